This design comes from an exercise in tuning for small area on the open sky130 flow, not from production work. Function was checked by simulation only, so behaviour that the tests miss may differ from the original. Order is by start time. A run may have started before the one above it ended, and the first run may already hold edits. Not every run is shown, and edits may drop behaviour that the tests do not exercise. No driver is modelled on the clock port, so clocking that relies on it looks cheaper here than on a real chip.

## design/flow/run.sh

```bash
#!/bin/bash
# synth_recipe.tcl (not shown) runs the flow's synth.tcl, then flattens the netlist and writes it again
# the make line also repeats each setting of config.mk as NAME=value (left out here)
make -C /OpenROAD-flow-scripts/flow DESIGN_CONFIG=/design/flow/config.mk WORK_HOME=/design/flow/orfs CLKGATE_MAP_FILE= SYNTH_SCRIPT=/design/flow/synth_recipe.tcl finish
```

## design/flow/config.mk

```make
export PLATFORM = sky130hd
export DESIGN_NAME = FemtoRV32
export DESIGN_NICKNAME = FemtoRV32
export VERILOG_FILES = /design/flow/design.v
export SDC_FILE = /design/flow/constraint.sdc
export NUM_CORES = 4
export LEC_CHECK = 0
export CAP_MARGIN = 20
export CORE_MARGIN = 2
export CORE_UTILIZATION = 40
export SLEW_MARGIN = 20
```

## design/flow/constraint.sdc

```tcl
create_clock -name core_clock -period 20.0 [get_ports {clk}]
set_input_delay 4.0000 -clock core_clock [delete_from_list [all_inputs] [get_ports {clk}]]
set_output_delay 4.0000 -clock core_clock [all_outputs]
set_load 0.01 [all_outputs]
```

## design/flow/design.v

```verilog
module FemtoRV32(
   input 	 clk,
   output [31:0] mem_addr,   
   output [31:0] mem_wdata,  
   output [3:0]  mem_wmask,  
   input [31:0]  mem_rdata,  
   output 	 mem_rstrb,  
   input 	 mem_rbusy,  
   input 	 mem_wbusy,  
   input 	 reset       
);
   parameter RESET_ADDR       = 32'h00000000;
   parameter ADDR_WIDTH       = 24;
   reg tee;
 wire [4:0] rdId = instr[11:7];
 (* onehot *)
 wire [7:0] funct3Is = 8'b00000001 << instr[14:12];
 wire [31:0] Uimm = {    instr[31],   instr[30:12], {12{1'b0}}};
 wire [31:0] Iimm = {{21{instr[31]}}, instr[30:20]};
 /*verilator lint_off UNUSED*/  
 wire [31:0] Simm = {{21{instr[31]}}, instr[30:25],instr[11:7]};
 wire [31:0] Bimm = {{20{instr[31]}}, instr[7],instr[30:25],instr[11:8],1'b0};
 wire [31:0] Jimm = {{12{instr[31]}}, instr[19:12],instr[20],instr[30:21],1'b0};
 /*verilator lint_on UNUSED*/
   wire isLoad    =  (instr[6:2] == 5'b00000);  
   wire isALUimm  =  (instr[6:2] == 5'b00100);  
   wire isStore   =  (instr[6:2] == 5'b01000);  
   wire isALUreg  =  (instr[6:2] == 5'b01100);  
   wire isSYSTEM  =  (instr[6:2] == 5'b11100);  
   wire isJAL     =  (instr[6:2] == 5'b11011);  
   wire isJALR    =  (instr[6:2] == 5'b11001);  
   wire isLUI     =  (instr[6:2] == 5'b01101);  
   wire isAUIPC   =  (instr[6:2] == 5'b00101);  
   wire isBranch  =  (instr[6:2] == 5'b11000);  
   wire isTEE     =  (instr[6:2] == 5'b00111);
   wire isALU = isALUimm | isALUreg;
   reg [31:0] rs1;
   reg [31:0] rs2;
   (* no_rw_check *)
   reg [31:0] registerFile [31:0];
   always @(posedge clk) begin
     if (writeBack)
       if (rdId != 0)
         registerFile[rdId] <= writeBackData;
   end
   wire [31:0] aluIn1 = rs1;
   wire [31:0] aluIn2 = isALUreg | isBranch | isTEE ? rs2 : Iimm;
   reg  [31:0] aluReg;        
   reg  [4:0]  aluShamt;      
   wire aluBusy = |aluShamt;  
   wire aluWr;                
   wire [31:0] aluPlus = aluIn1 + aluIn2;
   wire [32:0] aluMinus = {1'b1, ~aluIn2} + {1'b0,aluIn1} + 33'b1;
   wire        LT  = (aluIn1[31] ^ aluIn2[31]) ? aluIn1[31] : aluMinus[32];
   wire        LTU = aluMinus[32];
   wire        EQ  = (aluMinus[31:0] == 0);
   wire [31:0] aluOut =
     (funct3Is[0]  ? instr[30] & instr[5] ? aluMinus[31:0] : aluPlus : 32'b0) |
     (funct3Is[2]  ? {31'b0, LT}                                     : 32'b0) |
     (funct3Is[3]  ? {31'b0, LTU}                                    : 32'b0) |
     (funct3Is[4]  ? aluIn1 ^ aluIn2                                 : 32'b0) |
     (funct3Is[6]  ? aluIn1 | aluIn2                                 : 32'b0) |
     (funct3Is[7]  ? aluIn1 & aluIn2                                 : 32'b0) |
     (funct3IsShift ? aluReg                                         : 32'b0) ;
   wire funct3IsShift = funct3Is[1] | funct3Is[5];
   always @(posedge clk) begin
      if(aluWr) begin
         if (funct3IsShift) begin   
	    aluReg <= aluIn1;
	    aluShamt <= aluIn2[4:0];
	 end
      end
      if (|aluShamt) begin
         aluShamt <= aluShamt - 1;
	 aluReg <= funct3Is[1] ? aluReg << 1 :               
		   {instr[30] & aluReg[31], aluReg[31:1]};   
      end
      if(!reset) aluShamt <= 0;
   end
   wire predicate =
        funct3Is[0] &  EQ  |  
        funct3Is[1] & !EQ  |  
        funct3Is[4] &  LT  |  
        funct3Is[5] & !LT  |  
        funct3Is[6] &  LTU |  
        funct3Is[7] & !LTU ;  
   reg  [ADDR_WIDTH-1:0] PC;  
   reg  [31:2] instr;         
   wire [ADDR_WIDTH-1:0] PCplus4 = PC + 4;
   wire [ADDR_WIDTH-1:0] PCplusImm = PC + ( instr[3] ? Jimm[ADDR_WIDTH-1:0] :
					    instr[4] ? Uimm[ADDR_WIDTH-1:0] :
					               Bimm[ADDR_WIDTH-1:0] );
   wire [ADDR_WIDTH-1:0] loadstore_addr = rs1[ADDR_WIDTH-1:0] +
		   (instr[5] ? Simm[ADDR_WIDTH-1:0] : Iimm[ADDR_WIDTH-1:0]);
   /*verilator lint_off WIDTH*/
   wire mem_address_is_tee;
   assign mem_address_is_tee = loadstore_addr[21] && loadstore_addr[20];  
   assign mem_addr = (state[WAIT_INSTR_bit] | state[FETCH_INSTR_bit]) ?
                  PC :
                  ((mem_address_is_tee && !tee) ? 32'h400004 : loadstore_addr);
   wire [31:0] writeBackData  =
      (isSYSTEM            ? cycles     : 32'b0) |   
      (isLUI               ? Uimm       : 32'b0) |   
      (isALU               ? aluOut     : 32'b0) |   
      (isAUIPC             ? PCplusImm  : 32'b0) |   
      (isJALR   | isJAL    ? PCplus4    : 32'b0) |   
      (isLoad              ? LOAD_data  : 32'b0) ;   
   /*verilator lint_on WIDTH*/
   wire mem_byteAccess     = instr[13:12] == 2'b00;  
   wire mem_halfwordAccess = instr[13:12] == 2'b01;  
   wire LOAD_sign =
	!instr[14] & (mem_byteAccess ? LOAD_byte[7] : LOAD_halfword[15]);
   wire [31:0] LOAD_data =
         mem_byteAccess ? {{24{LOAD_sign}},     LOAD_byte} :
     mem_halfwordAccess ? {{16{LOAD_sign}}, LOAD_halfword} :
                          mem_rdata ;
   wire [15:0] LOAD_halfword =
	       loadstore_addr[1] ? mem_rdata[31:16] : mem_rdata[15:0];
   wire  [7:0] LOAD_byte =
	       loadstore_addr[0] ? LOAD_halfword[15:8] : LOAD_halfword[7:0];
   assign mem_wdata[ 7: 0] = (mem_address_is_tee && !tee)? 8'b0111  : rs2[7:0];
   assign mem_wdata[15: 8] = loadstore_addr[0] ? rs2[7:0]  : rs2[15: 8];
   assign mem_wdata[23:16] = loadstore_addr[1] ? rs2[7:0]  : rs2[23:16];
   assign mem_wdata[31:24] = loadstore_addr[0] ? rs2[7:0]  :
			     loadstore_addr[1] ? rs2[15:8] : rs2[31:24];
   wire [3:0] STORE_wmask =
	      mem_byteAccess      ?
	            (loadstore_addr[1] ?
		          (loadstore_addr[0] ? 4'b1000 : 4'b0100) :
		          (loadstore_addr[0] ? 4'b0010 : 4'b0001)
                    ) :
	      mem_halfwordAccess ?
	            (loadstore_addr[1] ? 4'b1100 : 4'b0011) :
              4'b1111;
   localparam FETCH_INSTR_bit     = 0;
   localparam WAIT_INSTR_bit      = 1;
   localparam EXECUTE_bit         = 2;
   localparam WAIT_ALU_OR_MEM_bit = 3;
   localparam NB_STATES           = 4;
   localparam FETCH_INSTR     = 1 << FETCH_INSTR_bit;
   localparam WAIT_INSTR      = 1 << WAIT_INSTR_bit;
   localparam EXECUTE         = 1 << EXECUTE_bit;
   localparam WAIT_ALU_OR_MEM = 1 << WAIT_ALU_OR_MEM_bit;
   (* onehot *)
   reg [NB_STATES-1:0] state;
   wire writeBack = ~(isBranch | isStore ) &
	            (state[EXECUTE_bit] | state[WAIT_ALU_OR_MEM_bit]);
   assign mem_rstrb = state[EXECUTE_bit] & isLoad | state[FETCH_INSTR_bit];
   assign mem_wmask = {4{state[EXECUTE_bit] & isStore}} & STORE_wmask;
   assign aluWr = state[EXECUTE_bit] & isALU;
   wire jumpToPCplusImm = isJAL | (isBranch & predicate);
   wire needToWait = isLoad | isStore | isALU & funct3IsShift;
   always @(posedge clk) begin
      if(!reset) begin
         state      <= WAIT_ALU_OR_MEM;  
         PC         <= RESET_ADDR[ADDR_WIDTH-1:0];
         tee        <= 0;
      end else
      case(1'b1)
        state[WAIT_INSTR_bit]: begin
           if(!mem_rbusy) begin  
              rs1 <= (mem_rdata[19:15] == 5'd0) ? 32'b0 : registerFile[mem_rdata[19:15]];
              rs2 <= (mem_rdata[24:20] == 5'd0) ? 32'b0 : registerFile[mem_rdata[24:20]];
              instr <= mem_rdata[31:2];  
              state <= EXECUTE;          
              tee <= (mem_rdata == 32'h0000007b) ? 1 : ((mem_rdata == 32'h0000007f) ? 0 : tee);
           end
        end
        state[EXECUTE_bit]: begin
           PC <= isJALR          ? {aluPlus[ADDR_WIDTH-1:1],1'b0} :
                 jumpToPCplusImm ? PCplusImm :
                 PCplus4;
	   state <= isTEE ? FETCH_INSTR : (needToWait ? WAIT_ALU_OR_MEM : FETCH_INSTR);
        end
        state[WAIT_ALU_OR_MEM_bit]: begin
           if(!aluBusy & !mem_rbusy & !mem_wbusy) state <= FETCH_INSTR;
        end
        default: begin  
          state <= WAIT_INSTR;
        end
      endcase
   end
   reg [31:0]  cycles;
   always @(posedge clk) cycles <= !reset ? 0 : cycles + 1;
endmodule
```

==> impl_metrics.json, run 1 <==
{
  "regArea_sq_um": 35830,
  "grt_setup_unrepaired": "no",
  "nFillCells": 14190,
  "grt_max_degree": 102,
  "cts_tree": "built",
  "maxSlewHeadroom_pct": 27.47,
  "syn_area_per_cell_sq_um": 14.42,
  "grt_util_all_layers_pct": 28.37,
  "path_max_fanout": 31,
  "overflow": 0,
  "grt_pass1_wl_microns": 337400,
  "via_per_inst": 6.622,
  "hold_viol_final": 0,
  "critPathLaunch": "instr[5]",
  "end_kind": "primary output",
  "fmax_mhz": 96.28,
  "start_util_pct": 40.27,
  "port_buffers": 96,
  "fp.dieArea_sq_um": 167100,
  "most-common-layout-cells": "1150 x edfxtp_1, 521 x mux4_2, 264 x nand2_1, 238 x nor2_1, 179 x a21oi_1",
  "ant_nets": 0,
  "synth_area_leaders": "edfxtp_1 53%, mux4_2 18%, ha_1 2.7%",
  "route.detailed.wl_per_inst_microns": 34.85,
  "layout_min_cycle_time_ns": 10.39,
  "status": "timing/DRC/antenna clean",
  "nets": 4802,
  "root_buffer": "clkbuf_16",
  "skew_ns": 0.04844,
  "place_congestion": 0.9891,
  "ys_warn_count": 1,
  "timing.critical_path.buf_inv": 1,
  "syn_inst": 4547,
  "cp.required_ns": 16.00,
  "die-height_microns": 408.8,
  "synthFlopType": "edfxtp_1",
  "timing.critical_path.mode_cell": "o21ai_0",
  "holdBufCountCts": 0,
  "setup_viol": 0,
  "clock_latency_ns": 0.78,
  "crit_family": "compound AO/OA/AOI/OAI gates",
  "setup.worst_path.class": "flop to primary output",
  "hpwlAfterDp_microns": 149600,
  "crit_chain": "mux2_2 > ha_1 > a21o_1 > a21o_1 > a21oi_1 > o21ai_0 > a31oi_1 > o21ai_0 > a211o_1 > a21oi_1 > xnor2_1 > and3b_1 > nor2_1 > o21ai_0 > clkdlybuf4s50_1",
  "rows": 148,
  "cts_made_buffers": 135,
  "drive_gt1_share_pct": 22.29,
  "ctsHtreeMaxLevel": 4,
  "hp-class": "flop to flop",
  "holdCritStartpoint": "cycles[0]",
  "antenna_found_initial": 12,
  "post-cts-setup-buffers": 0,
  "synthArstFlopShare_pct": 0,
  "grt_pass1_vias": 44370,
  "ys_ff_latch": 1215,
  "slowest_stage": "and3b_1",
  "synthToLayoutAreaGrowth_pct": 12.76,
  "synth.distinct_cells": 88,
  "synth-seq-area-share_pct": 54.66,
  "yosysTopAreaCellShare_pct": 52.68,
  "drc": 0,
  "tightest_slew_ns": 1.081,
  "cts.path.max_buffers": 3,
  "fp.dieW_microns": 408.8,
  "dr.pass1.iters": 8,
  "cp.arrival_ns": 6.39,
  "synth_edf_count": 1150,
  "reg2reg_slack_ns": 11.89,
  "synth_area_sq_um": 65560,
  "drt_iter0_drc": 6932,
  "final_max_slew_viol_count": 0,
  "period_share_pct": 51.93,
  "clkTransAtPathRegs_ns": 0.06,
  "routed_wirelength_microns": 240800,
  "slowest_delay_ns": 0.83,
  "core_area_sq_um": 162800,
  "cp-start-kind": "flop",
  "final_common_cell": "edfxtp_1",
  "vias": 45750,
  "drv_cap": 0,
  "ioPinCount": 105,
  "clock_sinks": 1215,
  "cts-resized-gates": 0,
  "fin_setup_tns_ns": 0,
  "r2r-start": "instr[3]",
  "multi_input_area_sq_um": 28460,
  "synth_area_leader_cell": "edfxtp_1"
}
[cells in the mapped netlist (20+ instances only)]
cell and number:
dfxtp_1 65, and2_1 26, a22o_1 23, nand2b_1 36, a221oi_1 43, o211ai_1 45, inv_1 137, a21oi_1 179
mux4_2 521, a221o_1 20, nand4_1 23, clkbuf_1 246, o21ai_0 164, xor2_1 50, nand3_1 48, nand2_1 266
nor3_1 47, a211oi_1 46, a222oi_1 21, nor2b_1 29, a31oi_1 53, buf_1 73, o31ai_1 38, nor2_1 271
edfxtp_1 1150, mux2i_1 144, o22ai_1 62, ha_1 144, a21o_1 58, xnor2_1 88, o221ai_1 45, mux2_2 89
nor4_1 31
[final cells by class]
type                    instances  share of cell area [%]
clock buffers                 177                   4.826
clock inverters                70                   1.038
flip-flops and latches       1215                   48.48
multi-input cells            2892                   38.51
diodes                          5                 0.01693
repair buffers                235                   2.747
inverters                     139                  0.7058
well taps                    2175                   3.682
[sequential cells by signal (all words and copies together), names as in the netlist]
name,count
state,4
tee,1
rs2,32
PC,23
cycles,32
registerFile,1024
aluReg,32
aluShamt,5
rs1,32
instr,30
[cells by family after synthesis]
family / count (synthesis) / share of synthesized area [%]
muxes: 754 / 21.63
AOI/OAI and AO/OA: 941 / 9.950
xor gates and xnor gates: 138 / 1.844
buffers and inverters: 479 / 2.821
other: 1 / 0.005720
adders and majority gates: 148 / 2.871
and+or+nand+nor: 871 / 6.220
DFF: 1215 / 54.66
[metrics by stage]
step	util [%]	instances	area (sq um)	setup WS, ns	hold slack [ns]
2_1_floorplan	-	4586	65700	11.21	0.4258
3_3_place_gp	42.71	6654	69520	10.63	0.4580
3_5_place_dp	42.74	6656	69570	10.51	0.4659
4_1_cts	45.40	6903	73900	9.670	0.4796
5_1_grt	45.41	6904	73910	9.204	0.5071
6_report	45.41	6908	73920	9.614	0.4749
[metal layers]
| metal | wire, microns | track usage, % |
|---|---|---|
| met5 | 20 | 0 |
| met4 | 13250 | 13.81 |
| met3 | 26010 | 5.934 |
| met2 | 108000 | 43.19 |
| met1 | 93440 | 38.73 |
[path summary, 6_finish.rpt]
check	to	cells past startpoint
hold / removal	cycles[0]	1
setup reg to reg	PC[7]	19
setup / recovery	mem_addr[2]	15
hold reg to reg	cycles[0]	1
Power of run 1 is not shown: the default activity estimate is doubtful for this run.
==> run 2, diff against run 1 <==
==> design/flow/design.v (replaced) <==
module FemtoRV32(
   input 	 clk,
   output [31:0] mem_addr,   
   output [31:0] mem_wdata,  
   output [3:0]  mem_wmask,  
   input [31:0]  mem_rdata,  
   output 	 mem_rstrb,  
   input 	 mem_rbusy,  
   input 	 mem_wbusy,  
   input 	 reset       
);
   parameter RESET_ADDR       = 32'h00000000;
   parameter ADDR_WIDTH       = 24;
   reg tee;
   reg  [ADDR_WIDTH-1:1] PC;   
   reg  [31:2] instr;
   localparam FETCH_INSTR_bit     = 0;
   localparam WAIT_INSTR_bit      = 1;
   localparam EXECUTE_bit         = 2;
   localparam WAIT_ALU_OR_MEM_bit = 3;
   localparam FETCH_INSTR     = 4'b0001;
   localparam WAIT_INSTR      = 4'b0010;
   localparam EXECUTE         = 4'b0100;
   localparam WAIT_ALU_OR_MEM = 4'b1000;
   reg [3:0] state;
   wire [4:0] rdId = instr[11:7];
   wire [7:0] funct3Is = 8'b00000001 << instr[14:12];
   wire [31:0] Uimm = {    instr[31],   instr[30:12], {12{1'b0}}};
   wire [31:0] Iimm = {{21{instr[31]}}, instr[30:20]};
   wire [31:0] Simm = {{21{instr[31]}}, instr[30:25],instr[11:7]};
   wire [31:0] Bimm = {{20{instr[31]}}, instr[7],instr[30:25],instr[11:8],1'b0};
   wire [31:0] Jimm = {{12{instr[31]}}, instr[19:12],instr[20],instr[30:21],1'b0};
   wire isLoad    =  (instr[6:2] == 5'b00000);
   wire isALUimm  =  (instr[6:2] == 5'b00100);
   wire isStore   =  (instr[6:2] == 5'b01000);
   wire isALUreg  =  (instr[6:2] == 5'b01100);
   wire isSYSTEM  =  (instr[6:2] == 5'b11100);
   wire isJAL     =  (instr[6:2] == 5'b11011);
   wire isJALR    =  (instr[6:2] == 5'b11001);
   wire isLUI     =  (instr[6:2] == 5'b01101);
   wire isAUIPC   =  (instr[6:2] == 5'b00101);
   wire isBranch  =  (instr[6:2] == 5'b11000);
   wire isALU = isALUimm | isALUreg;
   reg [31:0] registerFile [31:1];
   wire [4:0]  rdAddr = state[WAIT_INSTR_bit] ? mem_rdata[19:15] : instr[24:20];
   wire [31:0] rdPort = (rdAddr == 5'd0) ? 32'b0 : registerFile[rdAddr];
   wire [31:0] writeBackData;
   wire        writeBack;
   always @(posedge clk) begin
     if (writeBack && rdId != 0)
       registerFile[rdId] <= writeBackData;
   end
   reg  [31:0] aluReg;    
   reg  [4:0]  aluShamt;
   wire [31:0] aluIn1 = aluReg;
   wire [31:0] aluIn2 = isALUreg | isBranch ? rdPort : Iimm;
   wire aluBusy = |aluShamt;
   wire [31:0] aluPlus = aluIn1 + aluIn2;
   wire [32:0] aluMinus = {1'b1, ~aluIn2} + {1'b0,aluIn1} + 33'b1;
   wire        LT  = (aluIn1[31] ^ aluIn2[31]) ? aluIn1[31] : aluMinus[32];
   wire        LTU = aluMinus[32];
   wire        EQ  = (aluMinus[31:0] == 0);
   wire funct3IsShift = funct3Is[1] | funct3Is[5];
   wire [31:0] aluOut =
     (funct3Is[0]  ? instr[30] & instr[5] ? aluMinus[31:0] : aluPlus : 32'b0) |
     (funct3Is[2]  ? {31'b0, LT}                                     : 32'b0) |
     (funct3Is[3]  ? {31'b0, LTU}                                    : 32'b0) |
     (funct3Is[4]  ? aluIn1 ^ aluIn2                                 : 32'b0) |
     (funct3Is[6]  ? aluIn1 | aluIn2                                 : 32'b0) |
     (funct3Is[7]  ? aluIn1 & aluIn2                                 : 32'b0) |
     (funct3IsShift ? aluReg                                         : 32'b0) ;
   wire aluWr = state[EXECUTE_bit] & isALU;
   always @(posedge clk) begin
      if (state[WAIT_INSTR_bit] & reset & !mem_rbusy)
         aluReg <= rdPort;
      else if (|aluShamt)
         aluReg <= funct3Is[1] ? aluReg << 1 :
                   {instr[30] & aluReg[31], aluReg[31:1]};
      if (!reset)
         aluShamt <= 0;
      else if (aluWr & funct3IsShift)
         aluShamt <= aluIn2[4:0];
      else if (|aluShamt)
         aluShamt <= aluShamt - 1;
   end
   wire predicate =
        funct3Is[0] &  EQ  |
        funct3Is[1] & !EQ  |
        funct3Is[4] &  LT  |
        funct3Is[5] & !LT  |
        funct3Is[6] &  LTU |
        funct3Is[7] & !LTU ;
   wire [ADDR_WIDTH-1:0] PCfull = {PC, 1'b0};
   wire [ADDR_WIDTH-1:0] PCplus4 = PCfull + 4;
   wire [ADDR_WIDTH-1:0] PCplusImm = PCfull + ( instr[3] ? Jimm[ADDR_WIDTH-1:0] :
                                                instr[4] ? Uimm[ADDR_WIDTH-1:0] :
                                                           Bimm[ADDR_WIDTH-1:0] );
   wire [ADDR_WIDTH-1:0] loadstore_addr = aluReg[ADDR_WIDTH-1:0] +
                   (instr[5] ? Simm[ADDR_WIDTH-1:0] : Iimm[ADDR_WIDTH-1:0]);
   wire redirect = loadstore_addr[21] & loadstore_addr[20] & !tee;
   assign mem_addr = state[EXECUTE_bit] ?
                     (redirect ? 32'h400004 : {8'b0, loadstore_addr}) :
                     {8'b0, PCfull};
   reg [31:0] cycles;
   wire mem_byteAccess     = instr[13:12] == 2'b00;
   wire mem_halfwordAccess = instr[13:12] == 2'b01;
   wire [15:0] LOAD_halfword = loadstore_addr[1] ? mem_rdata[31:16] : mem_rdata[15:0];
   wire  [7:0] LOAD_byte     = loadstore_addr[0] ? LOAD_halfword[15:8] : LOAD_halfword[7:0];
   wire LOAD_sign = !instr[14] & (mem_byteAccess ? LOAD_byte[7] : LOAD_halfword[15]);
   wire [31:0] LOAD_data =
         mem_byteAccess ? {{24{LOAD_sign}},     LOAD_byte} :
     mem_halfwordAccess ? {{16{LOAD_sign}}, LOAD_halfword} :
                          mem_rdata ;
   assign writeBackData  =
      (isSYSTEM            ? cycles              : 32'b0) |
      (isLUI               ? Uimm                : 32'b0) |
      (isALU               ? aluOut              : 32'b0) |
      (isAUIPC             ? {8'b0, PCplusImm}   : 32'b0) |
      (isJALR   | isJAL    ? {8'b0, PCplus4}     : 32'b0) |
      (isLoad              ? LOAD_data           : 32'b0) ;
   wire [31:0] rs2 = rdPort;
   assign mem_wdata[ 7: 0] = redirect ? 8'b0111 : rs2[7:0];
   assign mem_wdata[15: 8] = loadstore_addr[0] ? rs2[7:0]  : rs2[15: 8];
   assign mem_wdata[23:16] = loadstore_addr[1] ? rs2[7:0]  : rs2[23:16];
   assign mem_wdata[31:24] = loadstore_addr[0] ? rs2[7:0]  :
                             loadstore_addr[1] ? rs2[15:8] : rs2[31:24];
   wire [3:0] STORE_wmask =
              mem_byteAccess      ?
                    (loadstore_addr[1] ?
                          (loadstore_addr[0] ? 4'b1000 : 4'b0100) :
                          (loadstore_addr[0] ? 4'b0010 : 4'b0001)
                    ) :
              mem_halfwordAccess ?
                    (loadstore_addr[1] ? 4'b1100 : 4'b0011) :
              4'b1111;
   assign writeBack = ~(isBranch | isStore) &
                      (state[EXECUTE_bit] |
                       state[WAIT_ALU_OR_MEM_bit] & ~(isALU & ~funct3IsShift));
   assign mem_rstrb = state[EXECUTE_bit] & isLoad | state[FETCH_INSTR_bit];
   assign mem_wmask = {4{state[EXECUTE_bit] & isStore}} & STORE_wmask;
   wire jumpToPCplusImm = isJAL | (isBranch & predicate);
   wire needToWait = isLoad | isStore | isALU & funct3IsShift;
   always @(posedge clk) begin
      if(!reset) begin
         state      <= WAIT_ALU_OR_MEM;
         PC         <= RESET_ADDR[ADDR_WIDTH-1:1];
         tee        <= 0;
      end else
      case(1'b1)
        state[WAIT_INSTR_bit]: begin
           if(!mem_rbusy) begin
              instr <= mem_rdata[31:2];
              state <= EXECUTE;
              tee <= (mem_rdata == 32'h0000007b) ? 1'b1 :
                     ((mem_rdata == 32'h0000007f) ? 1'b0 : tee);
           end
        end
        state[EXECUTE_bit]: begin
           PC <= isJALR          ? aluPlus[ADDR_WIDTH-1:1] :
                 jumpToPCplusImm ? PCplusImm[ADDR_WIDTH-1:1] :
                 PCplus4[ADDR_WIDTH-1:1];
           state <= needToWait ? WAIT_ALU_OR_MEM : FETCH_INSTR;
        end
        state[WAIT_ALU_OR_MEM_bit]: begin
           if(!aluBusy & !mem_rbusy & !mem_wbusy) state <= FETCH_INSTR;
        end
        default: begin
          state <= WAIT_INSTR;
        end
      endcase
   end
   always @(posedge clk) cycles <= !reset ? 0 : cycles + 1;
endmodule
==> impl_metrics.json, run 2 <==
{
  "timing.critical_path.buf_inv": 4,
  "ys_ff_latch": 1119,
  "ys_warn_count": 1,
  "drc": 0,
  "dr.pass1.iters": 6,
  "largest_register_ffs": 992,
  "end_kind": "primary output",
  "cts-resized-gates": 0,
  "synth_area_leader_cell": "edfxtp_1",
  "ctsHtreeMaxLevel": 3,
  "maxSlewHeadroom_pct": 25.27,
  "cp-start-kind": "primary input",
  "drv_cap": 0,
  "finish.utilization_pct": 45.36,
  "grt_setup_unrepaired": "no",
  "crit_chain": "clkdlybuf4s50_1 > mux2_8 > buf_4 > buf_4 > nand2_1 > and3_1 > a311oi_1 > a311oi_1 > a311oi_1 > o21ai_0 > mux2i_1 > clkdlybuf4s50_1",
  "skew_ns": 0.04658,
  "tightest_slew_ns": 1.109,
  "drive_gt1_share_pct": 7.934,
  "cp.required_ns": 16.00,
  "core_area_sq_um": 139000,
  "grt_pass1_vias": 40580,
  "timing.critical_path.mode_cell": "a311oi_1",
  "synth_area_leaders": "edfxtp_1 57%, nand2_1 8.2%, nand3_1 4.5%",
  "post-cts-setup-buffers": 0,
  "hpwlAfterDp_microns": 127400,
  "root_buffer": "clkbuf_16",
  "regArea_sq_um": 32950,
  "slowest_stage": "mux2_8",
  "cts_made_buffers": 116,
  "synthFlopType": "edfxtp_1",
  "synth_area_sq_um": 55860,
  "largest-register": "registerFile",
  "overflow": 0,
  "cts.path.max_buffers": 3,
  "clock_sinks": 1119,
  "layout_min_cycle_time_ns": 13.65,
  "top_regs": "registerFile x992, aluReg x32, cycles x32",
  "placed_area_sq_um": 59340,
  "syn_area_per_cell_sq_um": 10.62,
  "finalNonFillerCells": 7224,
  "die-height_microns": 377.7,
  "critPathLaunch": "mem_rdata[16]",
  "grt_pass1_wl_microns": 296400,
  "most-common-layout-cells": "1225 x nand2_1, 1054 x edfxtp_1, 499 x nand3_1, 252 x o21ai_0, 194 x a311oi_1",
  "synth_edf_count": 1054,
  "status": "timing/DRC/antenna clean",
  "grt_max_degree": 170,
  "final_max_slew_viol_count": 0,
  "grt_util_all_layers_pct": 28.62,
  "holdBufCountCts": 0,
  "path_max_fanout": 113,
  "cts_tree": "built",
  "setup_viol": 0,
  "clkTransAtPathRegs_ns": 0.06,
  "via_per_inst": 6.087,
  "synthToLayoutAreaGrowth_pct": 12.87,
  "hold_viol_final": 0,
  "setup.worst_path.class": "primary input to primary output",
  "place_inst": 7011,
  "synth_most_common_cell": "nand2_1",
  "fin_setup_tns_ns": 0,
  "hp-class": "flop to flop",
  "ioPinCount": 105,
  "final_common_cell": "nand2_1",
  "yosysTopAreaCellShare_pct": 56.66,
  "ant_nets": 0,
  "fp.dieW_microns": 377.7,
  "start_util_pct": 40.18,
  "rows": 137,
  "multi_input_area_sq_um": 21500,
  "vias": 43970,
  "drt_iter0_drc": 5326,
  "synth_commonest_cells": "1225 x nand2_1, 1054 x edfxtp_1, 501 x nand3_1, 276 x clkbuf_1, 272 x o21ai_0",
  "period_share_pct": 68.25,
  "r2r-start": "instr[21]",
  "clock_latency_ns": 0.77,
  "slowest_delay_ns": 0.75,
  "place_congestion": 1.041,
  "synth.distinct_cells": 98,
  "synth-seq-area-share_pct": 58.99,
  "final_cell_area_sq_um": 63050,
  "nFillCells": 12850,
  "crit_family": "buffers and inverters",
  "nets": 5439,
  "antenna_found_initial": 15,
  "routed_wirelength_microns": 208400,
  "fp.dieArea_sq_um": 142700,
  "fmax_mhz": 73.26,
  "route.detailed.wl_per_inst_microns": 28.84,
  "port_buffers": 96,
  "synthArstFlopShare_pct": 0,
  "syn_inst": 5260,
  "holdCritStartpoint": "cycles[0]",
  "cp.arrival_ns": 9.65
}
-- run 2: cell types whose count changed in the layout (fill, tap and decap cells not counted), sizes merged, moves of 32 or more --
cell / delta
mux2: -74
mux2i: -112
mux4: -520
edfxtp: -96
o22ai: -45
o21ai: +108
conb: -32
nand2: +960
nor2: -67
a21oi: -41
and3: +72
nand3: +453
a311oi: +184
-- run 2: final timing paths --
check	slack, ns	cells after the start	to
worst max register to register	10.35	24	PC[8]
worst min-delay path	0.47	1	cycles[0]
worst max-delay path	6.35	12	mem_wdata[20]
worst min register to register	0.47	1	cycles[0]
-- run 2: cell families after synthesis --
logic type      synth area share (%)
simple gates                   18.11
other cells                 0.006713
compound gates                 13.02
xor+xnor                       2.164
mux                           0.9161
buf+inv                        3.402
flops                          58.99
fa+ha+maj                      3.391
-- run 2: worst register-to-register path: cells and delay by family, from the launching register on --
| kind | cells | cell delay, ns |
|---|---|---|
| AOI/OAI and AO/OA | 9 | 3.10 |
| adders and majority gates | 1 | 0.81 |
| buffers and inverters | 3 | 1.42 |
| DFF | 1 | 0.72 |
| muxes | 1 | 0.78 |
| and+or+nand+nor | 10 | 2.71 |
-- run 2: cell type report --
cell class / instances / area share (%)
Antenna cell: 4 / 0.01587
Clock buffer: 149 / 4.868
Clock inverter: 59 / 0.9664
Inverter: 123 / 0.7322
Multi-Input combinational cell: 3657 / 34.09
Sequential cell: 1119 / 52.26
Tap cell: 1876 / 3.723
Timing Repair Buffer: 237 / 3.342
-- run 2: metal layers --
layer	part of all wire, %	track usage [%]
met1	41	38.52
met4	4.2	11.78
met3	8.9	5.413
met5	0.022	0
met2	46	45.38
-- run 2: through the flow --
stage               setup WS [ns]  hold slack [ns]
floorplan                   9.267           0.4258
global route                6.136           0.5057
detailed placement          6.537           0.4509
CTS                         6.536           0.4646
finish                      6.351           0.4706
global placement            6.210           0.4386
Power of run 2 is not shown: the default activity estimate is doubtful for this run.
==> run 3, diff against run 2 <==
==> design/flow/design.v (replaced) <==
module FemtoRV32(
   input 	 clk,
   output [31:0] mem_addr,   
   output [31:0] mem_wdata,  
   output [3:0]  mem_wmask,  
   input [31:0]  mem_rdata,  
   output 	 mem_rstrb,  
   input 	 mem_rbusy,  
   input 	 mem_wbusy,  
   input 	 reset       
);
   reg tee;
   reg  [23:1] PC;        
   reg  [31:2] instr;
   reg         pcPending;  
   reg         taken;      
   localparam FETCH_INSTR_bit     = 0;
   localparam WAIT_INSTR_bit      = 1;
   localparam EXECUTE_bit         = 2;
   localparam WAIT_ALU_OR_MEM_bit = 3;
   localparam FETCH_INSTR     = 4'b0001;
   localparam WAIT_INSTR      = 4'b0010;
   localparam EXECUTE         = 4'b0100;
   localparam WAIT_ALU_OR_MEM = 4'b1000;
   reg [3:0] state;
   wire sFetch = state[FETCH_INSTR_bit];
   wire sWaitI = state[WAIT_INSTR_bit];
   wire sExec  = state[EXECUTE_bit];
   wire sWait  = state[WAIT_ALU_OR_MEM_bit];
   wire [4:0] rdId = instr[11:7];
   wire [7:0] funct3Is = 8'b00000001 << instr[14:12];
   wire [31:0] Uimm = {    instr[31],   instr[30:12], {12{1'b0}}};
   wire [31:0] Iimm = {{21{instr[31]}}, instr[30:20]};
   wire [31:0] Simm = {{21{instr[31]}}, instr[30:25],instr[11:7]};
   wire [31:0] Bimm = {{20{instr[31]}}, instr[7],instr[30:25],instr[11:8],1'b0};
   wire [31:0] Jimm = {{12{instr[31]}}, instr[19:12],instr[20],instr[30:21],1'b0};
   wire isLoad    =  (instr[6:2] == 5'b00000);
   wire isALUimm  =  (instr[6:2] == 5'b00100);
   wire isStore   =  (instr[6:2] == 5'b01000);
   wire isALUreg  =  (instr[6:2] == 5'b01100);
   wire isSYSTEM  =  (instr[6:2] == 5'b11100);
   wire isJAL     =  (instr[6:2] == 5'b11011);
   wire isJALR    =  (instr[6:2] == 5'b11001);
   wire isLUI     =  (instr[6:2] == 5'b01101);
   wire isAUIPC   =  (instr[6:2] == 5'b00101);
   wire isBranch  =  (instr[6:2] == 5'b11000);
   wire isALU = isALUimm | isALUreg;
   wire funct3IsShift = funct3Is[1] | funct3Is[5];
   reg [31:0] registerFile [31:1];
   wire [4:0]  rdAddr = sWaitI ? mem_rdata[19:15] : instr[24:20];
   reg [31:0] rdPort;
   integer k;
   always @* begin
      rdPort = 32'b0;
      for (k = 1; k < 32; k = k + 1)
         rdPort = rdPort | ({32{rdAddr == k}} & registerFile[k]);
   end
   wire [31:0] writeBackData;
   wire        writeBack;
   always @(posedge clk) begin
     if (writeBack && rdId != 0)
       registerFile[rdId] <= writeBackData;
   end
   reg  [31:0] aluReg;    
   reg  [4:0]  aluShamt;
   wire [31:0] rs2 = rdPort;
   wire usePC = sFetch ? ~(pcPending & isJALR) : (isJAL | isJALR | isAUIPC);
   wire [31:0] addA = usePC ? {8'b0, PC, 1'b0} : aluReg;
   reg  [31:0] addB;
   always @* begin
      if (sFetch)
         addB = !pcPending ? 32'd0 :
                isJALR     ? Iimm  :
                !taken     ? 32'd4 :
                instr[3]   ? Jimm  : Bimm;
      else if (isALUreg | isBranch)
         addB = rs2;
      else if (isStore)
         addB = Simm;
      else if (isJAL | isJALR)
         addB = 32'd4;
      else if (isAUIPC)
         addB = Uimm;
      else
         addB = Iimm;
   end
   wire doSub = ~sFetch & (isBranch | isALU & (funct3Is[0] ? instr[30] & instr[5] : 1'b1));
   wire [32:0] sum = {1'b0, addA} + {1'b0, addB ^ {32{doSub}}} + {32'b0, doSub};
   wire        LTU = ~sum[32];
   wire        LT  = (addA[31] ^ addB[31]) ? addA[31] : LTU;
   wire        EQ  = (sum[31:0] == 0);
   wire [31:0] aluIn1 = aluReg;
   wire [31:0] aluIn2 = addB;
   wire [31:0] aluOut =
     (funct3Is[0]  ? sum[31:0]                                       : 32'b0) |
     (funct3Is[2]  ? {31'b0, LT}                                     : 32'b0) |
     (funct3Is[3]  ? {31'b0, LTU}                                    : 32'b0) |
     (funct3Is[4]  ? aluIn1 ^ aluIn2                                 : 32'b0) |
     (funct3Is[6]  ? aluIn1 | aluIn2                                 : 32'b0) |
     (funct3Is[7]  ? aluIn1 & aluIn2                                 : 32'b0) |
     (funct3IsShift ? aluReg                                         : 32'b0) ;
   wire aluWr = sExec & isALU;
   wire aluBusy = |aluShamt;
   always @(posedge clk) begin
      if (sWaitI & reset & !mem_rbusy)
         aluReg <= rdPort;
      else if (aluBusy)
         aluReg <= funct3Is[1] ? aluReg << 1 :
                   {instr[30] & aluReg[31], aluReg[31:1]};
      if (!reset)
         aluShamt <= 0;
      else if (aluWr & funct3IsShift)
         aluShamt <= aluIn2[4:0];
      else if (aluBusy)
         aluShamt <= aluShamt - 1;
   end
   wire predicate =
        funct3Is[0] &  EQ  |
        funct3Is[1] & !EQ  |
        funct3Is[4] &  LT  |
        funct3Is[5] & !LT  |
        funct3Is[6] &  LTU |
        funct3Is[7] & !LTU ;
   wire [23:0] loadstore_addr = sum[23:0];
   wire redirect = loadstore_addr[21] & loadstore_addr[20] & !tee;
   assign mem_addr = (sExec & redirect) ? 32'h400004 :
                     {8'b0, sum[23:1], sum[0] & sExec};
   reg [31:0] cycles;
   wire mem_byteAccess     = instr[13:12] == 2'b00;
   wire mem_halfwordAccess = instr[13:12] == 2'b01;
   wire [15:0] LOAD_halfword = loadstore_addr[1] ? mem_rdata[31:16] : mem_rdata[15:0];
   wire  [7:0] LOAD_byte     = loadstore_addr[0] ? LOAD_halfword[15:8] : LOAD_halfword[7:0];
   wire LOAD_sign = !instr[14] & (mem_byteAccess ? LOAD_byte[7] : LOAD_halfword[15]);
   wire [31:0] LOAD_data =
         mem_byteAccess ? {{24{LOAD_sign}},     LOAD_byte} :
     mem_halfwordAccess ? {{16{LOAD_sign}}, LOAD_halfword} :
                          mem_rdata ;
   assign writeBackData  =
      (isSYSTEM                      ? cycles             : 32'b0) |
      (isLUI                         ? Uimm               : 32'b0) |
      (isALU                         ? aluOut             : 32'b0) |
      (isAUIPC | isJALR | isJAL      ? {8'b0, sum[23:0]}  : 32'b0) |
      (isLoad                        ? LOAD_data          : 32'b0) ;
   assign mem_wdata[ 7: 0] = redirect ? 8'b0111 : rs2[7:0];
   assign mem_wdata[15: 8] = loadstore_addr[0] ? rs2[7:0]  : rs2[15: 8];
   assign mem_wdata[23:16] = loadstore_addr[1] ? rs2[7:0]  : rs2[23:16];
   assign mem_wdata[31:24] = loadstore_addr[0] ? rs2[7:0]  :
                             loadstore_addr[1] ? rs2[15:8] : rs2[31:24];
   wire [3:0] STORE_wmask =
              mem_byteAccess      ?
                    (loadstore_addr[1] ?
                          (loadstore_addr[0] ? 4'b1000 : 4'b0100) :
                          (loadstore_addr[0] ? 4'b0010 : 4'b0001)
                    ) :
              mem_halfwordAccess ?
                    (loadstore_addr[1] ? 4'b1100 : 4'b0011) :
              4'b1111;
   assign writeBack = ~(isBranch | isStore) &
                      (sExec | sWait & ~(isALU & ~funct3IsShift));
   assign mem_rstrb = sExec & isLoad | sFetch;
   assign mem_wmask = {4{sExec & isStore}} & STORE_wmask;
   wire needToWait = isLoad | isStore | isALU & funct3IsShift;
   always @(posedge clk) begin
      if(!reset) begin
         state      <= WAIT_ALU_OR_MEM;
         PC         <= 23'b0;
         pcPending  <= 1'b0;
         tee        <= 0;
      end else
      case(1'b1)
        sWaitI: begin
           if(!mem_rbusy) begin
              instr <= mem_rdata[31:2];
              state <= EXECUTE;
              tee <= (mem_rdata == 32'h0000007b) ? 1'b1 :
                     ((mem_rdata == 32'h0000007f) ? 1'b0 : tee);
           end
        end
        sExec: begin
           pcPending <= 1'b1;
           taken <= isJAL | (isBranch & predicate);
           state <= needToWait ? WAIT_ALU_OR_MEM : FETCH_INSTR;
        end
        sWait: begin
           if(!aluBusy & !mem_rbusy & !mem_wbusy) state <= FETCH_INSTR;
        end
        default: begin
           PC <= sum[23:1];
           pcPending <= 1'b0;
           state <= WAIT_INSTR;
        end
      endcase
   end
   always @(posedge clk) cycles <= !reset ? 0 : cycles + 1;
endmodule
==> impl_metrics.json, run 3 <==
{
  "grt_pass1_wl_microns": 263000,
  "routed_wirelength_microns": 188700,
  "cts.path.max_buffers": 3,
  "most-common-layout-cells": "1055 x edfxtp_1, 257 x nor2_1, 214 x a22oi_1, 210 x nand2_1, 170 x a21oi_1",
  "grt_max_degree": 66,
  "drc": 0,
  "cp.required_ns": 16.00,
  "syn_inst": 3646,
  "hp-class": "flop to flop",
  "ys_ff_latch": 1121,
  "core_area_sq_um": 121600,
  "synthFlopType": "edfxtp_1",
  "path_max_fanout": 21,
  "use_met1_pct": 39.65,
  "final_max_slew_viol_count": 0,
  "hold_viol_final": 0,
  "top_regs": "registerFile x992, aluReg x32, cycles x32",
  "syn_area_per_cell_sq_um": 13.42,
  "yosysTopAreaCellShare_pct": 64.72,
  "synthToLayoutAreaGrowth_pct": 15.02,
  "ys_warn_count": 1,
  "fmax_mhz": 58.34,
  "multi_input_area_sq_um": 15200,
  "status": "timing/DRC/antenna clean",
  "regArea_sq_um": 33000,
  "final_common_cell": "edfxtp_1",
  "drive_gt1_share_pct": 11.15,
  "synth_area_leader_cell": "edfxtp_1",
  "vias": 35510,
  "fp.dieW_microns": 353.8,
  "largest-register": "registerFile",
  "fp.dieArea_sq_um": 125200,
  "period_share_pct": 85.70,
  "hpwlAfterDp_microns": 115400,
  "cts-resized-gates": 0,
  "ctsHtreeMaxLevel": 3,
  "rows": 128,
  "route.detailed.wl_per_inst_microns": 34.41,
  "synthArstFlopShare_pct": 0,
  "synth_area_leaders": "edfxtp_1 65%, a22oi_1 3.4%, dfxtp_1 2.7%",
  "via_per_inst": 6.474,
  "start_util_pct": 40.27,
  "skew_ns": 0.04836,
  "holdBufCountCts": 0,
  "drt_iter0_drc": 5544,
  "cp-start-kind": "primary input",
  "maxSlewHeadroom_pct": 24.99,
  "die-height_microns": 353.8,
  "tightest_slew_ns": 1.123,
  "clock_latency_ns": 0.74,
  "grt_setup_unrepaired": "no",
  "post-cts-setup-buffers": 0,
  "dr.pass1.iters": 6,
  "cts_made_buffers": 112,
  "grt_util_all_layers_pct": 29.54,
  "synth_commonest_cells": "1055 x edfxtp_1, 309 x nor2_1, 220 x a22oi_1, 214 x nand2_1, 184 x clkbuf_1",
  "clkTransAtPathRegs_ns": 0.06,
  "use_met3_pct": 5.887,
  "port_buffers": 96,
  "grt_pass1_vias": 33410,
  "cp.arrival_ns": 13.14,
  "grt_util_met2_pct": 46.67,
  "ant_nets": 0,
  "overflow": 0,
  "synth_area_sq_um": 48950,
  "nets": 3905,
  "synth_most_common_cell": "edfxtp_1",
  "busiest_layer": "met2",
  "ioPinCount": 105,
  "setup_viol": 0,
  "cts_tree": "built",
  "synth-seq-area-share_pct": 67.42,
  "synth.distinct_cells": 94,
  "clock_sinks": 1121,
  "nFillCells": 10650,
  "layout_min_cycle_time_ns": 17.14,
  "end_kind": "primary output",
  "synth_edf_count": 1055,
  "fin_setup_tns_ns": 0,
  "drv_cap": 0,
  "place_congestion": 0.9790,
  "largest_register_ffs": 992,
  "setup.worst_path.class": "primary input to primary output",
  "antenna_found_initial": 6,
  "root_buffer": "clkbuf_16"
}
-- run 3: changes by cell type in the layout (fill, tap and decap cells not counted), sizes merged, moves of 61 or more --
| cell | previous run | this run |
|---|---|---|
| a221oi | 16 | 127 |
| a22o | 5 | 113 |
| a22oi | 15 | 222 |
| a311oi | 194 | 2 |
| and3 | 89 | 28 |
| nand2 | 1226 | 214 |
| nand3 | 501 | 68 |
| nor2 | 205 | 311 |
| o21ai | 274 | 184 |
-- run 3: layer usage --
| layer | vias up | wire length (microns) |
|---|---|---|
| li1 | 14660 | - |
| met1 | 18040 | 73090 |
| met2 | 2398 | 86600 |
| met3 | 418 | 20230 |
| met4 | 4 | 8808 |
| met5 | - | 22 |
-- run 3: critical path, cell delays in order --
cell and delay [ns]:
clkdlybuf4s50_1 0.69, nor3b_1 0.88, o21ai_1 0.53, nor2_4 0.84, buf_4 0.43, a222oi_1 0.11
nand4_1 0.15, or3_1 0.32, nor2_1 0.09, a211oi_1 0.29, nor2_1 0.13, mux2i_1 0.31
ha_1 0.33, nand2_1 0.10, o21ai_0 0.17, inv_1 0.07, o21ai_0 0.19, a21oi_1 0.10
o21ai_0 0.47, a211oi_1 0.16, o21ai_1 0.25, xor2_1 0.48, nand2_1 0.80, nor2_1 0.32
buf_4 0.28, nor2_1 0.06, clkdlybuf4s50_1 0.52
-- run 3: logic make-up (layout without fill, tap and decap cells) --
logic type | count (synthesis) | in the layout | share of synthesized area (%)
flops | 1121 | 1121 | 67.42
compound gates | 1057 | 1057 | 15.49
simple gates | 890 | 890 | 8.773
buf+inv | 335 | 540 | 2.756
fa+ha+maj | 102 | 102 | 2.623
mux | 80 | 80 | 1.858
xor+xnor | 60 | 60 | 1.074
other cells | 1 | 10 | 0.007661
-- run 3: final timing paths --
| path | to | start | cells past startpoint | slack (ns) |
|---|---|---|---|---|
| setup / recovery | mem_addr[15] | mem_rdata[18] | 27 | 2.86 |
| hold reg to reg | PC[11] | PC[11] | 2 | 0.46 |
| hold / removal | PC[11] | PC[11] | 2 | 0.46 |
| setup reg to reg | taken | state[1] | 25 | 10.12 |
-- run 3: final cells by class --
class / instances / area share [%]
Sequential cell: 1121 / 58.62
Multi-Input combinational cell: 2197 / 26.99
Clock buffer: 135 / 5.170
Timing Repair Buffer: 240 / 3.654
Tap cell: 1625 / 3.612
Clock inverter: 70 / 1.309
Inverter: 95 / 0.6334
Antenna cell: 2 / 0.008890
-- run 3: per-stage QoR --
stage | setup WS [ns] | utilization [%] | instances | area [sq um] | hold WS, ns
6_report | 2.859 | 46.31 | 5485 | 56300 | 0.4612
5_1_grt | 2.318 | 46.31 | 5483 | 56290 | 0.4842
4_1_cts | 3.121 | 46.29 | 5483 | 56260 | 0.4601
3_5_place_dp | 3.173 | 43.29 | 5278 | 52620 | 0.4495
3_3_place_gp | 3.153 | 43.25 | 5275 | 52570 | 0.4441
2_1_floorplan | 7.119 | - | 3653 | 48970 | 0.4215
Power of run 3 is not shown: the default activity estimate is doubtful for this run.
==> run 4, diff against run 3 <==
--- a/design/flow/config.mk
+++ b/design/flow/config.mk
@@ -8,4 +8,5 @@
 export CAP_MARGIN = 20
 export CORE_MARGIN = 2
 export CORE_UTILIZATION = 40
+export CTS_BUF_LIST = sky130_fd_sc_hd__clkbuf_4
 export SLEW_MARGIN = 20
==> impl_metrics.json, run 4 <==
{
  "status": "timing/DRC/antenna clean",
  "largest_register_ffs": 992,
  "cts.path.max_buffers": 4,
  "die-height_microns": 353.8,
  "clkTransAtPathRegs_ns": 0.06,
  "slowest_delay_ns": 0.93,
  "nets": 4101,
  "ctsHtreeMaxLevel": 5,
  "layout_min_cycle_time_ns": 17.20,
  "setup_viol": 0,
  "wl_met2_microns": 87400,
  "via_per_inst": 6.341,
  "antenna_found_initial": 10,
  "preCtsSetupSlack_ns": 3.173,
  "cts_tree": "built",
  "rows": 128,
  "vias": 36680,
  "end_kind": "primary output",
  "drv_cap": 0,
  "timing.critical_path.mode_cell": "nor2_1",
  "hold_viol_final": 0,
  "synthFlopType": "edfxtp_1",
  "clock_sinks": 1121,
  "final_cell_area_sq_um": 56220,
  "cp.required_ns": 16.00,
  "synthArstFlopShare_pct": 0,
  "root_buffer": "clkbuf_4",
  "path_max_fanout": 21,
  "worst_slack_ns": 2.800,
  "cts-resized-gates": 0,
  "grt_pass1_wl_microns": 266300,
  "grt_setup_unrepaired": "no",
  "synth_area_leader_cell": "edfxtp_1",
  "grt_max_degree": 66,
  "drc": 0,
  "grt_pass1_vias": 35020,
  "synth-seq-area-share_pct": 67.42,
  "final_common_cell": "edfxtp_1",
  "wl_met1_microns": 72160,
  "nFillCells": 10870,
  "routed_wirelength_microns": 190700,
  "dr.max_layer_used": "met5",
  "syn_area_per_cell_sq_um": 13.42,
  "largest-register": "registerFile",
  "overflow": 0,
  "top_regs": "registerFile x992, aluReg x32, cycles x32",
  "period_share_pct": 86.00,
  "timing.critical_path.buf_inv": 4,
  "post-cts-setup-buffers": 0,
  "ys_ff_latch": 1121,
  "dr_wl_met3_microns": 22220,
  "setup.worst_path.class": "primary input to primary output",
  "clock_latency_ns": 1.24,
  "slowest_stage": "nor3b_1",
  "fp.dieW_microns": 353.8,
  "fp.dieArea_sq_um": 125200,
  "crit_family": "simple AND/OR/NAND/NOR gates",
  "tightest_slew_ns": 1.126,
  "ant_nets": 0,
  "final_max_slew_viol_count": 0,
  "cp.arrival_ns": 13.20,
  "synth_edf_count": 1055,
  "fmax_mhz": 58.14,
  "drt_iter0_drc": 5633,
  "start_util_pct": 40.27,
  "most-common-layout-cells": "1055 x edfxtp_1, 409 x clkbuf_4, 257 x nor2_1, 214 x a22oi_1, 210 x nand2_1",
  "skew_ns": 0.1316,
  "syn_inst": 3646,
  "route.detailed.wl_per_inst_microns": 32.97,
  "dr.pass1.iters": 8,
  "cts_made_buffers": 308,
  "hpwlAfterDp_microns": 115400,
  "drive_gt1_share_pct": 16.96,
  "ys_warn_count": 1,
  "cp-start-kind": "primary input",
  "core_area_sq_um": 121600,
  "maxSlewHeadroom_pct": 24.64,
  "synth_most_common_cell": "edfxtp_1",
  "hp-class": "flop to flop",
  "ioPinCount": 105,
  "yosysTopAreaCellShare_pct": 64.72,
  "fin_setup_tns_ns": 0,
  "synth_commonest_cells": "1055 x edfxtp_1, 309 x nor2_1, 220 x a22oi_1, 214 x nand2_1, 184 x clkbuf_1",
  "synth.distinct_cells": 94,
  "synthToLayoutAreaGrowth_pct": 14.85,
  "synth_area_sq_um": 48950,
  "port_buffers": 96,
  "synth_area_leaders": "edfxtp_1 65%, a22oi_1 3.4%, dfxtp_1 2.7%",
  "placed_area_sq_um": 52620,
  "holdBufCountCts": 0,
  "grt_util_all_layers_pct": 29.92,
  "place_congestion": 0.9790
}
[run 4: cell counts after synthesis]
Identical to the previous run, type by type.
[run 4: layout make-up]
type                            instances  area [sq um]  area share (%)
Clock inverter                         88         479.2          0.8524
Inverter                               95         356.6          0.6343
Clock buffer                          409          3070           5.462
Sequential cell                      1121         33000           58.70
Multi-Input combinational cell       2197         15200           27.03
Antenna cell                            9         22.52         0.04006
Tap cell                             1625          2033           3.617
Timing Repair Buffer                  240          2057           3.659
[run 4: final timing paths]
path	from	to	slack, ns	cells after the start
max	mem_rdata[18]	mem_addr[9]	2.80	25
min	PC[11]	PC[11]	0.46	2
max reg2reg	state[1]	taken	10.02	25
min reg2reg	PC[11]	PC[11]	0.46	2
[run 4: kinds of logic after synthesis]
kind of cell | share of synthesized area (%)
fa+ha+maj | 2.623
mux | 1.858
compound gates | 15.49
xor+xnor | 1.074
flops | 67.42
simple gates | 8.773
buf+inv | 2.756
other cells | 0.007661
[run 4: metal layers]
metal  track usage, %  up-vias
met5                0        -
met4            14.26        6
met3            7.485      431
met2            46.90     2606
li1                 -    15270
met1            38.98    18370
[run 4: stage by stage]
step | hold slack (ns) | std cells | util (%)
floorplan | 0.4215 | 3653 | -
global route | 0.4839 | 5783 | 46.25
CTS | 0.4606 | 5775 | 46.21
finish | 0.4612 | 5784 | 46.25
detailed placement | 0.4495 | 5278 | 43.29
global placement | 0.4441 | 5275 | 43.25
[run 4: worst reg2reg max path, stage by stage (launching register included)]
cell and delay [ns]:
dfxtp_1 0.31, buf_4 0.39, nor3b_1 0.91, o21ai_1 0.54, nor2_4 0.80, buf_4 0.43
a222oi_1 0.19, nand4_1 0.16, nor3_1 0.05, nand2_1 0.74, a211oi_1 0.29, a21oi_1 0.19
a21oi_1 0.08, ha_1 0.37, a21o_1 0.20, a221oi_1 0.70, o21bai_1 0.41, o21ai_0 0.40
xor2_1 0.68, nand2_1 0.17, nor3_1 0.20, nand4_1 0.13, nor4b_2 0.56, nand4_1 0.13
and4bb_1 0.58, mux2i_1 0.14
Power of run 4 is not shown: the default activity estimate is doubtful for this run.
==> run 5, diff against run 4 <==
==> design/flow/flow/run.sh (new file) <==
#!/bin/bash
# Own layout flow:
#  1. the standard synthesis, unchanged (standard.sh synth);
#  2. the combinational logic of its netlist re-mapped with an area-oriented
#     ABC script (flow/remap.sh); registers keep their instances, names and
#     cell types;
#  3. the rest of the standard ORFS flow (standard.sh), with CTS told not to
#     add dummy loads and the ports buffered with the smallest buffer.
# Each tool's output goes to a log file of its own in this folder.
set -euo pipefail
cd "$(dirname "$0")/.."
export CTS_ARGS="-sink_clustering_enable -repair_clock_nets -dont_use_dummy_load"
export BUFFER_PORTS_ARGS="-buffer_cell sky130_fd_sc_hd__buf_1"
R=orfs/results/sky130hd/FemtoRV32/base
bash standard.sh synth > synth.log 2>&1
cp $R/1_2_yosys.v $R/1_2_yosys_standard.v
bash flow/remap.sh $R/1_2_yosys_standard.v $R/1_2_yosys.v remap.log
rm -f $R/1_synth.odb $R/1_synth.sdc
bash standard.sh > standard.log 2>&1
==> design/flow/flow/remap.sh (new file) <==
#!/bin/bash
# Re-map the combinational logic of the standard synthesis netlist with an
# area-oriented ABC script. Registers (and tie cells) are kept as they are:
# same instances, names and cell types.
# usage: remap.sh IN.v OUT.v LOG
set -euo pipefail
IN=$1; OUT=$2; LOG=$3
HERE=$(cd "$(dirname "$0")" && pwd)
LIB=${FLOW_HOME:-/OpenROAD-flow-scripts/flow}/platforms/sky130hd/lib/sky130_fd_sc_hd__tt_025C_1v80.lib
YOSYS=${YOSYS_EXE:-yosys}
command -v $YOSYS >/dev/null 2>&1 || YOSYS=/OpenROAD-flow-scripts/tools/install/yosys/bin/yosys
# cells kept as black boxes: every sequential cell and tie cell in the netlist
KEEP=$(grep -oE "^\s*sky130_fd_sc_hd__[a-z0-9_]+" "$IN" | sort -u | grep -E "__(df|edf|sdf|dl|conb)" | tr '\n' ' ')
# dont-use cells of the platform
DU=""
for c in $(grep -E "^\s*export DONT_USE_CELLS|^\s+sky130" ${FLOW_HOME:-/OpenROAD-flow-scripts/flow}/platforms/sky130hd/config.mk | grep -oE "sky130_fd_sc_hd__[a-z0-9_]+"); do DU="$DU -dont_use $c"; done
TMP=$(mktemp -d)
cat > $TMP/area.abc <<EOT
&get -n
&st
&dch
&nf -R 1000
&st
&syn2
&dch
&nf -R 1000
&st
&dch
&nf -R 1000
&put
EOT
cat > $TMP/remap.ys <<EOT
read_liberty -ignore_miss_func $LIB
blackbox $KEEP
read_verilog $IN
hierarchy -top FemtoRV32
flatten
opt_clean -purge
abc -script $TMP/area.abc -liberty $LIB $DU
opt_clean -purge
setundef -zero
hilomap -singleton -hicell sky130_fd_sc_hd__conb_1 HI -locell sky130_fd_sc_hd__conb_1 LO
insbuf -buf sky130_fd_sc_hd__buf_4 A X
opt_clean -purge
stat -liberty $LIB
select FemtoRV32
write_verilog -noattr -nohex -nodec -selected $OUT
EOT
$YOSYS -s $TMP/remap.ys > "$LOG" 2>&1
rm -rf $TMP
==> design/flow/standard.sh (new file) <==
#!/bin/bash
# synth_recipe.tcl (not shown) runs the flow's synth.tcl, then flattens the netlist and writes it again
# the make line also repeats each setting of config.mk as NAME=value (left out here)
make -C /OpenROAD-flow-scripts/flow DESIGN_CONFIG=/design/flow/config.mk WORK_HOME=/design/flow/orfs CLKGATE_MAP_FILE= SYNTH_SCRIPT=/design/flow/synth_recipe.tcl "${@:-finish}"
--- a/design/flow/config.mk
+++ b/design/flow/config.mk
@@ -8,5 +8,4 @@
 export CAP_MARGIN = 20
 export CORE_MARGIN = 2
 export CORE_UTILIZATION = 40
-export CTS_BUF_LIST = sky130_fd_sc_hd__clkbuf_4
 export SLEW_MARGIN = 20
removed: design/flow/run.sh
==> impl_metrics.json, run 5 <==
{
  "slowest_stage": "a31oi_1",
  "ioPinCount": 105,
  "holdBufCountCts": 0,
  "route.detailed.wl_per_inst_microns": 35.49,
  "fp.dieArea_sq_um": 116700,
  "post-cts-setup-buffers": 0,
  "grt_util_all_layers_pct": 30.29,
  "worst_slack_ns": 2.719,
  "hp-class": "flop to flop",
  "synthToLayoutAreaGrowth_pct": 14.82,
  "vias": 34010,
  "cts_tree": "built",
  "grt_pass1_vias": 31660,
  "drive_gt1_share_pct": 9.863,
  "fmax_mhz": 57.87,
  "period_share_pct": 86.41,
  "start_util_pct": 40.41,
  "skew_ns": 0.1099,
  "cts_made_buffers": 111,
  "syn_inst": 3224,
  "finish.utilization_pct": 46.40,
  "rows": 123,
  "status": "timing/DRC/antenna clean",
  "preCtsSetupSlack_ns": 2.600,
  "drc": 0,
  "setup_viol": 0,
  "cp.required_ns": 16.00,
  "ctsHtreeMaxLevel": 3,
  "via_per_inst": 6.692,
  "cts.path.max_buffers": 3,
  "die-height_microns": 341.6,
  "clock_sinks": 1121,
  "syn_area_per_cell_sq_um": 14.14,
  "fin_setup_tns_ns": 0,
  "hold_viol_final": 0,
  "fp.dieW_microns": 341.6,
  "core_area_sq_um": 112800,
  "tightest_slew_ns": 1.277,
  "place_congestion": 0.9738,
  "overflow": 0,
  "maxSlewHeadroom_pct": 12.67,
  "largest_register_ffs": 992,
  "ys_warn_count": 1,
  "timing.critical_path.mode_cell": "a21oi_1",
  "nets": 3617,
  "end_kind": "primary output",
  "routed_wirelength_microns": 180400,
  "nFillCells": 9833,
  "final_common_cell": "edfxtp_1",
  "top_regs": "registerFile x992, aluReg x32, cycles x32",
  "port_buffers": 96,
  "setup.worst_path.class": "primary input to primary output",
  "dr.pass1.iters": 9,
  "ant_nets": 0,
  "cp.arrival_ns": 13.28,
  "path_max_fanout": 32,
  "largest-register": "registerFile",
  "hpwlAfterDp_microns": 109800,
  "grt_max_degree": 53,
  "final_max_slew_viol_count": 0,
  "drv_cap": 0,
  "cp-start-kind": "primary input",
  "layout_min_cycle_time_ns": 17.28,
  "slowest_delay_ns": 0.76,
  "drt_iter0_drc": 6267,
  "clkTransAtPathRegs_ns": 0.05,
  "antenna_found_initial": 7,
  "cts-resized-gates": 0,
  "synth_area_sq_um": 45590,
  "root_buffer": "clkbuf_16",
  "clock_latency_ns": 0.73,
  "grt_pass1_wl_microns": 249000,
  "most-common-layout-cells": "1055 x edfxtp_1, 322 x nand2_1, 242 x nor2_1, 202 x o21ai_0, 188 x a222oi_1",
  "grt_setup_unrepaired": "no"
}
==> run 5: area by class of cell <==
| class | count | area (sq um) | share of cell area (%) |
|---|---|---|---|
| well taps | 1500 | 1877 | 3.586 |
| inverters | 33 | 123.9 | 0.2367 |
| repair buffers | 245 | 1501 | 2.868 |
| diodes | 3 | 7.507 | 0.01434 |
| flip-flops and latches | 1121 | 33000 | 63.05 |
| clock buffers | 111 | 2778 | 5.307 |
| multi-input cells | 2069 | 13050 | 24.94 |
==> run 5: per-stage QoR <==
stage	cells	instance area [sq um]	hold WS (ns)
2_1_floorplan	3231	45610	0.4248
3_3_place_gp	4965	49500	0.4334
3_5_place_dp	4966	49510	0.4421
4_1_cts	5077	52290	0.4527
5_1_grt	5079	52340	0.4800
6_report	5082	52340	0.4520
==> run 5: worst max-delay path, delay by kind of cell <==
family          cells  cell delay [ns]
compound gates     13             3.87
xor+xnor            1             0.29
fa+ha+maj           2             0.80
buf+inv             4             1.03
simple gates       13             3.26
==> run 5: path summary, 6_finish.rpt <==
check	startpoint	endpoint	slack [ns]	depth (start not counted)
worst max-delay path	mem_rdata[19]	mem_addr[2]	2.72	33
worst min-delay path	PC[15]	PC[15]	0.45	2
worst max register to register	state[1]	taken	9.16	36
worst min register to register	PC[15]	PC[15]	0.45	2
==> run 5: per-layer routing <==
layer / routed length (microns) / vias to the layer above / GRT usage, %
met5: 13 / - / 0
met4: 10020 / 2 / 14.39
met3: 23620 / 472 / 7.072
met2: 79950 / 2693 / 46.40
met1: 66780 / 16980 / 40.84
li1: - / 13860 / -
Power of run 5 is not shown: the default activity estimate is doubtful for this run.
==> run 6, diff against run 5 <==
--- a/design/flow/design.v
+++ b/design/flow/design.v
@@ -84,20 +84,29 @@
       else
          addB = Iimm;
    end
-   wire doSub = ~sFetch & (isBranch | isALU & (funct3Is[0] ? instr[30] & instr[5] : 1'b1));
-   wire [32:0] sum = {1'b0, addA} + {1'b0, addB ^ {32{doSub}}} + {32'b0, doSub};
+   wire doSub = ~sFetch & (isBranch | isALU & (funct3Is[0] ? instr[30] & instr[5] :
+                                                 (funct3Is[2] | funct3Is[3])));
+   wire [31:0] addBx = addB ^ {32{doSub}};
+   wire [31:0] aluP  = addA ^ addBx;
+   wire [31:0] aluG  = addA & addBx;
+   wire [32:0] carry;
+   assign carry[0] = doSub;
+   genvar gi;
+   generate for (gi = 0; gi < 32; gi = gi + 1) begin : addc
+      assign carry[gi+1] = aluG[gi] | (aluP[gi] & carry[gi]);
+   end endgenerate
+   wire [32:0] sum = {carry[32], aluP ^ carry[31:0]};
    wire        LTU = ~sum[32];
    wire        LT  = (addA[31] ^ addB[31]) ? addA[31] : LTU;
    wire        EQ  = (sum[31:0] == 0);
-   wire [31:0] aluIn1 = aluReg;
-   wire [31:0] aluIn2 = addB;
+   wire [31:0] aluIn2 = addB;    
    wire [31:0] aluOut =
      (funct3Is[0]  ? sum[31:0]                                       : 32'b0) |
      (funct3Is[2]  ? {31'b0, LT}                                     : 32'b0) |
      (funct3Is[3]  ? {31'b0, LTU}                                    : 32'b0) |
-     (funct3Is[4]  ? aluIn1 ^ aluIn2                                 : 32'b0) |
-     (funct3Is[6]  ? aluIn1 | aluIn2                                 : 32'b0) |
-     (funct3Is[7]  ? aluIn1 & aluIn2                                 : 32'b0) |
+     (funct3Is[4]  ? aluP                                            : 32'b0) |
+     (funct3Is[6]  ? aluP | aluG                                     : 32'b0) |
+     (funct3Is[7]  ? aluG                                            : 32'b0) |
      (funct3IsShift ? aluReg                                         : 32'b0) ;
    wire aluWr = sExec & isALU;
    wire aluBusy = |aluShamt;
==> design/flow/flow/run.sh (replaced) <==
#!/bin/bash
# Own layout flow:
#  1. the standard synthesis, unchanged (standard.sh synth);
#  2. the combinational logic of its netlist re-mapped with an area-oriented
#     ABC script (flow/remap.sh); registers keep their instances, names and
#     cell types;
#  3. the rest of the standard ORFS flow (standard.sh), with CTS using larger
#     sink clusters and no dummy loads, and the ports buffered with the
#     smallest buffer.
# Each tool's output goes to a log file of its own in this folder.
set -euo pipefail
cd "$(dirname "$0")/.."
export CTS_ARGS="-sink_clustering_enable -repair_clock_nets -dont_use_dummy_load -buf_list sky130_fd_sc_hd__clkbuf_16 -sink_clustering_size 30 -sink_clustering_max_diameter 80"
export BUFFER_PORTS_ARGS="-buffer_cell sky130_fd_sc_hd__buf_1"
export PRE_CTS_TCL=$PWD/flow/pre_cts.tcl
R=orfs/results/sky130hd/FemtoRV32/base
bash standard.sh synth > synth.log 2>&1
cp $R/1_2_yosys.v $R/1_2_yosys_standard.v
bash flow/remap.sh $R/1_2_yosys_standard.v $R/1_2_yosys.v remap.log
rm -f $R/1_synth.odb $R/1_synth.sdc
bash standard.sh > standard.log 2>&1
==> design/flow/flow/pre_cts.tcl (new file) <==
set_max_transition -clock_path 0.100 [all_clocks]
--- a/design/flow/config.mk
+++ b/design/flow/config.mk
@@ -7,5 +7,5 @@
 export LEC_CHECK = 0
 export CAP_MARGIN = 20
 export CORE_MARGIN = 2
-export CORE_UTILIZATION = 40
+export CORE_UTILIZATION = 55
 export SLEW_MARGIN = 20
==> impl_metrics.json, run 6 <==
{
  "status": "timing/DRC/antenna clean",
  "syn_inst": 3059,
  "cts_made_buffers": 52,
  "period_share_pct": 93.98,
  "post-cts-setup-buffers": 0,
  "fmax_mhz": 53.20,
  "drv_cap": 0,
  "hpwlAfterDp_microns": 105700,
  "grt_max_degree": 67,
  "largest_register_ffs": 992,
  "cts-resized-gates": 0,
  "place_congestion": 1.002,
  "setup_viol": 0,
  "reg2regPathDepth": 56,
  "routed_wirelength_microns": 176000,
  "whs_path_depth": 1,
  "final_max_slew_viol_count": 0,
  "clkTransAtPathRegs_ns": 0.05,
  "top_regs": "registerFile x992, aluReg x32, cycles x32",
  "reg2reg_slack_ns": 6.34,
  "slowest_stage": "o21ai_0",
  "drt_iter0_drc": 6202,
  "holdBufCountCts": 0,
  "r2r-end": "registerFile[24][0]",
  "grt_pass1_vias": 30800,
  "via_per_inst": 7.503,
  "start_util_pct": 55.52,
  "cts_tree": "built",
  "cp.required_ns": 16.00,
  "holdPathEnd": "cycles[9]",
  "r2r-start": "state[1]",
  "vias": 33120,
  "nFillCells": 6056,
  "die-height_microns": 289.2,
  "path_max_fanout": 32,
  "dr.pass1.iters": 9,
  "drive_gt1_share_pct": 8.890,
  "setup.worst_path.class": "primary input to primary output",
  "drc": 0,
  "timing.critical_path.mode_cell": "nor2_1",
  "synthToLayoutAreaGrowth_pct": 10.69,
  "nets": 3390,
  "cp.arrival_ns": 14.80,
  "hold_viol_final": 0,
  "ant_nets": 0,
  "clock_sinks": 1121,
  "slowest_delay_ns": 0.89,
  "skew_ns": 0.1288,
  "grt_pass1_wl_microns": 240100,
  "fp.dieArea_sq_um": 83610,
  "ys_warn_count": 1,
  "final_common_cell": "edfxtp_1",
  "syn_area_per_cell_sq_um": 14.62,
  "ioPinCount": 105,
  "port_buffers": 96,
  "most-common-layout-cells": "1055 x edfxtp_1, 261 x nand2_1, 217 x nor2_1, 198 x a21oi_1, 191 x a222oi_1",
  "largest-register": "registerFile",
  "layout_min_cycle_time_ns": 18.80,
  "antenna_found_initial": 3,
  "core_area_sq_um": 80550,
  "clock_latency_ns": 0.70,
  "rows": 104,
  "tightest_slew_ns": 1.050,
  "cp-start-kind": "primary input",
  "end_kind": "primary output",
  "synth_area_sq_um": 44720,
  "overflow": 0,
  "grt_util_all_layers_pct": 41.80,
  "holdCritStartpoint": "cycles[9]",
  "route.detailed.wl_per_inst_microns": 39.86,
  "fp.dieW_microns": 289.2,
  "hp-class": "flop to flop",
  "maxSlewHeadroom_pct": 29.23,
  "fin_setup_tns_ns": 0,
  "grt_setup_unrepaired": "no"
}
[run 6: cell types whose count changed in the layout (fill, tap and decap cells not counted), sizes merged, moves of 16 or more]
cell,delta
clkbuf,-60
nand2,-62
o21ai,-17
nand3,-27
mux2i,-26
a21oi,+16
a221oi,+20
or3,+23
nor2,-24
[run 6: critical path: cells and delay by family]
kind / cells / cell delay, ns
xor+xnor: 1 / 0.25
fa+ha+maj: 2 / 0.87
simple gates: 19 / 2.67
buf+inv: 6 / 1.64
compound gates: 17 / 5.28
[run 6: routing by layer]
layer	global-route usage (%)	up-vias	share of wire, %
met4	22.55	2	6.7
met2	65.64	3031	46
li1	-	13210	-
met1	54.63	16300	34
met5	0	-	0.0068
met3	9.559	571	14
[run 6: area by class of cell]
cell class	count	area (sq um)	area share, %
inverter	33	123.9	0.2502
sequential	1121	33000	66.67
timing repair buffer	242	1458	2.945
tap	1060	1326	2.679
clock buffer	52	1301	2.629
multi-input combinational	1904	12280	24.82
antenna	2	5.005	0.01011
[run 6: worst max path at each step]
stage                        end  cells past startpoint  slack (ns)     startpoint
global placement    mem_addr[23]                     45        1.75  mem_rdata[19]
global route        mem_addr[23]                     45        0.59  mem_rdata[19]
finish              mem_addr[23]                     45        1.20  mem_rdata[19]
detailed placement  mem_addr[23]                     45        1.51  mem_rdata[19]
CTS                 mem_addr[23]                     45        1.46  mem_rdata[19]
floorplan           mem_addr[10]                     38        3.55  mem_rdata[19]
[run 6: per-stage QoR]
| stage | cell area (sq um) | setup slack (ns) | cells | util [%] | hold WS (ns) |
|---|---|---|---|---|---|
| 2_1_floorplan | 44750 | 3.549 | 3066 | - | 0.4280 |
| 3_3_place_gp | 48120 | 1.747 | 4359 | 59.75 | 0.4744 |
| 3_5_place_dp | 48140 | 1.507 | 4359 | 59.77 | 0.4849 |
| 4_1_cts | 49440 | 1.459 | 4411 | 61.39 | 0.5027 |
| 5_1_grt | 49500 | 0.5883 | 4412 | 61.45 | 0.5258 |
| 6_report | 49500 | 1.204 | 4414 | 61.45 | 0.5068 |
Power of run 6 is not shown: the default activity estimate is doubtful for this run.
==> run 7, diff against run 6 <==
==> design/flow/config.mk (replaced) <==
export PLATFORM = sky130hd
export DESIGN_NAME = FemtoRV32
export DESIGN_NICKNAME = FemtoRV32
export VERILOG_FILES = /design/flow/design.v
export SDC_FILE = /design/flow/constraint.sdc
export NUM_CORES = 4
export LEC_CHECK = 0
export CAP_MARGIN = 0
export CORE_MARGIN = 2
export CORE_UTILIZATION = 65
export SLEW_MARGIN = 0
==> impl_metrics.json, run 7 <==
{
  "slowest_delay_ns": 0.94,
  "cts-resized-gates": 0,
  "timing.hold.ws_ns": 0.5037,
  "nets": 3380,
  "most-common-layout-cells": "1055 x edfxtp_1, 261 x nand2_1, 217 x nor2_1, 198 x a21oi_1, 191 x a222oi_1",
  "hpwlAfterDp_microns": 100000,
  "synthToLayoutAreaGrowth_pct": 9.686,
  "final_max_slew_viol_count": 0,
  "syn_area_per_cell_sq_um": 14.62,
  "port_buffers": 96,
  "grt_util_met2_pct": 69.92,
  "top_regs": "registerFile x992, aluReg x32, cycles x32",
  "cp.required_ns": 16.00,
  "fmax_mhz": 53.40,
  "largest_register_ffs": 992,
  "use_met3_pct": 15.31,
  "drt_iter0_drc": 7129,
  "fp.dieW_microns": 266.3,
  "use_met1_pct": 61.51,
  "nFillCells": 4446,
  "antenna_found_initial": 5,
  "routed_wirelength_microns": 170500,
  "tightest_slew_ns": 1.354,
  "skew_ns": 0.06845,
  "cp-start-kind": "primary input",
  "cts_made_buffers": 48,
  "regArea_sq_um": 33000,
  "start_util_pct": 65.43,
  "end_kind": "primary output",
  "place_congestion": 1.011,
  "multi_input_area_sq_um": 12210,
  "drc": 0,
  "slowest_stage": "nor2_2",
  "grt_pass1_vias": 32140,
  "ant_nets": 0,
  "clkTransAtPathRegs_ns": 0.08,
  "grt_util_all_layers_pct": 47.88,
  "grt_pass1_wl_microns": 235200,
  "drv_cap": 0,
  "cts_tree": "built",
  "syn_inst": 3059,
  "reg2reg_slack_ns": 6.27,
  "grt_setup_unrepaired": "no",
  "hold_viol_final": 0,
  "grt_max_degree": 67,
  "synth_area_sq_um": 44720,
  "vias": 33830,
  "rows": 96,
  "timing.critical_path.mode_cell": "nor2_1",
  "post-cts-setup-buffers": 0,
  "route.detailed.wl_per_inst_microns": 40.35,
  "path_max_fanout": 19,
  "dr.pass1.iters": 9,
  "overflow": 0,
  "largest-register": "registerFile",
  "final_common_cell": "edfxtp_1",
  "maxSlewHeadroom_pct": 9.757,
  "hp-class": "flop to flop",
  "layout_min_cycle_time_ns": 18.73,
  "fin_setup_tns_ns": 0,
  "period_share_pct": 93.64,
  "setup.worst_path.class": "primary input to primary output",
  "ioPinCount": 105,
  "drive_gt1_share_pct": 8.588,
  "fp.dieArea_sq_um": 70920,
  "via_per_inst": 8.007,
  "holdBufCountCts": 0,
  "clock_sinks": 1121,
  "clock_latency_ns": 0.67,
  "setup_viol": 0,
  "busiest_layer": "met2",
  "die-height_microns": 266.3,
  "core_area_sq_um": 68350,
  "cp.arrival_ns": 14.73,
  "ys_warn_count": 1,
  "status": "timing/DRC/antenna clean"
}
==> run 7: cell type report <==
class / instances / share of cell area (%)
Antenna cell: 1 / 0.005102
Clock buffer: 48 / 2.449
Inverter: 33 / 0.2525
Multi-Input combinational cell: 1904 / 24.89
Sequential cell: 1121 / 67.28
Tap cell: 882 / 2.250
Timing Repair Buffer: 236 / 2.880
==> run 7: per-layer routing <==
metal	up-vias	wire (microns)
li1	13180	-
met1	16010	52360
met2	3753	72730
met3	888	30340
met4	6	14910
met5	-	115
==> run 7: critical path: cells and delay by family <==
family / cells / cell delay (ns)
xor+xnor: 2 / 0.40
simple gates: 23 / 4.74
fa+ha+maj: 1 / 0.41
buf+inv: 4 / 1.34
compound gates: 15 / 3.79
==> run 7: final timing paths <==
kind                 startpoint                  end  cells past startpoint
hold reg to reg       cycles[3]            cycles[3]                      1
hold / removal        cycles[3]            cycles[3]                      1
setup / recovery  mem_rdata[16]          mem_addr[1]                     45
setup reg to reg       state[1]  registerFile[29][0]                     58
==> run 7: per-stage QoR <==
| step | setup WS (ns) | instance area (sq um) | instances | utilization [%] |
|---|---|---|---|---|
| after floorplan | 3.549 | 44750 | 3066 | - |
| after global placement | 1.827 | 47850 | 4176 | 70.01 |
| after detailed placement | 1.642 | 47850 | 4176 | 70.01 |
| after CTS | 1.581 | 49050 | 4224 | 71.77 |
| after global routing | 0.7722 | 49050 | 4224 | 71.77 |
| final | 1.273 | 49050 | 4225 | 71.77 |
Power of run 7 is not shown: the default activity estimate is doubtful for this run.

-- separate check: timing with driven ports --
The results above use ideal ports. As a check the final layouts listed here were re-extracted and re-timed, cells and wires unchanged. Step 1: set_driving_cell puts a clkbuf_16 on clk and a buf_2 on each other input, an assumption about the parent block. Step 2 times the ports against the registers' clock, not the clock port: input delays grow and output delays shrink by t, the midpoint of the rising clock arrivals with the driver on. a / b / c = no drivers / after step 1 / after step 2; a / b = the first two.
run | t, ns | slack for setup (ns) | worst data-port slew with drivers (ns) | cell pins on the clock port's net
run 1 | 0.838 | 9.614 / 9.533 / 10.370 | 0.12 | 1
run 2 | 0.832 | 6.351 / 6.324 / 6.324 | 0.11 | 1
run 3 | 0.789 | 2.859 / 2.839 / 2.839 | 0.23 | 1
run 4 | 1.248 | 2.800 / 2.780 / 2.780 | 0.21 | 1
run 5 | 0.743 | 2.719 / 2.688 / 2.688 | 0.06 | 1
run 6 | 0.710 | 1.204 / 1.161 / 1.161 | 0.08 | 1
run 7 | 0.697 | 1.273 / 1.247 / 1.247 | 0.07 | 1
After both steps every run listed still meets setup and hold. The setup slack of run 6, which loses most, moves by -0.043 ns with the drivers and by -0.043 ns with both steps.
